This design comes from an exercise in tuning for small area on the open sky130 flow, not from production work.
The RTL was checked by simulation tests, not by an equivalence proof against the original design.
The runs stand in the order in which they began. Some may have run side by side, so a run need not build on the results above it, and the first need not be the original design.
Some runs may be left out. An edit can pass the tests and still lose a function that they never use.
Power is estimated from default activity; no workload was simulated.

==> design.v <==
module glyph_font (
    input  logic [4:0] glyph,
    input  logic [2:0] row,
    output logic [7:0] line
);
    always_comb begin
        case ({glyph, row})
            {5'd1, 3'd0}: line = 8'b00100000;
            {5'd1, 3'd1}: line = 8'b00110000;
            {5'd1, 3'd2}: line = 8'b00111000;
            {5'd1, 3'd3}: line = 8'b00111100;
            {5'd1, 3'd4}: line = 8'b00111000;
            {5'd1, 3'd5}: line = 8'b00110000;
            {5'd1, 3'd6}: line = 8'b00100000;
            {5'd2, 3'd3}: line = 8'b01111110;
            {5'd3, 3'd0}: line = 8'b00111100;
            {5'd3, 3'd1}: line = 8'b01100110;
            {5'd3, 3'd2}: line = 8'b01101110;
            {5'd3, 3'd3}: line = 8'b01110110;
            {5'd3, 3'd4}: line = 8'b01100110;
            {5'd3, 3'd5}: line = 8'b01100110;
            {5'd3, 3'd6}: line = 8'b00111100;
            {5'd4, 3'd0}: line = 8'b00011000;
            {5'd4, 3'd1}: line = 8'b00111000;
            {5'd4, 3'd2}: line = 8'b00011000;
            {5'd4, 3'd3}: line = 8'b00011000;
            {5'd4, 3'd4}: line = 8'b00011000;
            {5'd4, 3'd5}: line = 8'b00011000;
            {5'd4, 3'd6}: line = 8'b01111110;
            {5'd5, 3'd0}: line = 8'b00111100;
            {5'd5, 3'd1}: line = 8'b01100110;
            {5'd5, 3'd2}: line = 8'b00000110;
            {5'd5, 3'd3}: line = 8'b00011100;
            {5'd5, 3'd4}: line = 8'b00110000;
            {5'd5, 3'd5}: line = 8'b01100000;
            {5'd5, 3'd6}: line = 8'b01111110;
            {5'd6, 3'd0}: line = 8'b01111110;
            {5'd6, 3'd1}: line = 8'b01100000;
            {5'd6, 3'd2}: line = 8'b01111100;
            {5'd6, 3'd3}: line = 8'b00000110;
            {5'd6, 3'd4}: line = 8'b00000110;
            {5'd6, 3'd5}: line = 8'b01100110;
            {5'd6, 3'd6}: line = 8'b00111100;
            {5'd7, 3'd0}: line = 8'b00011000;
            {5'd7, 3'd1}: line = 8'b00111100;
            {5'd7, 3'd2}: line = 8'b01100110;
            {5'd7, 3'd3}: line = 8'b01100110;
            {5'd7, 3'd4}: line = 8'b01111110;
            {5'd7, 3'd5}: line = 8'b01100110;
            {5'd7, 3'd6}: line = 8'b01100110;
            {5'd8, 3'd0}: line = 8'b00111100;
            {5'd8, 3'd1}: line = 8'b01100110;
            {5'd8, 3'd2}: line = 8'b01100000;
            {5'd8, 3'd3}: line = 8'b01100000;
            {5'd8, 3'd4}: line = 8'b01100000;
            {5'd8, 3'd5}: line = 8'b01100110;
            {5'd8, 3'd6}: line = 8'b00111100;
            {5'd9, 3'd0}: line = 8'b01111000;
            {5'd9, 3'd1}: line = 8'b01101100;
            {5'd9, 3'd2}: line = 8'b01100110;
            {5'd9, 3'd3}: line = 8'b01100110;
            {5'd9, 3'd4}: line = 8'b01100110;
            {5'd9, 3'd5}: line = 8'b01101100;
            {5'd9, 3'd6}: line = 8'b01111000;
            {5'd10, 3'd0}: line = 8'b01111110;
            {5'd10, 3'd1}: line = 8'b01100000;
            {5'd10, 3'd2}: line = 8'b01100000;
            {5'd10, 3'd3}: line = 8'b01111100;
            {5'd10, 3'd4}: line = 8'b01100000;
            {5'd10, 3'd5}: line = 8'b01100000;
            {5'd10, 3'd6}: line = 8'b01111110;
            {5'd11, 3'd0}: line = 8'b01111110;
            {5'd11, 3'd1}: line = 8'b01100000;
            {5'd11, 3'd2}: line = 8'b01100000;
            {5'd11, 3'd3}: line = 8'b01111100;
            {5'd11, 3'd4}: line = 8'b01100000;
            {5'd11, 3'd5}: line = 8'b01100000;
            {5'd11, 3'd6}: line = 8'b01100000;
            {5'd12, 3'd0}: line = 8'b00111100;
            {5'd12, 3'd1}: line = 8'b01100110;
            {5'd12, 3'd2}: line = 8'b01100000;
            {5'd12, 3'd3}: line = 8'b01101110;
            {5'd12, 3'd4}: line = 8'b01100110;
            {5'd12, 3'd5}: line = 8'b01100110;
            {5'd12, 3'd6}: line = 8'b00111110;
            {5'd13, 3'd0}: line = 8'b01100110;
            {5'd13, 3'd1}: line = 8'b01100110;
            {5'd13, 3'd2}: line = 8'b01100110;
            {5'd13, 3'd3}: line = 8'b01111110;
            {5'd13, 3'd4}: line = 8'b01100110;
            {5'd13, 3'd5}: line = 8'b01100110;
            {5'd13, 3'd6}: line = 8'b01100110;
            {5'd14, 3'd0}: line = 8'b01111110;
            {5'd14, 3'd1}: line = 8'b00011000;
            {5'd14, 3'd2}: line = 8'b00011000;
            {5'd14, 3'd3}: line = 8'b00011000;
            {5'd14, 3'd4}: line = 8'b00011000;
            {5'd14, 3'd5}: line = 8'b00011000;
            {5'd14, 3'd6}: line = 8'b01111110;
            {5'd15, 3'd0}: line = 8'b00011110;
            {5'd15, 3'd1}: line = 8'b00000110;
            {5'd15, 3'd2}: line = 8'b00000110;
            {5'd15, 3'd3}: line = 8'b00000110;
            {5'd15, 3'd4}: line = 8'b01100110;
            {5'd15, 3'd5}: line = 8'b01100110;
            {5'd15, 3'd6}: line = 8'b00111100;
            {5'd16, 3'd0}: line = 8'b01100000;
            {5'd16, 3'd1}: line = 8'b01100000;
            {5'd16, 3'd2}: line = 8'b01100000;
            {5'd16, 3'd3}: line = 8'b01100000;
            {5'd16, 3'd4}: line = 8'b01100000;
            {5'd16, 3'd5}: line = 8'b01100000;
            {5'd16, 3'd6}: line = 8'b01111110;
            {5'd17, 3'd0}: line = 8'b01100011;
            {5'd17, 3'd1}: line = 8'b01110111;
            {5'd17, 3'd2}: line = 8'b01111111;
            {5'd17, 3'd3}: line = 8'b01101011;
            {5'd17, 3'd4}: line = 8'b01100011;
            {5'd17, 3'd5}: line = 8'b01100011;
            {5'd17, 3'd6}: line = 8'b01100011;
            {5'd18, 3'd0}: line = 8'b01100110;
            {5'd18, 3'd1}: line = 8'b01110110;
            {5'd18, 3'd2}: line = 8'b01111110;
            {5'd18, 3'd3}: line = 8'b01111110;
            {5'd18, 3'd4}: line = 8'b01101110;
            {5'd18, 3'd5}: line = 8'b01100110;
            {5'd18, 3'd6}: line = 8'b01100110;
            {5'd19, 3'd0}: line = 8'b00111100;
            {5'd19, 3'd1}: line = 8'b01100110;
            {5'd19, 3'd2}: line = 8'b01100110;
            {5'd19, 3'd3}: line = 8'b01100110;
            {5'd19, 3'd4}: line = 8'b01100110;
            {5'd19, 3'd5}: line = 8'b01100110;
            {5'd19, 3'd6}: line = 8'b00111100;
            {5'd20, 3'd0}: line = 8'b01111100;
            {5'd20, 3'd1}: line = 8'b01100110;
            {5'd20, 3'd2}: line = 8'b01100110;
            {5'd20, 3'd3}: line = 8'b01111100;
            {5'd20, 3'd4}: line = 8'b01100000;
            {5'd20, 3'd5}: line = 8'b01100000;
            {5'd20, 3'd6}: line = 8'b01100000;
            {5'd21, 3'd0}: line = 8'b01111100;
            {5'd21, 3'd1}: line = 8'b01100110;
            {5'd21, 3'd2}: line = 8'b01100110;
            {5'd21, 3'd3}: line = 8'b01111100;
            {5'd21, 3'd4}: line = 8'b01101100;
            {5'd21, 3'd5}: line = 8'b01100110;
            {5'd21, 3'd6}: line = 8'b01100110;
            {5'd22, 3'd0}: line = 8'b00111100;
            {5'd22, 3'd1}: line = 8'b01100110;
            {5'd22, 3'd2}: line = 8'b01100000;
            {5'd22, 3'd3}: line = 8'b00111100;
            {5'd22, 3'd4}: line = 8'b00000110;
            {5'd22, 3'd5}: line = 8'b01100110;
            {5'd22, 3'd6}: line = 8'b00111100;
            {5'd23, 3'd0}: line = 8'b01111110;
            {5'd23, 3'd1}: line = 8'b00011000;
            {5'd23, 3'd2}: line = 8'b00011000;
            {5'd23, 3'd3}: line = 8'b00011000;
            {5'd23, 3'd4}: line = 8'b00011000;
            {5'd23, 3'd5}: line = 8'b00011000;
            {5'd23, 3'd6}: line = 8'b00011000;
            {5'd24, 3'd0}: line = 8'b01100110;
            {5'd24, 3'd1}: line = 8'b01100110;
            {5'd24, 3'd2}: line = 8'b01100110;
            {5'd24, 3'd3}: line = 8'b01100110;
            {5'd24, 3'd4}: line = 8'b01100110;
            {5'd24, 3'd5}: line = 8'b00111100;
            {5'd24, 3'd6}: line = 8'b00011000;
            {5'd25, 3'd0}: line = 8'b01100110;
            {5'd25, 3'd1}: line = 8'b01100110;
            {5'd25, 3'd2}: line = 8'b01100110;
            {5'd25, 3'd3}: line = 8'b00111100;
            {5'd25, 3'd4}: line = 8'b00011000;
            {5'd25, 3'd5}: line = 8'b00011000;
            {5'd25, 3'd6}: line = 8'b00011000;
            default: line = 8'b0;
        endcase
    end
endmodule
module text_map_status (
    input  logic [6:0] xc,
    output logic [4:0] glyph
);
    always_comb begin
        case (xc)
            7'd5: glyph = 5'd20;
            7'd6: glyph = 5'd20;
            7'd7: glyph = 5'd16;
            7'd8: glyph = 5'd16;
            7'd9: glyph = 5'd7;
            7'd10: glyph = 5'd7;
            7'd11: glyph = 5'd25;
            7'd12: glyph = 5'd25;
            7'd13: glyph = 5'd10;
            7'd14: glyph = 5'd10;
            7'd15: glyph = 5'd21;
            7'd16: glyph = 5'd21;
            7'd19: glyph = 5'd4;
            7'd20: glyph = 5'd4;
            7'd45: glyph = 5'd20;
            7'd46: glyph = 5'd20;
            7'd47: glyph = 5'd16;
            7'd48: glyph = 5'd16;
            7'd49: glyph = 5'd7;
            7'd50: glyph = 5'd7;
            7'd51: glyph = 5'd25;
            7'd52: glyph = 5'd25;
            7'd53: glyph = 5'd10;
            7'd54: glyph = 5'd10;
            7'd55: glyph = 5'd21;
            7'd56: glyph = 5'd21;
            7'd59: glyph = 5'd5;
            7'd60: glyph = 5'd5;
            default: glyph = 5'd0;
        endcase
    end
endmodule
module text_map_title (
    input  logic [6:0] xc,
    output logic [4:0] glyph
);
    always_comb begin
        case (xc)
            7'd31: glyph = 5'd9;
            7'd32: glyph = 5'd9;
            7'd33: glyph = 5'd14;
            7'd34: glyph = 5'd14;
            7'd35: glyph = 5'd8;
            7'd36: glyph = 5'd8;
            7'd37: glyph = 5'd10;
            7'd38: glyph = 5'd10;
            7'd41: glyph = 5'd21;
            7'd42: glyph = 5'd21;
            7'd43: glyph = 5'd7;
            7'd44: glyph = 5'd7;
            7'd45: glyph = 5'd8;
            7'd46: glyph = 5'd8;
            7'd47: glyph = 5'd10;
            7'd48: glyph = 5'd10;
            default: glyph = 5'd0;
        endcase
    end
endmodule
module text_map_subtitle (
    input  logic [6:0] xc,
    output logic [4:0] glyph
);
    always_comb begin
        case (xc)
            7'd30: glyph = 5'd5;
            7'd31: glyph = 5'd3;
            7'd32: glyph = 5'd5;
            7'd33: glyph = 5'd6;
            7'd35: glyph = 5'd24;
            7'd36: glyph = 5'd12;
            7'd37: glyph = 5'd7;
            7'd39: glyph = 5'd20;
            7'd40: glyph = 5'd21;
            7'd41: glyph = 5'd19;
            7'd42: glyph = 5'd15;
            7'd43: glyph = 5'd10;
            7'd44: glyph = 5'd8;
            7'd45: glyph = 5'd23;
            default: glyph = 5'd0;
        endcase
    end
endmodule
module text_map_finish (
    input  logic [6:0] xc,
    output logic [4:0] glyph
);
    always_comb begin
        case (xc)
            7'd28: glyph = 5'd11;
            7'd29: glyph = 5'd11;
            7'd30: glyph = 5'd11;
            7'd31: glyph = 5'd11;
            7'd32: glyph = 5'd14;
            7'd33: glyph = 5'd14;
            7'd34: glyph = 5'd14;
            7'd35: glyph = 5'd14;
            7'd36: glyph = 5'd18;
            7'd37: glyph = 5'd18;
            7'd38: glyph = 5'd18;
            7'd39: glyph = 5'd18;
            7'd40: glyph = 5'd14;
            7'd41: glyph = 5'd14;
            7'd42: glyph = 5'd14;
            7'd43: glyph = 5'd14;
            7'd44: glyph = 5'd22;
            7'd45: glyph = 5'd22;
            7'd46: glyph = 5'd22;
            7'd47: glyph = 5'd22;
            7'd48: glyph = 5'd13;
            7'd49: glyph = 5'd13;
            7'd50: glyph = 5'd13;
            7'd51: glyph = 5'd13;
            default: glyph = 5'd0;
        endcase
    end
endmodule
module text_map_labels (
    input  logic [6:0] xc,
    output logic [4:0] glyph
);
    always_comb begin
        case (xc)
            7'd8: glyph = 5'd8;
            7'd9: glyph = 5'd8;
            7'd10: glyph = 5'd19;
            7'd11: glyph = 5'd19;
            7'd12: glyph = 5'd16;
            7'd13: glyph = 5'd16;
            7'd14: glyph = 5'd19;
            7'd15: glyph = 5'd19;
            7'd16: glyph = 5'd21;
            7'd17: glyph = 5'd21;
            7'd20: glyph = 5'd9;
            7'd21: glyph = 5'd9;
            7'd22: glyph = 5'd10;
            7'd23: glyph = 5'd10;
            7'd24: glyph = 5'd23;
            7'd25: glyph = 5'd23;
            7'd26: glyph = 5'd10;
            7'd27: glyph = 5'd10;
            7'd28: glyph = 5'd8;
            7'd29: glyph = 5'd8;
            7'd30: glyph = 5'd23;
            7'd31: glyph = 5'd23;
            7'd54: glyph = 5'd20;
            7'd55: glyph = 5'd20;
            7'd56: glyph = 5'd16;
            7'd57: glyph = 5'd16;
            7'd58: glyph = 5'd7;
            7'd59: glyph = 5'd7;
            7'd60: glyph = 5'd25;
            7'd61: glyph = 5'd25;
            7'd62: glyph = 5'd10;
            7'd63: glyph = 5'd10;
            7'd64: glyph = 5'd21;
            7'd65: glyph = 5'd21;
            default: glyph = 5'd0;
        endcase
    end
endmodule
module text_map_menu1 (
    input  logic [6:0] xc,
    output logic [4:0] glyph
);
    always_comb begin
        case (xc)
            7'd25: glyph = 5'd22;
            7'd26: glyph = 5'd22;
            7'd27: glyph = 5'd23;
            7'd28: glyph = 5'd23;
            7'd29: glyph = 5'd7;
            7'd30: glyph = 5'd7;
            7'd31: glyph = 5'd21;
            7'd32: glyph = 5'd21;
            7'd33: glyph = 5'd23;
            7'd34: glyph = 5'd23;
            7'd37: glyph = 5'd12;
            7'd38: glyph = 5'd12;
            7'd39: glyph = 5'd7;
            7'd40: glyph = 5'd7;
            7'd41: glyph = 5'd17;
            7'd42: glyph = 5'd17;
            7'd43: glyph = 5'd10;
            7'd44: glyph = 5'd10;
            default: glyph = 5'd0;
        endcase
    end
endmodule
module text_map_menu2 (
    input  logic [6:0] xc,
    output logic [4:0] glyph
);
    always_comb begin
        case (xc)
            7'd25: glyph = 5'd10;
            7'd26: glyph = 5'd10;
            7'd27: glyph = 5'd18;
            7'd28: glyph = 5'd18;
            7'd29: glyph = 5'd9;
            7'd30: glyph = 5'd9;
            7'd33: glyph = 5'd12;
            7'd34: glyph = 5'd12;
            7'd35: glyph = 5'd7;
            7'd36: glyph = 5'd7;
            7'd37: glyph = 5'd17;
            7'd38: glyph = 5'd17;
            7'd39: glyph = 5'd10;
            7'd40: glyph = 5'd10;
            default: glyph = 5'd0;
        endcase
    end
endmodule
module text_map_score (
    input  logic [6:0] xc,
    output logic [4:0] glyph
);
    always_comb begin
        case (xc)
            7'd24: glyph = 5'd21;
            7'd25: glyph = 5'd21;
            7'd26: glyph = 5'd10;
            7'd27: glyph = 5'd10;
            7'd28: glyph = 5'd16;
            7'd29: glyph = 5'd16;
            7'd30: glyph = 5'd10;
            7'd31: glyph = 5'd10;
            7'd32: glyph = 5'd7;
            7'd33: glyph = 5'd7;
            7'd34: glyph = 5'd22;
            7'd35: glyph = 5'd22;
            7'd36: glyph = 5'd10;
            7'd37: glyph = 5'd10;
            7'd40: glyph = 5'd2;
            7'd41: glyph = 5'd2;
            7'd44: glyph = 5'd5;
            7'd45: glyph = 5'd5;
            7'd46: glyph = 5'd6;
            7'd47: glyph = 5'd6;
            7'd48: glyph = 5'd4;
            7'd49: glyph = 5'd4;
            7'd50: glyph = 5'd5;
            7'd51: glyph = 5'd5;
            7'd52: glyph = 5'd3;
            7'd53: glyph = 5'd3;
            7'd54: glyph = 5'd6;
            7'd55: glyph = 5'd6;
            default: glyph = 5'd0;
        endcase
    end
endmodule
module sprite_rom_p1 (
    input  logic [3:0] row,
    input  logic [2:0] col,
    output logic [11:0] rgb
);
    always_comb begin
        case ({row, col})
            7'd14: rgb = 12'h111;
            7'd15: rgb = 12'h111;
            7'd20: rgb = 12'h111;
            7'd21: rgb = 12'hFAA;
            7'd22: rgb = 12'hFAA;
            7'd23: rgb = 12'hFAA;
            7'd27: rgb = 12'h111;
            7'd28: rgb = 12'hE8A;
            7'd29: rgb = 12'hFAA;
            7'd30: rgb = 12'hFDD;
            7'd31: rgb = 12'hFAA;
            7'd35: rgb = 12'hE89;
            7'd36: rgb = 12'hFAA;
            7'd37: rgb = 12'hFAA;
            7'd38: rgb = 12'hFDC;
            7'd39: rgb = 12'hFAA;
            7'd41: rgb = 12'h112;
            7'd42: rgb = 12'hFA9;
            7'd43: rgb = 12'hFAA;
            7'd44: rgb = 12'hFAA;
            7'd45: rgb = 12'hFA9;
            7'd47: rgb = 12'hFAA;
            7'd48: rgb = 12'h112;
            7'd49: rgb = 12'hFA9;
            7'd50: rgb = 12'hF9A;
            7'd51: rgb = 12'hF9A;
            7'd52: rgb = 12'hC68;
            7'd53: rgb = 12'hFA9;
            7'd54: rgb = 12'hB85;
            7'd55: rgb = 12'hFAA;
            7'd56: rgb = 12'h112;
            7'd57: rgb = 12'hE8A;
            7'd58: rgb = 12'hD79;
            7'd59: rgb = 12'hFAA;
            7'd60: rgb = 12'hD79;
            7'd61: rgb = 12'hFAA;
            7'd62: rgb = 12'hFAA;
            7'd63: rgb = 12'hFAA;
            7'd64: rgb = 12'hC68;
            7'd65: rgb = 12'hC68;
            7'd66: rgb = 12'hD79;
            7'd67: rgb = 12'hFAA;
            7'd68: rgb = 12'hFAA;
            7'd69: rgb = 12'hFAA;
            7'd70: rgb = 12'hFAA;
            7'd71: rgb = 12'hFAA;
            7'd73: rgb = 12'h112;
            7'd74: rgb = 12'hF99;
            7'd75: rgb = 12'hF9A;
            7'd76: rgb = 12'hFAA;
            7'd77: rgb = 12'hFAA;
            7'd78: rgb = 12'hFAA;
            7'd79: rgb = 12'hFAA;
            7'd82: rgb = 12'h112;
            7'd83: rgb = 12'hD22;
            7'd84: rgb = 12'hF99;
            7'd85: rgb = 12'hFAA;
            7'd86: rgb = 12'hFAA;
            7'd87: rgb = 12'hFAA;
            7'd89: rgb = 12'h112;
            7'd90: rgb = 12'hC02;
            7'd91: rgb = 12'h801;
            7'd92: rgb = 12'hD23;
            7'd93: rgb = 12'hC68;
            7'd94: rgb = 12'hF9A;
            7'd95: rgb = 12'hF9A;
            7'd96: rgb = 12'h112;
            7'd97: rgb = 12'h801;
            7'd98: rgb = 12'hC02;
            7'd99: rgb = 12'hC02;
            7'd100: rgb = 12'hC02;
            7'd101: rgb = 12'hE34;
            7'd102: rgb = 12'hD23;
            7'd103: rgb = 12'hB22;
            7'd104: rgb = 12'h112;
            7'd105: rgb = 12'h801;
            7'd106: rgb = 12'hC02;
            7'd107: rgb = 12'hC02;
            7'd108: rgb = 12'hC02;
            7'd109: rgb = 12'hC02;
            7'd110: rgb = 12'hA11;
            7'd111: rgb = 12'h112;
            7'd113: rgb = 12'h112;
            7'd114: rgb = 12'h112;
            7'd115: rgb = 12'h001;
            7'd116: rgb = 12'h001;
            7'd117: rgb = 12'h112;
            7'd118: rgb = 12'h112;
            default: rgb = 12'h000;
        endcase
    end
endmodule
module sprite_rom_p2 (
    input  logic [7:0] addr,
    output logic [11:0] rgb
);
    always_comb begin
        case (addr)
            8'd6: rgb = 12'hF64;
            8'd7: rgb = 12'hF64;
            8'd8: rgb = 12'hF64;
            8'd9: rgb = 12'hF64;
            8'd20: rgb = 12'hF65;
            8'd21: rgb = 12'h832;
            8'd22: rgb = 12'hFEC;
            8'd23: rgb = 12'hFEC;
            8'd24: rgb = 12'hFEC;
            8'd25: rgb = 12'hFEC;
            8'd26: rgb = 12'hD50;
            8'd27: rgb = 12'hD50;
            8'd35: rgb = 12'hF64;
            8'd36: rgb = 12'hFEC;
            8'd37: rgb = 12'hFEC;
            8'd38: rgb = 12'hFEC;
            8'd39: rgb = 12'hFEC;
            8'd40: rgb = 12'hFEC;
            8'd41: rgb = 12'hFEC;
            8'd42: rgb = 12'hFEC;
            8'd43: rgb = 12'hA75;
            8'd44: rgb = 12'hD50;
            8'd51: rgb = 12'hFEC;
            8'd52: rgb = 12'hFEC;
            8'd53: rgb = 12'hFEC;
            8'd55: rgb = 12'hFEC;
            8'd56: rgb = 12'hFEC;
            8'd58: rgb = 12'hFEC;
            8'd59: rgb = 12'hFEC;
            8'd60: rgb = 12'hD50;
            8'd66: rgb = 12'hFEC;
            8'd67: rgb = 12'hFEC;
            8'd68: rgb = 12'hFEC;
            8'd69: rgb = 12'hFFF;
            8'd70: rgb = 12'hFEC;
            8'd71: rgb = 12'hFEC;
            8'd72: rgb = 12'hFFF;
            8'd73: rgb = 12'hFEC;
            8'd74: rgb = 12'hFEC;
            8'd75: rgb = 12'hCA6;
            8'd81: rgb = 12'hFEC;
            8'd82: rgb = 12'hFEC;
            8'd83: rgb = 12'hFEC;
            8'd85: rgb = 12'hFEC;
            8'd86: rgb = 12'hFEC;
            8'd88: rgb = 12'hFEC;
            8'd89: rgb = 12'hFEC;
            8'd90: rgb = 12'hCA6;
            8'd95: rgb = 12'hF64;
            8'd96: rgb = 12'hFEC;
            8'd97: rgb = 12'hFEC;
            8'd98: rgb = 12'hFEC;
            8'd100: rgb = 12'hFEC;
            8'd101: rgb = 12'hFEC;
            8'd103: rgb = 12'hFEC;
            8'd104: rgb = 12'hFEC;
            8'd105: rgb = 12'hCA6;
            8'd106: rgb = 12'hD50;
            8'd110: rgb = 12'hF64;
            8'd111: rgb = 12'hF64;
            8'd112: rgb = 12'hFEC;
            8'd113: rgb = 12'hFA7;
            8'd114: rgb = 12'hFA6;
            8'd115: rgb = 12'hFEC;
            8'd116: rgb = 12'hFEC;
            8'd117: rgb = 12'hFEC;
            8'd118: rgb = 12'hFEC;
            8'd119: rgb = 12'hF96;
            8'd120: rgb = 12'hFA6;
            8'd121: rgb = 12'hFEC;
            8'd122: rgb = 12'hD50;
            8'd123: rgb = 12'hD50;
            8'd126: rgb = 12'hF64;
            8'd127: rgb = 12'hF64;
            8'd128: rgb = 12'hFEC;
            8'd129: rgb = 12'hFEC;
            8'd130: rgb = 12'hFEC;
            8'd131: rgb = 12'hFEC;
            8'd132: rgb = 12'hFEC;
            8'd133: rgb = 12'hFEC;
            8'd134: rgb = 12'hFEC;
            8'd135: rgb = 12'hFEC;
            8'd136: rgb = 12'hFEC;
            8'd137: rgb = 12'hFEC;
            8'd138: rgb = 12'hFEC;
            8'd139: rgb = 12'hC60;
            8'd140: rgb = 12'hD50;
            8'd143: rgb = 12'hF64;
            8'd144: rgb = 12'hF64;
            8'd145: rgb = 12'hFEC;
            8'd146: rgb = 12'hFEC;
            8'd147: rgb = 12'hFEC;
            8'd148: rgb = 12'hFEC;
            8'd149: rgb = 12'hFEC;
            8'd150: rgb = 12'hFEC;
            8'd151: rgb = 12'hFEC;
            8'd152: rgb = 12'hFEC;
            8'd153: rgb = 12'hFEC;
            8'd154: rgb = 12'hFEC;
            8'd155: rgb = 12'hD50;
            8'd156: rgb = 12'hD50;
            8'd160: rgb = 12'hF64;
            8'd161: rgb = 12'hFEC;
            8'd162: rgb = 12'hFEC;
            8'd163: rgb = 12'hFEC;
            8'd164: rgb = 12'hFEC;
            8'd165: rgb = 12'hFEC;
            8'd166: rgb = 12'hFEC;
            8'd167: rgb = 12'hFEC;
            8'd168: rgb = 12'hFEC;
            8'd169: rgb = 12'hFEC;
            8'd170: rgb = 12'hFEC;
            8'd171: rgb = 12'hD50;
            8'd177: rgb = 12'hFEC;
            8'd178: rgb = 12'hFEC;
            8'd179: rgb = 12'hFEC;
            8'd180: rgb = 12'hFEC;
            8'd181: rgb = 12'hFEC;
            8'd182: rgb = 12'hFEC;
            8'd183: rgb = 12'hFEC;
            8'd184: rgb = 12'hFEC;
            8'd185: rgb = 12'hC50;
            8'd192: rgb = 12'hF64;
            8'd193: rgb = 12'hFEC;
            8'd194: rgb = 12'hFEC;
            8'd195: rgb = 12'hFEC;
            8'd196: rgb = 12'hFEC;
            8'd197: rgb = 12'hFEC;
            8'd198: rgb = 12'hFEC;
            8'd199: rgb = 12'hFEC;
            8'd200: rgb = 12'hC50;
            8'd201: rgb = 12'h100;
            8'd206: rgb = 12'hF92;
            8'd207: rgb = 12'hFA2;
            8'd208: rgb = 12'hF64;
            8'd209: rgb = 12'hF64;
            8'd210: rgb = 12'hFEC;
            8'd211: rgb = 12'hFEC;
            8'd212: rgb = 12'hFEC;
            8'd213: rgb = 12'hFEC;
            8'd214: rgb = 12'hC50;
            8'd215: rgb = 12'hC50;
            8'd216: rgb = 12'hFA2;
            8'd217: rgb = 12'hFA2;
            8'd221: rgb = 12'hF92;
            8'd222: rgb = 12'hF92;
            8'd223: rgb = 12'hF64;
            8'd224: rgb = 12'hF64;
            8'd225: rgb = 12'h840;
            8'd226: rgb = 12'h840;
            8'd227: rgb = 12'h840;
            8'd228: rgb = 12'h840;
            8'd229: rgb = 12'hC50;
            8'd230: rgb = 12'hC50;
            8'd231: rgb = 12'hF92;
            8'd232: rgb = 12'hFA2;
            default: rgb = 12'h000;
        endcase
    end
endmodule
`timescale 1ns / 1ps
module UI_Generator (
    input logic       clk,
    input logic       reset,
    input logic [9:0] x_pixel,
    input logic [9:0] y_pixel,
    input logic is_intro_state,
    input logic menu_select,
    input  logic [3:0] p1_pos,
    input  logic [3:0] p2_pos,
    output logic       turn_done,
    input  logic       pos_valid,
    input  logic       winner_valid,
    input  logic       turn,
    output logic [3:0] ui_r,
    output logic [3:0] ui_g,
    output logic [3:0] ui_b,
    output logic       ui_enable
);
    logic [9:0] x, y;
    assign x = x_pixel;
    assign y = y_pixel;
    localparam logic [1:0] S_IDLE = 2'd0, S_MOVE = 2'd1, S_JUMP = 2'd2, S_FLAG = 2'd3;
    logic [8:0] tick;
    logic       frame_tick;
    logic       pv_prev;
    logic [1:0] state;
    logic [4:0] cnt;
    logic       cur;
    logic [3:0] tgt_t, p1_t, p2_t;
    logic       td;
    always_ff @(posedge clk or posedge reset) begin
        if (reset) begin
            tick <= 9'd0;
            frame_tick <= 1'b0;
        end else if (tick == 9'd399) begin
            tick <= 9'd0;
            frame_tick <= 1'b1;
        end else begin
            tick <= tick + 9'd1;
            frame_tick <= 1'b0;
        end
    end
    always_ff @(posedge clk or posedge reset) begin
        if (reset) pv_prev <= 1'b0;
        else       pv_prev <= pos_valid;
    end
    logic pos_pulse;
    assign pos_pulse = pos_valid && !pv_prev;
    logic last_step;
    always_comb begin
        case (state)
            S_MOVE:  last_step = (cnt == 5'd23);
            S_JUMP:  last_step = (cnt == 5'd15);
            default: last_step = (cnt == 5'd19);
        endcase
    end
    always_ff @(posedge clk or posedge reset) begin
        if (reset) begin
            state <= S_IDLE;
            cnt   <= 5'd0;
            cur   <= 1'b0;
            tgt_t <= 4'd0;
            p1_t  <= 4'd0;
            p2_t  <= 4'd0;
            td    <= 1'b0;
        end else begin
            td <= 1'b0;
            if (state == S_IDLE) begin
                cnt <= 5'd0;
                if (pos_pulse) begin
                    cur   <= turn;
                    tgt_t <= turn ? p2_pos : p1_pos;
                    state <= S_MOVE;
                end
            end else if (frame_tick) begin
                if (last_step) begin
                    cnt <= 5'd0;
                    case (state)
                        S_MOVE: begin
                            if (cur) p2_t <= tgt_t;
                            else     p1_t <= tgt_t;
                            state <= S_JUMP;
                        end
                        S_JUMP: begin
                            state <= (tgt_t == 4'd10) ? S_FLAG : S_IDLE;
                            td    <= (tgt_t != 4'd10);
                        end
                        default: begin
                            state <= S_IDLE;
                            td    <= 1'b1;
                        end
                    endcase
                end else begin
                    cnt <= cnt + 5'd1;
                end
            end
        end
    end
    assign turn_done = td;
    function automatic logic [4:0] tile_unit(input logic [3:0] t);   
        tile_unit = (t <= 4'd10) ? 5'(4'd1 + 3 * t) : 5'd0;
    endfunction
    logic [3:0]  st_t;
    logic [4:0]  u_s, u_t, kmag;
    logic        kneg, neg;
    logic [9:0]  kc;
    logic [11:0] n5;
    logic [9:0]  q;
    logic [9:0]  xs, mv_x;
    assign st_t = cur ? p2_t : p1_t;
    assign u_s  = tile_unit(st_t);
    assign u_t  = tile_unit(tgt_t);
    assign kneg = (u_t < u_s);
    assign kmag = kneg ? (u_s - u_t) : (u_t - u_s);
    assign kc   = kmag * cnt;
    assign neg  = kneg && (cnt != 5'd0);
    assign n5   = {kc, 2'b00} + {2'b00, kc} + {11'd0, neg};
    always_comb begin
        logic [1:0] r;
        logic [2:0] t3;
        r = 2'd0;
        q = 10'd0;
        for (int i = 10; i >= 0; i--) begin
            t3 = {r, n5[i+1]};
            if (t3 >= 3'd3) begin
                if (i < 10) q[i] = 1'b1;
                r = 2'(t3 - 3'd3);
            end else begin
                r = t3[1:0];
            end
        end
    end
    assign xs   = 10'(u_s * 20);
    assign mv_x = xs + (neg ? 10'd683 : 10'd0) + (q ^ {10{neg}});
    logic [9:0] p1x, p2x, p1y, p2y;
    logic [9:0] cur_y;
    logic [5:0] jump_off;
    logic [9:0] slide_y;
    always_comb begin
        case (cnt[3:0])
            4'd0:  jump_off = 6'd0;
            4'd1:  jump_off = 6'd4;
            4'd2:  jump_off = 6'd8;
            4'd3:  jump_off = 6'd12;
            4'd4:  jump_off = 6'd16;
            4'd5:  jump_off = 6'd20;
            4'd6:  jump_off = 6'd24;
            4'd7:  jump_off = 6'd28;
            4'd8:  jump_off = 6'd30;
            4'd9:  jump_off = 6'd28;
            4'd10: jump_off = 6'd24;
            4'd11: jump_off = 6'd20;
            4'd12: jump_off = 6'd16;
            4'd13: jump_off = 6'd12;
            4'd14: jump_off = 6'd8;
            default: jump_off = 6'd4;
        endcase
        case (cnt)
            5'd0:  slide_y = 10'd90;
            5'd1:  slide_y = 10'd91;
            5'd2:  slide_y = 10'd93;
            5'd3:  slide_y = 10'd95;
            5'd4:  slide_y = 10'd96;
            5'd5:  slide_y = 10'd98;
            5'd6:  slide_y = 10'd100;
            5'd7:  slide_y = 10'd101;
            5'd8:  slide_y = 10'd103;
            5'd9:  slide_y = 10'd105;
            5'd10: slide_y = 10'd107;
            5'd11: slide_y = 10'd108;
            5'd12: slide_y = 10'd110;
            5'd13: slide_y = 10'd112;
            5'd14: slide_y = 10'd113;
            5'd15: slide_y = 10'd115;
            5'd16: slide_y = 10'd117;
            5'd17: slide_y = 10'd118;
            5'd18: slide_y = 10'd120;
            5'd19: slide_y = 10'd122;
            default: slide_y = 10'd124;
        endcase
        if (state == S_FLAG)      cur_y = slide_y;
        else if (state == S_JUMP) cur_y = 10'd124 - 10'(jump_off);
        else                      cur_y = 10'd124;
    end
    assign p1x = (state == S_MOVE && !cur) ? mv_x : 10'(tile_unit(p1_t) * 20);
    assign p2x = (state == S_MOVE &&  cur) ? mv_x : 10'(tile_unit(p2_t) * 20);
    assign p1y = !cur ? cur_y : 10'd124;
    assign p2y =  cur ? cur_y : 10'd124;
    logic [10:0] d1x, d1y, d2x, d2y;
    logic in_p1, in_p2, icon_rows, in_i1, in_i2;
    assign d1x = {1'b0, x} - {1'b0, p1x};
    assign d1y = {1'b0, y} - {1'b0, p1y};
    assign d2x = {1'b0, x} - {1'b0, p2x};
    assign d2y = {1'b0, y} - {1'b0, p2y};
    assign in_p1 = (d1x[10:4] == 7'd0) && (d1y[10:4] == 7'd0);
    assign in_p2 = (d2x[10:4] == 7'd0) && (d2y[10:4] == 7'd0);
    assign icon_rows = (y[9:4] == 6'd2);
    assign in_i1 = icon_rows && (x[9:4] == 6'd13);
    assign in_i2 = icon_rows && (x[9:4] == 6'd33);
    logic [3:0] k_row, k_col, e_row, e_col;
    logic [11:0] k_rgb, e_rgb;
    assign k_row = icon_rows ? y[3:0] : d1y[3:0];
    assign k_col = icon_rows ? x[3:0] : d1x[3:0];
    assign e_row = icon_rows ? y[3:0] : d2y[3:0];
    assign e_col = icon_rows ? x[3:0] : d2x[3:0];
    sprite_rom_p1 u_k (.row(k_row), .col(k_col[2:0] ^ {3{k_col[3]}}), .rgb(k_rgb));
    sprite_rom_p2 u_e (.addr({e_row, e_col}), .rgb(e_rgb));
    logic k_op, e_op;
    assign k_op = (k_rgb != 12'h000);
    assign e_op = (e_rgb != 12'h000);
    logic b_status, b_title, b_sub, b_fin, b_lab, b_m1, b_m2, b_score;
    assign b_status = (y >= 10'd32)  && (y < 10'd48);
    assign b_title  = (y >= 10'd140) && (y < 10'd156);
    assign b_sub    = (y >= 10'd200) && (y < 10'd208);
    assign b_fin    = (y >= 10'd224) && (y < 10'd256);
    assign b_lab    = (y >= 10'd257) && (y < 10'd273);
    assign b_m1     = (y >= 10'd280) && (y < 10'd296);
    assign b_m2     = (y >= 10'd320) && (y < 10'd336);
    assign b_score  = (y >= 10'd380) && (y < 10'd396);
    logic in_cur1, in_cur2, in_cursor_x, cursor_on;
    assign in_cursor_x = (x >= 10'd170) && (x < 10'd186);
    assign in_cur1 = b_m1 && in_cursor_x;
    assign in_cur2 = b_m2 && in_cursor_x;
    assign cursor_on = (in_cur1 && !menu_select) || (in_cur2 && menu_select);
    logic [4:0] g_status, g_title, g_sub, g_fin, g_lab, g_m1, g_m2, g_score, glyph;
    text_map_status   u_ts (.xc(x[9:3]), .glyph(g_status));
    text_map_title    u_tt (.xc(x[9:3]), .glyph(g_title));
    text_map_subtitle u_tu (.xc(x[9:3]), .glyph(g_sub));
    text_map_finish   u_tf (.xc(x[9:3]), .glyph(g_fin));
    text_map_labels   u_tl (.xc(x[9:3]), .glyph(g_lab));
    text_map_menu1    u_t1 (.xc(x[9:3]), .glyph(g_m1));
    text_map_menu2    u_t2 (.xc(x[9:3]), .glyph(g_m2));
    text_map_score    u_tc (.xc(x[9:3]), .glyph(g_score));
    logic [2:0] trow, tcol;
    logic [9:0] ym140, ym257, ym380, xm170;
    assign ym140 = y - 10'd140;
    assign ym257 = y - 10'd257;
    assign ym380 = y - 10'd380;
    assign xm170 = x - 10'd170;
    always_comb begin
        glyph = 5'd0;
        trow  = 3'd0;
        tcol  = 3'd0;
        if (b_status) begin
            glyph = g_status; trow = y[3:1];     tcol = {~x[3], x[2:1]};
        end else if (b_title) begin
            glyph = g_title;  trow = ym140[3:1]; tcol = {~x[3], x[2:1]};
        end else if (b_sub) begin
            glyph = g_sub;    trow = y[2:0];     tcol = x[2:0];
        end else if (b_fin) begin
            glyph = g_fin;    trow = y[4:2];     tcol = x[4:2];
        end else if (b_lab) begin
            glyph = g_lab;    trow = ym257[3:1]; tcol = x[3:1];
        end else if (b_m1) begin
            glyph = g_m1;     trow = {~y[3], y[2:1]}; tcol = {~x[3], x[2:1]};
        end else if (b_m2) begin
            glyph = g_m2;     trow = y[3:1];     tcol = {~x[3], x[2:1]};
        end else if (b_score) begin
            glyph = g_score;  trow = ym380[3:1]; tcol = x[3:1];
        end
        if (cursor_on) begin
            glyph = 5'd1;     tcol = xm170[3:1];
        end
    end
    logic [7:0] tline;
    logic tp;
    glyph_font u_font (.glyph(glyph), .row(trow), .line(tline));
    assign tp = tline[3'd7 - tcol];
    logic [11:0] game_c;
    logic        fin_area, fin_inner, fin_on;
    assign fin_area  = (x >= 10'd160) && (x < 10'd480) && (y >= 10'd160) && (y < 10'd320);
    assign fin_inner = (x >= 10'd168) && (x < 10'd472) && (y >= 10'd168) && (y < 10'd312);
    assign fin_on    = winner_valid && fin_area;
    logic       qb_rows, qb1, qb2, qb3, qb4, in_qb;
    logic [3:0] qlx, qly;
    logic       q_mark, q_outer, q_inner;
    assign qb_rows = (y >= 10'd72) && (y < 10'd88);
    assign qb1 = (x >= 10'd132) && (x < 10'd148);
    assign qb2 = (x >= 10'd252) && (x < 10'd268);
    assign qb3 = (x >= 10'd372) && (x < 10'd388);
    assign qb4 = (x >= 10'd492) && (x < 10'd508);
    assign in_qb = qb_rows && (qb1 || qb2 || qb3 || qb4);
    assign qlx = (qb1 || qb3) ? (x[3:0] - 4'd4) : (x[3:0] + 4'd4);
    assign qly = {~y[3], y[2:0]};
    always_comb begin
        case (qly)
            4'd3:  q_mark = (qlx >= 4'd5 && qlx <= 4'd10);
            4'd4:  q_mark = (qlx >= 4'd4 && qlx <= 4'd11);
            4'd5:  q_mark = (qlx == 4'd4 || qlx == 4'd11);
            4'd6:  q_mark = (qlx == 4'd10 || qlx == 4'd11);
            4'd7:  q_mark = (qlx == 4'd9 || qlx == 4'd10);
            4'd8:  q_mark = (qlx == 4'd8 || qlx == 4'd9);
            4'd9, 4'd10, 4'd12, 4'd13:
                   q_mark = (qlx == 4'd7 || qlx == 4'd8);
            default: q_mark = 1'b0;
        endcase
    end
    assign q_outer = (qlx == 4'd0) || (qlx == 4'd15) || (qly == 4'd0) || (qly == 4'd15);
    assign q_inner = (qlx == 4'd1) || (qlx == 4'd14) || (qly == 4'd1) || (qly == 4'd14);
    logic in_pole, in_flag;
    logic [3:0] flx;
    assign in_pole = (x >= 10'd620) && (x <= 10'd621) && (y >= 10'd80) && (y < 10'd150);
    assign in_flag = (x >= 10'd622) && (x <= 10'd637) && (y >= 10'd80) && (y < 10'd95);
    assign flx = x[3:0] + 4'd2;
    logic [9:0] ym150;
    logic [3:0] dcode;
    assign ym150 = y - 10'd150;
    assign dcode = {x[2:1], ym150[2:1]};
    always_comb begin
        game_c = 12'h000;
        if (y < 10'd70)        game_c = 12'h8CE;
        else if (y < 10'd140)  game_c = 12'h5AE;
        else if (y == 10'd140) game_c = 12'h7C3;
        else if (y < 10'd150)  game_c = 12'h5A2;
        else if (y < 10'd180) begin
            case (dcode)
                4'b0000, 4'b0101, 4'b1010, 4'b1111: game_c = 12'h642;
                4'b0001, 4'b0100, 4'b1001, 4'b1100: game_c = 12'h863;
                4'b0010, 4'b0111, 4'b1000, 4'b1101: game_c = 12'hA75;
                default:                            game_c = 12'h777;
            endcase
        end
        if (in_qb) begin
            if (q_mark)       game_c = 12'hFFF;
            else if (q_outer) game_c = 12'h852;
            else if (q_inner) game_c = 12'hC90;
            else              game_c = 12'hFC0;
        end
        if (in_pole)      game_c = 12'hEEE;
        else if (in_flag) game_c = (flx[2] ^ y[2]) ? 12'h000 : 12'hFFF;
        if (in_p2 && e_op) game_c = e_rgb;
        if (in_p1 && k_op) game_c = k_rgb;
        if (in_i1 && k_op)      game_c = k_rgb;
        else if (in_i2 && e_op) game_c = e_rgb;
        else if (b_status && tp) game_c = 12'h000;
        if (fin_on) begin
            if (!fin_inner)   game_c = 12'h000;
            else if (b_fin && tp) game_c = 12'hFCB;
            else              game_c = 12'hC40;
        end
    end
    logic [11:0] game_q;
    logic        fin_q;
    always_ff @(posedge clk) begin
        game_q <= game_c;
        fin_q  <= fin_on;
    end
    logic lab_rows, l1_box, l2_box, lab_edge_y, lab_on, lab_black;
    assign lab_rows   = (y >= 10'd250) && (y < 10'd280);
    assign lab_edge_y = (y < 10'd252) || (y >= 10'd278);
    assign l1_box = lab_rows && (x >= 10'd57) && (x < 10'd263);
    assign l2_box = lab_rows && (x >= 10'd425) && (x < 10'd535);
    assign lab_on = l1_box || l2_box;
    assign lab_black = lab_edge_y ||
                       (l1_box && (x < 10'd59 || x >= 10'd261)) ||
                       (l2_box && (x < 10'd427 || x >= 10'd533)) ||
                       (b_lab && tp);
    logic cam_border;
    assign cam_border = (y >= 10'd240) &&
                        ((y < 10'd252) || (y >= 10'd468) || (x < 10'd12) || (x >= 10'd628) ||
                         (x >= 10'd312 && x < 10'd328));
    function automatic logic disc(input logic [9:0] px, input logic [9:0] py,
                                  input int cx, input int cy, input int r);
        logic [10:0] dx, dy;
        logic [10:0] ax, ay;
        logic [10:0] s;
        dx = {1'b0, px} - 11'(cx);
        dy = {1'b0, py} - 11'(cy);
        ax = {6'd0, dx[10] ? 5'(-dx) : dx[4:0]};
        ay = {6'd0, dy[10] ? 5'(-dy) : dy[4:0]};
        s  = ax * ax + ay * ay;
        disc = (dx[10] ? (-dx < 11'(r)) : (dx < 11'(r))) &&
               (dy[10] ? (-dy < 11'(r)) : (dy < 11'(r))) &&
               (s < 11'(r * r));
    endfunction
    logic in_cloud, in_hill, in_bush, pipe_top, pipe_body, in_qblk, qblk_mark;
    logic t_border, t_box, in_ground, mortar;
    assign in_cloud = disc(x, y, 100, 70, 20) || disc(x, y, 120, 60, 25) || disc(x, y, 145, 65, 22) ||
                      disc(x, y, 500, 90, 18) || disc(x, y, 520, 80, 22) || disc(x, y, 540, 88, 18);
    logic [9:0] h1x, h2x, hy;
    assign h1x = x - 10'd520;
    assign h2x = x - 10'd180;
    assign hy  = y - 10'd416;
    assign in_hill = ((y >= 10'd356) && (y < 10'd416) && (10'(h1x * h1x + hy * hy) < 10'd256)) ||
                     ((y >= 10'd376) && (y < 10'd416) && (10'(h2x * h2x + hy * hy) < 10'd452));
    assign in_bush = ((y >= 10'd392) && (y < 10'd416) &&
                      (disc(x, y, 260, 404, 16) || disc(x, y, 280, 400, 20) || disc(x, y, 300, 404, 16))) ||
                     ((y >= 10'd396) && (y < 10'd416) &&
                      (disc(x, y, 560, 406, 14) || disc(x, y, 580, 402, 18) || disc(x, y, 600, 406, 14)));
    assign pipe_top  = (x >= 10'd80) && (x < 10'd136) && (y >= 10'd348) && (y < 10'd368);
    assign pipe_body = (x >= 10'd88) && (x < 10'd128) && (y >= 10'd368) && (y < 10'd416);
    logic [3:0] qx, qy;
    assign in_qblk = (x >= 10'd400) && (x < 10'd432) && (y >= 10'd200) && (y < 10'd232);
    assign qx = {~x[3], x[2:0]};
    assign qy = y[3:0];
    assign qblk_mark = (x >= 10'd408) && (x < 10'd424) && (y >= 10'd208) && (y < 10'd224) &&
                       ((qy < 4'd4 && qx >= 4'd4 && qx < 4'd12) ||
                        (qy >= 4'd4 && qy < 4'd8 && qx >= 4'd8 && qx < 4'd12) ||
                        (qy >= 4'd8 && qy < 4'd12 && qx >= 4'd6 && qx < 4'd10) ||
                        (qy >= 4'd14 && qx >= 4'd6 && qx < 4'd10));
    assign t_box    = (x >= 10'd168) && (x < 10'd472) && (y >= 10'd108) && (y < 10'd212);
    assign t_border = (x >= 10'd160) && (x < 10'd480) && (y >= 10'd100) && (y < 10'd220) && !t_box;
    logic [9:0] gy;
    assign in_ground = (y >= 10'd416);
    assign gy = y - 10'd416;
    assign mortar = (gy[4:0] == 5'd0) || (gy[4:0] == 5'd31) ||
                    ((y < 10'd448) ? (x[4:0] == 5'd0 || x[4:0] == 5'd31)
                                   : (x[4:0] == 5'd16 || x[4:0] == 5'd15));
    logic [11:0] intro_c;
    always_comb begin
        intro_c = 12'h5AF;
        if (in_cloud) intro_c = 12'hFFF;
        if (in_hill || in_bush) intro_c = 12'h0A8;
        if (pipe_top || pipe_body) begin
            intro_c = 12'h0A8;
            if (pipe_top && x < 10'd92)  intro_c = 12'h068;
            if (pipe_body && x < 10'd96) intro_c = 12'h068;
        end
        if (in_qblk) intro_c = qblk_mark ? 12'h000 : 12'hFA5;
        if (t_border) intro_c = 12'h000;
        if (t_box)    intro_c = 12'hC40;
        if ((b_title || b_sub) && tp) intro_c = 12'hFCB;
        if ((b_m1 || b_m2) && tp) intro_c = 12'hFFF;
        if (cursor_on && tp) intro_c = 12'hC40;
        if (b_score && tp) intro_c = 12'hFFF;
        if (in_ground) intro_c = mortar ? 12'h000 : 12'hC40;
    end
    always_comb begin
        if (is_intro_state) begin
            {ui_r, ui_g, ui_b} = intro_c;
            ui_enable = 1'b1;
        end else if (y < 10'd240 || fin_q) begin
            {ui_r, ui_g, ui_b} = game_q;
            ui_enable = 1'b1;
        end else if (lab_on) begin
            {ui_r, ui_g, ui_b} = lab_black ? 12'h000 : 12'hFFF;
            ui_enable = 1'b1;
        end else if (cam_border) begin
            {ui_r, ui_g, ui_b} = 12'hF9C;
            ui_enable = 1'b1;
        end else begin
            {ui_r, ui_g, ui_b} = 12'h000;
            ui_enable = 1'b0;
        end
    end
endmodule
==> run.sh <==
#!/bin/bash
# synth_recipe.tcl (not shown) runs the flow's synth.tcl, then flattens the netlist and writes it again
# the make line also repeats each setting of config.mk as NAME=value (left out here)
make -C /OpenROAD-flow-scripts/flow DESIGN_CONFIG=/design/flow/config.mk WORK_HOME=/design/flow/orfs CLKGATE_MAP_FILE= SYNTH_SCRIPT=/design/flow/synth_recipe.tcl finish
==> config.mk <==
export PLATFORM = sky130hd
export DESIGN_NAME = UI_Generator
export DESIGN_NICKNAME = UI_Generator
export VERILOG_FILES = /design/flow/design.v
export SDC_FILE = /design/flow/constraint.sdc
export NUM_CORES = 4
export LEC_CHECK = 0
export CAP_MARGIN = 20
export CORE_MARGIN = 2
export CORE_UTILIZATION = 40
export SLEW_MARGIN = 20
==> constraint.sdc <==
create_clock -name core_clock -period 40.0 [get_ports {clk}]
set_input_delay 8.0000 -clock core_clock [delete_from_list [all_inputs] [get_ports {clk}]]
set_output_delay 8.0000 -clock core_clock [all_outputs]
set_load 0.01 [all_outputs]
==> impl_metrics.yaml, run 1 <==
global_routing:
  grt_remaining_overflow: 0
  grt_max_degree: 50
  grt_pass1_wl_mm: 220.2
  grt_use_total: 0.2790
  antenna_found_initial: 6
  grt_pass1_vias: 37890
sta:
  fin_crit_sh: 0.6814
  drv_slew: 0
  clock_skew_ps: 17.24
  rsz0062_at_grt: "no"
  hold_ws_ps: 451.5
  hold_viol: 0
  setup_violations: 0
  relSlewSlack: 0.2318
  tightest_slew_ps: 1140
  tns_ps: 0
  fin_crit_ps: 27260
  fmax_ghz: 0.03669
placement:
  hpwl_mm: 111.5
  globalplace.congestion: 1.010
  numPortBuffers: 48
  placed_area_sq_mm: 0.04070
  placed_cells: 6507
run_status:
  outcome: "no timing/DRC/antenna violations"
pwr:
  power_mw: 1.741
  power.density_mw_per_mm2: 42.59
  p_sw_mw: 0.9614
  p_leak_nw: 19.27
  p_clk_frac: 0.031
  combPwrFrac: 0.943
  seqPwrFrac: 0.027
  ir_worst_vdd_v: 0.00007599
  switching_share: 0.5522
  p_int_mw: 0.7795
clock_network:
  cts_max_level: 2
  cts_buffers: 5
  clkLatencyLatePin_ps: 320
  postCtsHoldBufs: 0
  clkSinkCount: 45
  path_clk_slew_ps: 70
  cts_buffer_depth: 2
  cts_tree: "built"
  postCtsSetupRepairBufs: 0
  cts_resized: 0
  cts_root_buffer: "clkbuf_16"
synthesis:
  ys_top_cells_by_count: "nor2_1, ha_1, inv_1, nand2_1, a21oi_1"
  synth_cells: 5336
  ys_ff_latch: 45
  synth.largest_area_cell: "ha_1"
  synth_area_sq_mm: 0.03887
  synth.avg_cell_area_sq_um: 7.284
  ys_types: 115
  syn-num-nets: 6278
  synth-edff-count: 0
  yosys_warnings: 12
  synth_top_area_frac: 0.1970
  synth_flop_cell: "dfrtp_1"
  synth.most_common_cell: "nor2_1"
  synthArstFlopShare: 0.7111
  synthTopCellsByArea: "ha_1, fa_1, xnor2_1"
  yosysSeqAreaShare: 0.02730
cells_and_area:
  finalNonFillerCells: 6516
  drive_gt1_frac: 0.04600
  fillers: 10005
  num-nets-final: 6180
  area_growth_syn_to_layout_pct: 5.160
  postLayoutCellArea_sq_mm: 0.04087
setup_path:
  end_kind: "output pin"
  crit_arrival_ps: 19260
  cp_max_fo: 27
  max_stage_delay_ps: 850
  cp.required_ps: 32000
  cp_slowest_cell: "a41oi_1"
  worst_setup_path_start_kind: "primary input"
  path_class: "in -> out"
drt:
  drt_wl_total_mm: 142.1
  drc: 0
  vias: 39408
  firstDrtPassIters: 7
  routed_via_density: 6.048
  drt_iter0_markers: 4372
  drt.antenna.violating_nets: 0
  wl_per_cell_microns: 21.81
flow_run:
  cap_viol_max_count: 0
worst_hold_path:
  worst_hold_path_type: "reg -> reg"
floorplan:
  fp.dieW_microns: 315.7
  initial_utilization: 0.4025
  die_h_microns: 315.7
  dieArea_sq_mm: 0.09968
  io_pins: 49
  core_sq_mm: 0.09657
  num_rows: 114
## metrics by stage
step | util | worst slack (ps)
floorplan | - | 15670
global placement | 0.4214 | 13050
detailed placement | 0.4215 | 12980
CTS | 0.4233 | 12950
global route | 0.4233 | 12170
finish | 0.4233 | 12740
## path summary, 6_finish.rpt
kind / start / end / slack (ps) / depth (start not counted)
worst max register to register: cur / game_q[6] / 14780 / 96
min in group asynchronous: reset / cur / 8070 / 3
worst min register to register: tick[0] / tick[0] / 450 / 1
max in group asynchronous: reset / tick[1] / 31600 / 3
worst min-delay path: tick[0] / tick[0] / 450 / 1
worst max-delay path: y_pixel[5] / ui_g[2] / 12740 / 40
## power by group through the flow
stage	Combinational, mW	Clock (mW)	Sequential (mW)
6_report	1.64	0.0532	0.0466
5_1_grt	1.87	0.0554	0.0467
4_1_cts	1.64	0.0537	0.0466
3_5_place_dp	1.62	0	0.0475
3_3_place_gp	1.59	0	0.0476
2_1_floorplan	1.26	0	0.0474
## cell usage in the layout (no fill, tap or decap), types with 18 or more instances in the layout
cell type and instances:
a211oi_1 51, a21boi_0 18, a21o_1 75, a21oi_1 393, a221oi_1 21, a31oi_1 81, and2_1 61, and3_1 21
buf_4 109, clkdlybuf4s50_1 34, dfrtp_1 32, fa_1 295, ha_1 612, inv_1 582, mux2i_1 55, nand2_1 465
nand2b_1 60, nand3_1 99, nand4_1 35, nor2_1 617, nor2b_1 64, nor3_1 128, nor4_1 37, o211ai_1 45
o21a_1 20, o21ai_0 273, o21bai_1 66, o22ai_1 36, o31ai_1 25, or2_2 22, or3_1 24, xnor2_1 265
xor2_1 85
## final cells by class
class | count | area [sq um] | share of cell area
sequential | 45 | 1061 | 0.02596
tap | 1276 | 1597 | 0.03906
antenna | 1 | 2.502 | 0.00006122
clock inverter | 3 | 48.80 | 0.001194
multi-input combinational | 4433 | 34570 | 0.8459
inverter | 596 | 2237 | 0.05473
timing repair buffer | 157 | 1229 | 0.03006
clock buffer | 5 | 125.1 | 0.003061
## flip-flops by register name, indices dropped and copies added, names as in the netlist
name and flops:
td 1, fin_q 1, p2_t 4, state 2, frame_tick 1, cur 1
game_q 12, tick 9, pv_prev 1, p1_t 4, cnt 5, tgt_t 4
## critical path, delay by kind of cell
family / cells / cell delay [ps]
buffers and inverters: 9 / 1860
AND/OR/NAND/NOR: 4 / 1030
adder cells (fa/ha/maj): 9 / 3770
XOR/XNOR: 2 / 580
AO/OA/AOI/OAI: 16 / 3950
## cell families after synthesis
kind of cell | synth area share
AO/OA/AOI/OAI | 0.2314
XOR/XNOR | 0.08102
adder cells (fa/ha/maj) | 0.3492
buffers and inverters | 0.08405
flip-flops | 0.02730
multiplexers | 0.02005
AND/OR/NAND/NOR | 0.2070
## routing by layer
layer	wire length [microns]	GRT usage	vias up
met5	53	0	-
met4	6314	0.1084	8
met3	12690	0.03994	381
met2	60200	0.4272	1960
met1	62870	0.3947	18703
li1	-	-	18356
==> run 2, diff against run 1 <==
--- a/design.v
+++ b/design.v
@@ -435,4 +435,139 @@
     end
 endmodule
+module intro_hills (
+    input  logic [9:0] x,
+    input  logic [9:0] y,
+    output logic       o
+);
+    function automatic logic [9:0] radd(input logic [9:0] a, input logic [9:0] b, input logic ci);
+        logic c;
+        c = ci;
+        for (int i = 0; i < 10; i++) begin
+            radd[i] = a[i] ^ b[i] ^ c;
+            c = (a[i] & b[i]) | (c & (a[i] ^ b[i]));
+        end
+    endfunction
+    logic [4:0] q;
+    logic [3:0] p;
+    logic [9:0] qq, s1, s2, mm, x2;
+    assign q = x[4:0];
+    assign p = x[8:5];
+    assign s1 = radd({6'd0, p & {4{q[0]}}}, {6'd0, p[2:0] & {3{q[1]}}, 1'b0}, 1'b0);
+    assign s2 = radd({6'd0, p[1:0] & {2{q[2]}}, 2'b0}, {6'd0, p[0] & q[3], 3'b0}, 1'b0);
+    assign mm = radd(s1, s2, 1'b0);
+    always_comb begin
+        case (q)
+            5'd0: qq = 10'd0;
+            5'd1: qq = 10'd1;
+            5'd2: qq = 10'd4;
+            5'd3: qq = 10'd9;
+            5'd4: qq = 10'd16;
+            5'd5: qq = 10'd25;
+            5'd6: qq = 10'd36;
+            5'd7: qq = 10'd49;
+            5'd8: qq = 10'd64;
+            5'd9: qq = 10'd81;
+            5'd10: qq = 10'd100;
+            5'd11: qq = 10'd121;
+            5'd12: qq = 10'd144;
+            5'd13: qq = 10'd169;
+            5'd14: qq = 10'd196;
+            5'd15: qq = 10'd225;
+            5'd16: qq = 10'd256;
+            5'd17: qq = 10'd289;
+            5'd18: qq = 10'd324;
+            5'd19: qq = 10'd361;
+            5'd20: qq = 10'd400;
+            5'd21: qq = 10'd441;
+            5'd22: qq = 10'd484;
+            5'd23: qq = 10'd529;
+            5'd24: qq = 10'd576;
+            5'd25: qq = 10'd625;
+            5'd26: qq = 10'd676;
+            5'd27: qq = 10'd729;
+            5'd28: qq = 10'd784;
+            5'd29: qq = 10'd841;
+            5'd30: qq = 10'd900;
+            5'd31: qq = 10'd961;
+        endcase
+    end
+    assign x2 = radd(qq, {mm[3:0], 6'd0}, 1'b0);
+    logic [9:0] b;
+    always_comb begin
+        case (6'(10'd416 - y))
+            6'd60: b = 10'd528;
+            6'd59: b = 10'd409;
+            6'd58: b = 10'd292;
+            6'd57: b = 10'd177;
+            6'd56: b = 10'd64;
+            6'd55: b = 10'd977;
+            6'd54: b = 10'd868;
+            6'd53: b = 10'd761;
+            6'd52: b = 10'd656;
+            6'd51: b = 10'd553;
+            6'd50: b = 10'd452;
+            6'd49: b = 10'd353;
+            6'd48: b = 10'd256;
+            6'd47: b = 10'd161;
+            6'd46: b = 10'd68;
+            6'd45: b = 10'd1001;
+            6'd44: b = 10'd912;
+            6'd43: b = 10'd825;
+            6'd42: b = 10'd740;
+            6'd41: b = 10'd657;
+            6'd40: b = 10'd576;
+            6'd39: b = 10'd497;
+            6'd38: b = 10'd420;
+            6'd37: b = 10'd345;
+            6'd36: b = 10'd272;
+            6'd35: b = 10'd201;
+            6'd34: b = 10'd132;
+            6'd33: b = 10'd65;
+            6'd32: b = 10'd0;
+            6'd31: b = 10'd961;
+            6'd30: b = 10'd900;
+            6'd29: b = 10'd841;
+            6'd28: b = 10'd784;
+            6'd27: b = 10'd729;
+            6'd26: b = 10'd676;
+            6'd25: b = 10'd625;
+            6'd24: b = 10'd576;
+            6'd23: b = 10'd529;
+            6'd22: b = 10'd484;
+            6'd21: b = 10'd441;
+            6'd20: b = 10'd400;
+            6'd19: b = 10'd361;
+            6'd18: b = 10'd324;
+            6'd17: b = 10'd289;
+            6'd16: b = 10'd256;
+            6'd15: b = 10'd225;
+            6'd14: b = 10'd196;
+            6'd13: b = 10'd169;
+            6'd12: b = 10'd144;
+            6'd11: b = 10'd121;
+            6'd10: b = 10'd100;
+            6'd9: b = 10'd81;
+            6'd8: b = 10'd64;
+            6'd7: b = 10'd49;
+            6'd6: b = 10'd36;
+            6'd5: b = 10'd25;
+            6'd4: b = 10'd16;
+            6'd3: b = 10'd9;
+            6'd2: b = 10'd4;
+            6'd1: b = 10'd1;
+            default: b = 10'd0;
+        endcase
+    end
+    logic [9:0] u1, u2, u3;
+    assign u1 = radd({3'd0, x[6:0]}, {1'b0, x[6:0], 2'b0}, 1'b0);
+    assign u2 = radd({x[6:0], 3'b0}, {x[4:0], 5'b0}, 1'b0);
+    assign u3 = radd(u1, u2, 1'b0);
+    logic [9:0] xb, t1, t2;
+    assign xb = radd(x2, b, 1'b0);
+    assign t1 = radd(radd(xb, 10'd64, 1'b0), ~{x[5:0], 4'd0}, 1'b1);
+    assign t2 = radd(radd(xb, 10'd656, 1'b0), ~{u3[6:0], 3'd0}, 1'b1);
+    assign o = ((y >= 10'd356) && (y < 10'd416) && (t1[9:8] == 2'b00)) ||
+               ((y >= 10'd376) && (y < 10'd416) && (t2 < 10'd452));
+endmodule
 module sprite_rom_p1 (
     input  logic [3:0] row,
@@ -700,26 +835,17 @@
     end
 endmodule
-`timescale 1ns / 1ps
-module UI_Generator (
-    input logic       clk,
-    input logic       reset,
-    input logic [9:0] x_pixel,
-    input logic [9:0] y_pixel,
-    input logic is_intro_state,
-    input logic menu_select,
+module player_controller (
+    input  logic       clk,
+    input  logic       rst,
     input  logic [3:0] p1_pos,
     input  logic [3:0] p2_pos,
-    output logic       turn_done,
     input  logic       pos_valid,
-    input  logic       winner_valid,
     input  logic       turn,
-    output logic [3:0] ui_r,
-    output logic [3:0] ui_g,
-    output logic [3:0] ui_b,
-    output logic       ui_enable
+    output logic [9:0] p1x,
+    output logic [9:0] p2x,
+    output logic [6:0] cur_y,       
+    output logic       cur,         
+    output logic       turn_done
 );
-    logic [9:0] x, y;
-    assign x = x_pixel;
-    assign y = y_pixel;
     localparam logic [1:0] S_IDLE = 2'd0, S_MOVE = 2'd1, S_JUMP = 2'd2, S_FLAG = 2'd3;
     logic [8:0] tick;
@@ -728,9 +854,34 @@
     logic [1:0] state;
     logic [4:0] cnt;
-    logic       cur;
     logic [3:0] tgt_t, p1_t, p2_t;
-    logic       td;
-    always_ff @(posedge clk or posedge reset) begin
-        if (reset) begin
+    logic [9:0] mvx;
+    logic [2:0] rem;
+    function automatic logic [9:0] tile_x(input logic [3:0] t);
+        case (t)
+            4'd0:  tile_x = 10'd20;
+            4'd1:  tile_x = 10'd80;
+            4'd2:  tile_x = 10'd140;
+            4'd3:  tile_x = 10'd200;
+            4'd4:  tile_x = 10'd260;
+            4'd5:  tile_x = 10'd320;
+            4'd6:  tile_x = 10'd380;
+            4'd7:  tile_x = 10'd440;
+            4'd8:  tile_x = 10'd500;
+            4'd9:  tile_x = 10'd560;
+            4'd10: tile_x = 10'd620;
+            4'd11: tile_x = 10'd0;
+            default: tile_x = 'x;
+        endcase
+    endfunction
+    function automatic logic [9:0] radd(input logic [9:0] a, input logic [9:0] b, input logic ci);
+        logic c;
+        c = ci;
+        for (int i = 0; i < 10; i++) begin
+            radd[i] = a[i] ^ b[i] ^ c;
+            c = (a[i] & b[i]) | (c & (a[i] ^ b[i]));
+        end
+    endfunction
+    always_ff @(posedge clk or posedge rst) begin
+        if (rst) begin
             tick <= 9'd0;
             frame_tick <= 1'b0;
@@ -743,10 +894,8 @@
         end
     end
-    always_ff @(posedge clk or posedge reset) begin
-        if (reset) pv_prev <= 1'b0;
-        else       pv_prev <= pos_valid;
+    always_ff @(posedge clk or posedge rst) begin
+        if (rst) pv_prev <= 1'b0;
+        else     pv_prev <= pos_valid;
     end
-    logic pos_pulse;
-    assign pos_pulse = pos_valid && !pv_prev;
     logic last_step;
     always_comb begin
@@ -757,20 +906,22 @@
         endcase
     end
-    always_ff @(posedge clk or posedge reset) begin
-        if (reset) begin
-            state <= S_IDLE;
-            cnt   <= 5'd0;
-            cur   <= 1'b0;
-            tgt_t <= 4'd0;
-            p1_t  <= 4'd0;
-            p2_t  <= 4'd0;
-            td    <= 1'b0;
+    logic [3:0] new_t;
+    assign new_t = turn ? ((p2_pos > 4'd10) ? 4'd11 : p2_pos) : ((p1_pos > 4'd10) ? 4'd11 : p1_pos);
+    always_ff @(posedge clk or posedge rst) begin
+        if (rst) begin
+            state     <= S_IDLE;
+            cnt       <= 5'd0;
+            cur       <= 1'b0;
+            tgt_t     <= 4'd0;
+            p1_t      <= 4'd0;
+            p2_t      <= 4'd0;
+            turn_done <= 1'b0;
         end else begin
-            td <= 1'b0;
+            turn_done <= 1'b0;
             if (state == S_IDLE) begin
                 cnt <= 5'd0;
-                if (pos_pulse) begin
+                if (pos_valid && !pv_prev) begin
                     cur   <= turn;
-                    tgt_t <= turn ? p2_pos : p1_pos;
+                    tgt_t <= new_t;
                     state <= S_MOVE;
                 end
@@ -785,10 +936,10 @@
                         end
                         S_JUMP: begin
-                            state <= (tgt_t == 4'd10) ? S_FLAG : S_IDLE;
-                            td    <= (tgt_t != 4'd10);
+                            state     <= (tgt_t == 4'd10) ? S_FLAG : S_IDLE;
+                            turn_done <= (tgt_t != 4'd10);
                         end
                         default: begin
-                            state <= S_IDLE;
-                            td    <= 1'b1;
+                            state     <= S_IDLE;
+                            turn_done <= 1'b1;
                         end
                     endcase
@@ -799,100 +950,393 @@
         end
     end
-    assign turn_done = td;
-    function automatic logic [4:0] tile_unit(input logic [3:0] t);   
-        tile_unit = (t <= 4'd10) ? 5'(4'd1 + 3 * t) : 5'd0;
-    endfunction
-    logic [3:0]  st_t;
-    logic [4:0]  u_s, u_t, kmag;
-    logic        kneg, neg;
-    logic [9:0]  kc;
-    logic [11:0] n5;
-    logic [9:0]  q;
-    logic [9:0]  xs, mv_x;
-    assign st_t = cur ? p2_t : p1_t;
-    assign u_s  = tile_unit(st_t);
-    assign u_t  = tile_unit(tgt_t);
-    assign kneg = (u_t < u_s);
-    assign kmag = kneg ? (u_s - u_t) : (u_t - u_s);
-    assign kc   = kmag * cnt;
-    assign neg  = kneg && (cnt != 5'd0);
-    assign n5   = {kc, 2'b00} + {2'b00, kc} + {11'd0, neg};
-    always_comb begin
-        logic [1:0] r;
-        logic [2:0] t3;
-        r = 2'd0;
-        q = 10'd0;
-        for (int i = 10; i >= 0; i--) begin
-            t3 = {r, n5[i+1]};
-            if (t3 >= 3'd3) begin
-                if (i < 10) q[i] = 1'b1;
-                r = 2'(t3 - 3'd3);
-            end else begin
-                r = t3[1:0];
-            end
+    logic [3:0] st_t, w, m;
+    logic [4:0] dtt;
+    logic       s_zero, t_zero, kneg;
+    logic [4:0] a, a1, a2;
+    logic [2:0] b, b1, b2;
+    assign st_t   = cur ? p2_t : p1_t;
+    assign s_zero = (st_t == 4'd11);
+    assign t_zero = (tgt_t == 4'd11);
+    assign dtt    = {1'b0, tgt_t} + {1'b1, ~st_t} + 5'd1;
+    assign m      = dtt[4] ? 4'(~dtt[3:0] + 4'd1) : dtt[3:0];
+    assign w      = t_zero ? st_t : tgt_t;
+    always_comb begin
+        case (m)   
+            4'd0:  begin a1 = 5'd0;  b1 = 3'd0; end
+            4'd1:  begin a1 = 5'd2;  b1 = 3'd3; end
+            4'd2:  begin a1 = 5'd5;  b1 = 3'd0; end
+            4'd3:  begin a1 = 5'd7;  b1 = 3'd3; end
+            4'd4:  begin a1 = 5'd10; b1 = 3'd0; end
+            4'd5:  begin a1 = 5'd12; b1 = 3'd3; end
+            4'd6:  begin a1 = 5'd15; b1 = 3'd0; end
+            4'd7:  begin a1 = 5'd17; b1 = 3'd3; end
+            4'd8:  begin a1 = 5'd20; b1 = 3'd0; end
+            4'd9:  begin a1 = 5'd22; b1 = 3'd3; end
+            4'd10: begin a1 = 5'd25; b1 = 3'd0; end
+            default: begin a1 = 'x; b1 = 'x; end
+        endcase
+        case (w)   
+            4'd0:  begin a2 = 5'd0;  b2 = 3'd5; end
+            4'd1:  begin a2 = 5'd3;  b2 = 3'd2; end
+            4'd2:  begin a2 = 5'd5;  b2 = 3'd5; end
+            4'd3:  begin a2 = 5'd8;  b2 = 3'd2; end
+            4'd4:  begin a2 = 5'd10; b2 = 3'd5; end
+            4'd5:  begin a2 = 5'd13; b2 = 3'd2; end
+            4'd6:  begin a2 = 5'd15; b2 = 3'd5; end
+            4'd7:  begin a2 = 5'd18; b2 = 3'd2; end
+            4'd8:  begin a2 = 5'd20; b2 = 3'd5; end
+            4'd9:  begin a2 = 5'd23; b2 = 3'd2; end
+            4'd10: begin a2 = 5'd25; b2 = 3'd5; end
+            default: begin a2 = 'x; b2 = 'x; end
+        endcase
+        if (s_zero && t_zero) begin
+            a = 5'd0; b = 3'd0; kneg = 1'b0;
+        end else if (s_zero || t_zero) begin
+            a = a2; b = b2; kneg = t_zero;
+        end else begin
+            a = a1; b = b1; kneg = dtt[4];
+        end
+    end
+    logic       first, carry;
+    logic [3:0] rsum;
+    logic [4:0] delta;
+    logic [9:0] dstep, mvx_next;
+    assign first = (cnt == 5'd0);
+    assign rsum  = {1'b0, rem} + {1'b0, b} + {3'd0, first && kneg};
+    assign carry = (rsum >= 4'd6);
+    assign delta = a + {4'd0, carry};
+    assign dstep = kneg ? ~{5'd0, delta} : {5'd0, delta};
+    assign mvx_next = radd(radd(mvx, dstep, kneg), (first && kneg) ? 10'd682 : 10'd0, 1'b0);
+    always_ff @(posedge clk) begin
+        if (state == S_IDLE) begin
+            mvx <= tile_x(turn ? p2_t : p1_t);
+            rem <= 3'd0;
+        end else if (state == S_MOVE && frame_tick) begin
+            mvx <= mvx_next;
+            rem <= carry ? 3'(rsum - 4'd6) : rsum[2:0];
+        end
+    end
+    always_comb begin
+        cur_y = 7'd124;
+        if (state == S_JUMP) begin
+            case (cnt[3:0])
+                4'd1, 4'd15: cur_y = 7'd120;
+                4'd2, 4'd14: cur_y = 7'd116;
+                4'd3, 4'd13: cur_y = 7'd112;
+                4'd4, 4'd12: cur_y = 7'd108;
+                4'd5, 4'd11: cur_y = 7'd104;
+                4'd6, 4'd10: cur_y = 7'd100;
+                4'd7, 4'd9:  cur_y = 7'd96;
+                4'd8:        cur_y = 7'd94;
+                default:     cur_y = 7'd124;
+            endcase
+        end else if (state == S_FLAG) begin
+            case (cnt)
+                5'd0:  cur_y = 7'd90;
+                5'd1:  cur_y = 7'd91;
+                5'd2:  cur_y = 7'd93;
+                5'd3:  cur_y = 7'd95;
+                5'd4:  cur_y = 7'd96;
+                5'd5:  cur_y = 7'd98;
+                5'd6:  cur_y = 7'd100;
+                5'd7:  cur_y = 7'd101;
+                5'd8:  cur_y = 7'd103;
+                5'd9:  cur_y = 7'd105;
+                5'd10: cur_y = 7'd107;
+                5'd11: cur_y = 7'd108;
+                5'd12: cur_y = 7'd110;
+                5'd13: cur_y = 7'd112;
+                5'd14: cur_y = 7'd113;
+                5'd15: cur_y = 7'd115;
+                5'd16: cur_y = 7'd117;
+                5'd17: cur_y = 7'd118;
+                5'd18: cur_y = 7'd120;
+                default: cur_y = 7'd122;
+            endcase
         end
     end
-    assign xs   = 10'(u_s * 20);
-    assign mv_x = xs + (neg ? 10'd683 : 10'd0) + (q ^ {10{neg}});
-    logic [9:0] p1x, p2x, p1y, p2y;
-    logic [9:0] cur_y;
-    logic [5:0] jump_off;
-    logic [9:0] slide_y;
-    always_comb begin
-        case (cnt[3:0])
-            4'd0:  jump_off = 6'd0;
-            4'd1:  jump_off = 6'd4;
-            4'd2:  jump_off = 6'd8;
-            4'd3:  jump_off = 6'd12;
-            4'd4:  jump_off = 6'd16;
-            4'd5:  jump_off = 6'd20;
-            4'd6:  jump_off = 6'd24;
-            4'd7:  jump_off = 6'd28;
-            4'd8:  jump_off = 6'd30;
-            4'd9:  jump_off = 6'd28;
-            4'd10: jump_off = 6'd24;
-            4'd11: jump_off = 6'd20;
-            4'd12: jump_off = 6'd16;
-            4'd13: jump_off = 6'd12;
-            4'd14: jump_off = 6'd8;
-            default: jump_off = 6'd4;
-        endcase
-        case (cnt)
-            5'd0:  slide_y = 10'd90;
-            5'd1:  slide_y = 10'd91;
-            5'd2:  slide_y = 10'd93;
-            5'd3:  slide_y = 10'd95;
-            5'd4:  slide_y = 10'd96;
-            5'd5:  slide_y = 10'd98;
-            5'd6:  slide_y = 10'd100;
-            5'd7:  slide_y = 10'd101;
-            5'd8:  slide_y = 10'd103;
-            5'd9:  slide_y = 10'd105;
-            5'd10: slide_y = 10'd107;
-            5'd11: slide_y = 10'd108;
-            5'd12: slide_y = 10'd110;
-            5'd13: slide_y = 10'd112;
-            5'd14: slide_y = 10'd113;
-            5'd15: slide_y = 10'd115;
-            5'd16: slide_y = 10'd117;
-            5'd17: slide_y = 10'd118;
-            5'd18: slide_y = 10'd120;
-            5'd19: slide_y = 10'd122;
-            default: slide_y = 10'd124;
-        endcase
-        if (state == S_FLAG)      cur_y = slide_y;
-        else if (state == S_JUMP) cur_y = 10'd124 - 10'(jump_off);
-        else                      cur_y = 10'd124;
-    end
-    assign p1x = (state == S_MOVE && !cur) ? mv_x : 10'(tile_unit(p1_t) * 20);
-    assign p2x = (state == S_MOVE &&  cur) ? mv_x : 10'(tile_unit(p2_t) * 20);
-    assign p1y = !cur ? cur_y : 10'd124;
-    assign p2y =  cur ? cur_y : 10'd124;
-    logic [10:0] d1x, d1y, d2x, d2y;
+    assign p1x = (state == S_MOVE && !cur) ? mvx : tile_x(p1_t);
+    assign p2x = (state == S_MOVE &&  cur) ? mvx : tile_x(p2_t);
+endmodule
+module shape_cloud1 (
+    input  logic [9:0] x,
+    input  logic [9:0] y,
+    output logic       o
+);
+    function automatic logic ge(input logic [9:0] a, input logic [9:0] b);   
+        logic c;
+        c = 1'b1;
+        for (int i = 0; i < 10; i++) c = (a[i] & ~b[i]) | (c & ~(a[i] ^ b[i]));
+        ge = c;
+    endfunction
+    logic [9:0] l1, r1, l2, r2;
+    logic v1, v2;
+    always_comb begin
+        l1 = 'x; r1 = 'x; l2 = 'x; r2 = 'x; v1 = 1'b0; v2 = 1'b0;
+        case (y)
+            10'd36: begin v1 = 1'b1; l1 = 10'd114; r1 = 10'd126; end
+            10'd37: begin v1 = 1'b1; l1 = 10'd111; r1 = 10'd129; end
+            10'd38: begin v1 = 1'b1; l1 = 10'd109; r1 = 10'd131; end
+            10'd39: begin v1 = 1'b1; l1 = 10'd107; r1 = 10'd133; end
+            10'd40: begin v1 = 1'b1; l1 = 10'd106; r1 = 10'd134; end
+            10'd41: begin v1 = 1'b1; l1 = 10'd104; r1 = 10'd136; end
+            10'd42: begin v1 = 1'b1; l1 = 10'd103; r1 = 10'd137; end
+            10'd43: begin v1 = 1'b1; l1 = 10'd102; r1 = 10'd138; end
+            10'd44: begin v1 = 1'b1; l1 = 10'd101; r1 = 10'd151; end
+            10'd45: begin v1 = 1'b1; l1 = 10'd101; r1 = 10'd154; end
+            10'd46: begin v1 = 1'b1; l1 = 10'd100; r1 = 10'd156; end
+            10'd47: begin v1 = 1'b1; l1 = 10'd99; r1 = 10'd157; end
+            10'd48: begin v1 = 1'b1; l1 = 10'd99; r1 = 10'd158; end
+            10'd49: begin v1 = 1'b1; l1 = 10'd98; r1 = 10'd160; end
+            10'd50: begin v1 = 1'b1; l1 = 10'd98; r1 = 10'd161; end
+            10'd51: begin v1 = 1'b1; l1 = 10'd94; r1 = 10'd161; end
+            10'd52: begin v1 = 1'b1; l1 = 10'd92; r1 = 10'd162; end
+            10'd53: begin v1 = 1'b1; l1 = 10'd90; r1 = 10'd163; end
+            10'd54: begin v1 = 1'b1; l1 = 10'd89; r1 = 10'd164; end
+            10'd55: begin v1 = 1'b1; l1 = 10'd87; r1 = 10'd164; end
+            10'd56: begin v1 = 1'b1; l1 = 10'd86; r1 = 10'd165; end
+            10'd57: begin v1 = 1'b1; l1 = 10'd85; r1 = 10'd165; end
+            10'd58: begin v1 = 1'b1; l1 = 10'd85; r1 = 10'd165; end
+            10'd59: begin v1 = 1'b1; l1 = 10'd84; r1 = 10'd166; end
+            10'd60: begin v1 = 1'b1; l1 = 10'd83; r1 = 10'd166; end
+            10'd61: begin v1 = 1'b1; l1 = 10'd83; r1 = 10'd166; end
+            10'd62: begin v1 = 1'b1; l1 = 10'd82; r1 = 10'd166; end
+            10'd63: begin v1 = 1'b1; l1 = 10'd82; r1 = 10'd166; end
+            10'd64: begin v1 = 1'b1; l1 = 10'd81; r1 = 10'd166; end
+            10'd65: begin v1 = 1'b1; l1 = 10'd81; r1 = 10'd166; end
+            10'd66: begin v1 = 1'b1; l1 = 10'd81; r1 = 10'd166; end
+            10'd67: begin v1 = 1'b1; l1 = 10'd81; r1 = 10'd166; end
+            10'd68: begin v1 = 1'b1; l1 = 10'd81; r1 = 10'd166; end
+            10'd69: begin v1 = 1'b1; l1 = 10'd81; r1 = 10'd166; end
+            10'd70: begin v1 = 1'b1; l1 = 10'd81; r1 = 10'd166; end
+            10'd71: begin v1 = 1'b1; l1 = 10'd81; r1 = 10'd166; end
+            10'd72: begin v1 = 1'b1; l1 = 10'd81; r1 = 10'd165; end
+            10'd73: begin v1 = 1'b1; l1 = 10'd81; r1 = 10'd165; end
+            10'd74: begin v1 = 1'b1; l1 = 10'd81; r1 = 10'd165; end
+            10'd75: begin v1 = 1'b1; l1 = 10'd81; r1 = 10'd164; end
+            10'd76: begin v1 = 1'b1; l1 = 10'd81; r1 = 10'd164; end
+            10'd77: begin v1 = 1'b1; l1 = 10'd82; r1 = 10'd163; end
+            10'd78: begin v1 = 1'b1; l1 = 10'd82; r1 = 10'd162; end
+            10'd79: begin v1 = 1'b1; l1 = 10'd83; r1 = 10'd161; end
+            10'd80: begin v1 = 1'b1; l1 = 10'd83; r1 = 10'd161; end
+            10'd81: begin v1 = 1'b1; l1 = 10'd84; r1 = 10'd160; end
+            10'd82: begin v1 = 1'b1; l1 = 10'd85; r1 = 10'd158; end
+            10'd83: begin v1 = 1'b1; l1 = 10'd85; r1 = 10'd129; v2 = 1'b1; l2 = 10'd133; r2 = 10'd157; end
+            10'd84: begin v1 = 1'b1; l1 = 10'd86; r1 = 10'd126; v2 = 1'b1; l2 = 10'd134; r2 = 10'd156; end
+            10'd85: begin v1 = 1'b1; l1 = 10'd87; r1 = 10'd113; v2 = 1'b1; l2 = 10'd136; r2 = 10'd154; end
+            10'd86: begin v1 = 1'b1; l1 = 10'd89; r1 = 10'd111; v2 = 1'b1; l2 = 10'd139; r2 = 10'd151; end
+            10'd87: begin v1 = 1'b1; l1 = 10'd90; r1 = 10'd110; end
+            10'd88: begin v1 = 1'b1; l1 = 10'd92; r1 = 10'd108; end
+            10'd89: begin v1 = 1'b1; l1 = 10'd94; r1 = 10'd106; end
+            default: ;
+        endcase
+    end
+    assign o = (v1 && ge(x, l1) && ge(r1, x)) || (v2 && ge(x, l2) && ge(r2, x));
+endmodule
+module shape_cloud2 (
+    input  logic [9:0] x,
+    input  logic [9:0] y,
+    output logic       o
+);
+    function automatic logic ge(input logic [9:0] a, input logic [9:0] b);   
+        logic c;
+        c = 1'b1;
+        for (int i = 0; i < 10; i++) c = (a[i] & ~b[i]) | (c & ~(a[i] ^ b[i]));
+        ge = c;
+    endfunction
+    logic [9:0] l1, r1, l2, r2;
+    logic v1, v2;
+    always_comb begin
+        l1 = 'x; r1 = 'x; l2 = 'x; r2 = 'x; v1 = 1'b0; v2 = 1'b0;
+        case (y)
+            10'd59: begin v1 = 1'b1; l1 = 10'd514; r1 = 10'd526; end
+            10'd60: begin v1 = 1'b1; l1 = 10'd511; r1 = 10'd529; end
+            10'd61: begin v1 = 1'b1; l1 = 10'd509; r1 = 10'd531; end
+            10'd62: begin v1 = 1'b1; l1 = 10'd508; r1 = 10'd532; end
+            10'd63: begin v1 = 1'b1; l1 = 10'd507; r1 = 10'd533; end
+            10'd64: begin v1 = 1'b1; l1 = 10'd505; r1 = 10'd535; end
+            10'd65: begin v1 = 1'b1; l1 = 10'd504; r1 = 10'd536; end
+            10'd66: begin v1 = 1'b1; l1 = 10'd504; r1 = 10'd536; end
+            10'd67: begin v1 = 1'b1; l1 = 10'd503; r1 = 10'd537; end
+            10'd68: begin v1 = 1'b1; l1 = 10'd502; r1 = 10'd538; end
+            10'd69: begin v1 = 1'b1; l1 = 10'd501; r1 = 10'd539; end
+            10'd70: begin v1 = 1'b1; l1 = 10'd501; r1 = 10'd539; end
+            10'd71: begin v1 = 1'b1; l1 = 10'd500; r1 = 10'd545; end
+            10'd72: begin v1 = 1'b1; l1 = 10'd500; r1 = 10'd548; end
+            10'd73: begin v1 = 1'b1; l1 = 10'd495; r1 = 10'd549; end
+            10'd74: begin v1 = 1'b1; l1 = 10'd492; r1 = 10'd551; end
+            10'd75: begin v1 = 1'b1; l1 = 10'd491; r1 = 10'd552; end
+            10'd76: begin v1 = 1'b1; l1 = 10'd489; r1 = 10'd553; end
+            10'd77: begin v1 = 1'b1; l1 = 10'd488; r1 = 10'd554; end
+            10'd78: begin v1 = 1'b1; l1 = 10'd487; r1 = 10'd554; end
+            10'd79: begin v1 = 1'b1; l1 = 10'd486; r1 = 10'd555; end
+            10'd80: begin v1 = 1'b1; l1 = 10'd486; r1 = 10'd556; end
+            10'd81: begin v1 = 1'b1; l1 = 10'd485; r1 = 10'd556; end
+            10'd82: begin v1 = 1'b1; l1 = 10'd484; r1 = 10'd556; end
+            10'd83: begin v1 = 1'b1; l1 = 10'd484; r1 = 10'd557; end
+            10'd84: begin v1 = 1'b1; l1 = 10'd484; r1 = 10'd557; end
+            10'd85: begin v1 = 1'b1; l1 = 10'd483; r1 = 10'd557; end
+            10'd86: begin v1 = 1'b1; l1 = 10'd483; r1 = 10'd557; end
+            10'd87: begin v1 = 1'b1; l1 = 10'd483; r1 = 10'd557; end
+            10'd88: begin v1 = 1'b1; l1 = 10'd483; r1 = 10'd557; end
+            10'd89: begin v1 = 1'b1; l1 = 10'd483; r1 = 10'd557; end
+            10'd90: begin v1 = 1'b1; l1 = 10'd483; r1 = 10'd557; end
+            10'd91: begin v1 = 1'b1; l1 = 10'd483; r1 = 10'd557; end
+            10'd92: begin v1 = 1'b1; l1 = 10'd483; r1 = 10'd557; end
+            10'd93: begin v1 = 1'b1; l1 = 10'd483; r1 = 10'd557; end
+            10'd94: begin v1 = 1'b1; l1 = 10'd483; r1 = 10'd556; end
+            10'd95: begin v1 = 1'b1; l1 = 10'd483; r1 = 10'd556; end
+            10'd96: begin v1 = 1'b1; l1 = 10'd484; r1 = 10'd556; end
+            10'd97: begin v1 = 1'b1; l1 = 10'd484; r1 = 10'd555; end
+            10'd98: begin v1 = 1'b1; l1 = 10'd484; r1 = 10'd554; end
+            10'd99: begin v1 = 1'b1; l1 = 10'd485; r1 = 10'd554; end
+            10'd100: begin v1 = 1'b1; l1 = 10'd486; r1 = 10'd553; end
+            10'd101: begin v1 = 1'b1; l1 = 10'd486; r1 = 10'd526; v2 = 1'b1; l2 = 10'd528; r2 = 10'd552; end
+            10'd102: begin v1 = 1'b1; l1 = 10'd487; r1 = 10'd513; v2 = 1'b1; l2 = 10'd529; r2 = 10'd551; end
+            10'd103: begin v1 = 1'b1; l1 = 10'd488; r1 = 10'd512; v2 = 1'b1; l2 = 10'd531; r2 = 10'd549; end
+            10'd104: begin v1 = 1'b1; l1 = 10'd489; r1 = 10'd511; v2 = 1'b1; l2 = 10'd532; r2 = 10'd548; end
+            10'd105: begin v1 = 1'b1; l1 = 10'd491; r1 = 10'd509; v2 = 1'b1; l2 = 10'd535; r2 = 10'd545; end
+            10'd106: begin v1 = 1'b1; l1 = 10'd492; r1 = 10'd508; end
+            10'd107: begin v1 = 1'b1; l1 = 10'd495; r1 = 10'd505; end
+            default: ;
+        endcase
+    end
+    assign o = (v1 && ge(x, l1) && ge(r1, x)) || (v2 && ge(x, l2) && ge(r2, x));
+endmodule
+module shape_bush1 (
+    input  logic [9:0] x,
+    input  logic [9:0] y,
+    output logic       o
+);
+    function automatic logic ge(input logic [9:0] a, input logic [9:0] b);   
+        logic c;
+        c = 1'b1;
+        for (int i = 0; i < 10; i++) c = (a[i] & ~b[i]) | (c & ~(a[i] ^ b[i]));
+        ge = c;
+    endfunction
+    logic [9:0] l1, r1, l2, r2;
+    logic v1, v2;
+    always_comb begin
+        l1 = 'x; r1 = 'x; l2 = 'x; r2 = 'x; v1 = 1'b0; v2 = 1'b0;
+        case (y)
+            10'd392: begin v1 = 1'b1; l1 = 10'd250; r1 = 10'd310; end
+            10'd393: begin v1 = 1'b1; l1 = 10'd249; r1 = 10'd311; end
+            10'd394: begin v1 = 1'b1; l1 = 10'd248; r1 = 10'd312; end
+            10'd395: begin v1 = 1'b1; l1 = 10'd247; r1 = 10'd313; end
+            10'd396: begin v1 = 1'b1; l1 = 10'd247; r1 = 10'd313; end
+            10'd397: begin v1 = 1'b1; l1 = 10'd246; r1 = 10'd314; end
+            10'd398: begin v1 = 1'b1; l1 = 10'd246; r1 = 10'd314; end
+            10'd399: begin v1 = 1'b1; l1 = 10'd245; r1 = 10'd315; end
+            10'd400: begin v1 = 1'b1; l1 = 10'd245; r1 = 10'd315; end
+            10'd401: begin v1 = 1'b1; l1 = 10'd245; r1 = 10'd315; end
+            10'd402: begin v1 = 1'b1; l1 = 10'd245; r1 = 10'd315; end
+            10'd403: begin v1 = 1'b1; l1 = 10'd245; r1 = 10'd315; end
+            10'd404: begin v1 = 1'b1; l1 = 10'd245; r1 = 10'd315; end
+            10'd405: begin v1 = 1'b1; l1 = 10'd245; r1 = 10'd315; end
+            10'd406: begin v1 = 1'b1; l1 = 10'd245; r1 = 10'd315; end
+            10'd407: begin v1 = 1'b1; l1 = 10'd245; r1 = 10'd315; end
+            10'd408: begin v1 = 1'b1; l1 = 10'd245; r1 = 10'd315; end
+            10'd409: begin v1 = 1'b1; l1 = 10'd245; r1 = 10'd315; end
+            10'd410: begin v1 = 1'b1; l1 = 10'd246; r1 = 10'd314; end
+            10'd411: begin v1 = 1'b1; l1 = 10'd246; r1 = 10'd314; end
+            10'd412: begin v1 = 1'b1; l1 = 10'd247; r1 = 10'd313; end
+            10'd413: begin v1 = 1'b1; l1 = 10'd247; r1 = 10'd313; end
+            10'd414: begin v1 = 1'b1; l1 = 10'd248; r1 = 10'd312; end
+            10'd415: begin v1 = 1'b1; l1 = 10'd249; r1 = 10'd311; end
+            default: ;
+        endcase
+    end
+    assign o = (v1 && ge(x, l1) && ge(r1, x));
+endmodule
+module shape_bush2 (
+    input  logic [9:0] x,
+    input  logic [9:0] y,
+    output logic       o
+);
+    function automatic logic ge(input logic [9:0] a, input logic [9:0] b);   
+        logic c;
+        c = 1'b1;
+        for (int i = 0; i < 10; i++) c = (a[i] & ~b[i]) | (c & ~(a[i] ^ b[i]));
+        ge = c;
+    endfunction
+    logic [9:0] l1, r1, l2, r2;
+    logic v1, v2;
+    always_comb begin
+        l1 = 'x; r1 = 'x; l2 = 'x; r2 = 'x; v1 = 1'b0; v2 = 1'b0;
+        case (y)
+            10'd396: begin v1 = 1'b1; l1 = 10'd551; r1 = 10'd609; end
+            10'd397: begin v1 = 1'b1; l1 = 10'd550; r1 = 10'd610; end
+            10'd398: begin v1 = 1'b1; l1 = 10'd549; r1 = 10'd611; end
+            10'd399: begin v1 = 1'b1; l1 = 10'd548; r1 = 10'd612; end
+            10'd400: begin v1 = 1'b1; l1 = 10'd548; r1 = 10'd612; end
+            10'd401: begin v1 = 1'b1; l1 = 10'd547; r1 = 10'd613; end
+            10'd402: begin v1 = 1'b1; l1 = 10'd547; r1 = 10'd613; end
+            10'd403: begin v1 = 1'b1; l1 = 10'd547; r1 = 10'd613; end
+            10'd404: begin v1 = 1'b1; l1 = 10'd547; r1 = 10'd613; end
+            10'd405: begin v1 = 1'b1; l1 = 10'd547; r1 = 10'd613; end
+            10'd406: begin v1 = 1'b1; l1 = 10'd547; r1 = 10'd613; end
+            10'd407: begin v1 = 1'b1; l1 = 10'd547; r1 = 10'd613; end
+            10'd408: begin v1 = 1'b1; l1 = 10'd547; r1 = 10'd613; end
+            10'd409: begin v1 = 1'b1; l1 = 10'd547; r1 = 10'd613; end
+            10'd410: begin v1 = 1'b1; l1 = 10'd547; r1 = 10'd613; end
+            10'd411: begin v1 = 1'b1; l1 = 10'd547; r1 = 10'd613; end
+            10'd412: begin v1 = 1'b1; l1 = 10'd548; r1 = 10'd612; end
+            10'd413: begin v1 = 1'b1; l1 = 10'd548; r1 = 10'd612; end
+            10'd414: begin v1 = 1'b1; l1 = 10'd549; r1 = 10'd611; end
+            10'd415: begin v1 = 1'b1; l1 = 10'd550; r1 = 10'd610; end
+            default: ;
+        endcase
+    end
+    assign o = (v1 && ge(x, l1) && ge(r1, x));
+endmodule
+`timescale 1ns / 1ps
+module UI_Generator (
+    input logic       clk,
+    input logic       reset,
+    input logic [9:0] x_pixel,
+    input logic [9:0] y_pixel,
+    input logic is_intro_state,
+    input logic menu_select,
+    input  logic [3:0] p1_pos,
+    input  logic [3:0] p2_pos,
+    output logic       turn_done,
+    input  logic       pos_valid,
+    input  logic       winner_valid,
+    input  logic       turn,
+    output logic [3:0] ui_r,
+    output logic [3:0] ui_g,
+    output logic [3:0] ui_b,
+    output logic       ui_enable
+);
+    logic [9:0] x, y;
+    assign x = x_pixel;
+    assign y = y_pixel;
+    logic [9:0] p1x, p2x;
+    logic [6:0] cur_y;
+    logic       cur;
+    player_controller u_ctrl (
+        .clk(clk), .rst(reset), .p1_pos(p1_pos), .p2_pos(p2_pos),
+        .pos_valid(pos_valid), .turn(turn),
+        .p1x(p1x), .p2x(p2x), .cur_y(cur_y), .cur(cur), .turn_done(turn_done)
+    );
+    function automatic logic [10:0] rsub11(input logic [9:0] a, input logic [9:0] b);   
+        logic c;
+        logic [10:0] r;
+        c = 1'b1;
+        for (int i = 0; i < 10; i++) begin
+            r[i] = a[i] ^ ~b[i] ^ c;
+            c = (a[i] & ~b[i]) | (c & (a[i] ^ ~b[i]));
+        end
+        r[10] = ~c;
+        rsub11 = r;
+    endfunction
+    logic [10:0] d1x, d1y, d2x, d2y, dyc, dy124;
     logic in_p1, in_p2, icon_rows, in_i1, in_i2;
-    assign d1x = {1'b0, x} - {1'b0, p1x};
-    assign d1y = {1'b0, y} - {1'b0, p1y};
-    assign d2x = {1'b0, x} - {1'b0, p2x};
-    assign d2y = {1'b0, y} - {1'b0, p2y};
+    assign d1x   = rsub11(x, p1x);
+    assign d2x   = rsub11(x, p2x);
+    assign dyc   = rsub11(y, {3'd0, cur_y});
+    assign dy124 = {1'b0, y} - 11'd124;
+    assign d1y   = cur ? dy124 : dyc;
+    assign d2y   = cur ? dyc : dy124;
     assign in_p1 = (d1x[10:4] == 7'd0) && (d1y[10:4] == 7'd0);
     assign in_p2 = (d2x[10:4] == 7'd0) && (d2y[10:4] == 7'd0);
@@ -1062,32 +1506,14 @@
                         ((y < 10'd252) || (y >= 10'd468) || (x < 10'd12) || (x >= 10'd628) ||
                          (x >= 10'd312 && x < 10'd328));
-    function automatic logic disc(input logic [9:0] px, input logic [9:0] py,
-                                  input int cx, input int cy, input int r);
-        logic [10:0] dx, dy;
-        logic [10:0] ax, ay;
-        logic [10:0] s;
-        dx = {1'b0, px} - 11'(cx);
-        dy = {1'b0, py} - 11'(cy);
-        ax = {6'd0, dx[10] ? 5'(-dx) : dx[4:0]};
-        ay = {6'd0, dy[10] ? 5'(-dy) : dy[4:0]};
-        s  = ax * ax + ay * ay;
-        disc = (dx[10] ? (-dx < 11'(r)) : (dx < 11'(r))) &&
-               (dy[10] ? (-dy < 11'(r)) : (dy < 11'(r))) &&
-               (s < 11'(r * r));
-    endfunction
     logic in_cloud, in_hill, in_bush, pipe_top, pipe_body, in_qblk, qblk_mark;
     logic t_border, t_box, in_ground, mortar;
-    assign in_cloud = disc(x, y, 100, 70, 20) || disc(x, y, 120, 60, 25) || disc(x, y, 145, 65, 22) ||
-                      disc(x, y, 500, 90, 18) || disc(x, y, 520, 80, 22) || disc(x, y, 540, 88, 18);
-    logic [9:0] h1x, h2x, hy;
-    assign h1x = x - 10'd520;
-    assign h2x = x - 10'd180;
-    assign hy  = y - 10'd416;
-    assign in_hill = ((y >= 10'd356) && (y < 10'd416) && (10'(h1x * h1x + hy * hy) < 10'd256)) ||
-                     ((y >= 10'd376) && (y < 10'd416) && (10'(h2x * h2x + hy * hy) < 10'd452));
-    assign in_bush = ((y >= 10'd392) && (y < 10'd416) &&
-                      (disc(x, y, 260, 404, 16) || disc(x, y, 280, 400, 20) || disc(x, y, 300, 404, 16))) ||
-                     ((y >= 10'd396) && (y < 10'd416) &&
-                      (disc(x, y, 560, 406, 14) || disc(x, y, 580, 402, 18) || disc(x, y, 600, 406, 14)));
+    logic c1, c2, bu1, bu2;
+    shape_cloud1 u_c1 (.x(x), .y(y), .o(c1));
+    shape_cloud2 u_c2 (.x(x), .y(y), .o(c2));
+    shape_bush1  u_b1 (.x(x), .y(y), .o(bu1));
+    shape_bush2  u_b2 (.x(x), .y(y), .o(bu2));
+    intro_hills  u_h  (.x(x), .y(y), .o(in_hill));
+    assign in_cloud = c1 || c2;
+    assign in_bush  = bu1 || bu2;
     assign pipe_top  = (x >= 10'd80) && (x < 10'd136) && (y >= 10'd348) && (y < 10'd368);
     assign pipe_body = (x >= 10'd88) && (x < 10'd128) && (y >= 10'd368) && (y < 10'd416);
--- a/config.mk
+++ b/config.mk
@@ -6,4 +6,5 @@
 export NUM_CORES = 4
 export LEC_CHECK = 0
+export ABC_AREA = 1
 export CAP_MARGIN = 20
 export CORE_MARGIN = 2
==> impl_metrics.yaml, run 2 <==
run_status:
  outcome: "no timing/DRC/antenna violations"
pwr:
  p_clk_frac: 0.181
  p_leak_nw: 10.88
  combPwrFrac: 0.678
  p_sw_mw: 0.2286
  seqPwrFrac: 0.141
  power.density_mw_per_mm2: 20.21
  switching_share: 0.5252
  ir_worst_vdd_v: 0.00001989
  p_int_mw: 0.2067
synthesis:
  synth_area_sq_mm: 0.02028
  synth_cells: 3521
  synth.avg_cell_area_sq_um: 5.759
  synth_flop_cell: "dfrtp_1"
  synth_top_area_frac: 0.1740
  synthTopCellsByArea: "nand2_1, ha_1, inv_1"
  synth.most_common_cell: "nand2_1"
  ys_types: 78
  ys_ff_latch: 58
  synth-edff-count: 10
  yosysSeqAreaShare: 0.07010
  ys_top_cells_by_count: "nand2_1, inv_1, nor2_1, o21ai_0, nand3_1"
  syn-num-nets: 3845
  yosys_warnings: 18
  synth.largest_area_cell: "nand2_1"
  synthArstFlopShare: 0.5517
drt:
  routed_via_density: 5.925
  drc: 0
  vias: 24706
  drt_wl_total_mm: 85.17
  drt.antenna.violating_nets: 0
  wl_per_cell_microns: 20.43
  firstDrtPassIters: 6
  drt_iter0_markers: 3096
cells_and_area:
  largest_register_ffs: 12
  ff_latch_area_sq_mm: 0.001421
  fillers: 5686
  drive_gt1_frac: 0.04059
  num-nets-final: 3817
  regMostFlops: "game_q"
  final_cell_mix: "nand2_1, inv_1, nor2_1, o21ai_0, nand3_1"
  multi_input_area_sq_mm: 0.01633
  final_common_cell: "nand2_1"
  final_util: 0.4302
  insertedDiodeCount: 0
  area_growth_syn_to_layout_pct: 6.220
  largestRegisters: "game_q x12, u_ctrl.mvx x10, u_ctrl.tick x9"
clock_network:
  cts_buffer_depth: 2
  path_clk_slew_ps: 60
  cts_resized: 0
  cts_root_buffer: "clkbuf_16"
  clkSinkCount: 58
  postCtsSetupRepairBufs: 0
  cts_tree: "built"
  cts_max_level: 3
  postCtsHoldBufs: 0
  clkLatencyLatePin_ps: 350
  cts_buffers: 9
floorplan:
  initial_utilization: 0.4050
  dieArea_sq_mm: 0.05251
  die_h_microns: 229.2
  num_rows: 82
  io_pins: 49
  fp.dieW_microns: 229.2
  core_sq_mm: 0.05007
global_routing:
  top_usage_layer: "met2"
  antenna_found_initial: 0
  grt_use_total: 0.3135
  grt_remaining_overflow: 0
  met2_usage: 0.5065
  grt_max_degree: 48
  grt_pass1_wl_mm: 131.3
  use_met3: 0.04532
  use_met1: 0.4146
  grt_pass1_vias: 22877
setup_path:
  max_stage_delay_ps: 590
  r2r_slack_ps: 30690
  cp_max_fo: 19
  reg2regPathDepth: 38
  crit_arrival_ps: 17470
  worst_setup_path_start_kind: "primary input"
  cp_slowest_cell: "clkinv_1"
  timing.rr.end: "u_ctrl.mvx[9]"
  crit_path_end: "ui_r[0]"
  cp_common_cell: "fa_1"
  cp.required_ps: 32000
  r2r-start: "u_ctrl.cur"
  end_kind: "output pin"
  worstSetupStartpoint: "y_pixel[1]"
  path_class: "in -> out"
sta:
  tightest_slew_ps: 1176
  clock_skew_ps: 20.33
  hold_viol: 0
  tns_ps: 0
  fin_crit_sh: 0.6369
  fin_crit_ps: 25470
  setup_violations: 0
  fmax_ghz: 0.03926
  hold_ws_ps: 482.7
  relSlewSlack: 0.2088
  drv_slew: 0
  rsz0062_at_grt: "no"
placement:
  globalplace.congestion: 1.054
  numPortBuffers: 48
  hpwl_mm: 65.22
worst_hold_path:
  worst_hold_path_type: "reg -> reg"
flow_run:
  cap_viol_max_count: 0
run 2: cell types whose count changed in the layout (fill, tap and decap cells not counted), moves of 69 or more:
| cell | before | now |
|---|---|---|
| nand2_1 | 465 | 940 |
| fa_1 | 295 | 57 |
| inv_1 | 582 | 469 |
| nor2_1 | 617 | 349 |
| buf_4 | 109 | 40 |
| xnor2_1 | 265 | 18 |
| a21oi_1 | 393 | 218 |
| a21o_1 | 75 | 0 |
| ha_1 | 612 | 232 |
| nand3_1 | 99 | 251 |
| nor3_1 | 128 | 49 |
run 2: area by class of cell:
type,instances,share of cell area
Inverter,503,0.08778
Sequential cell,58,0.06599
Tap cell,672,0.03904
Multi-Input combinational cell,2833,0.7583
Timing Repair Buffer,88,0.03555
Clock inverter,6,0.002672
Clock buffer,10,0.01063
run 2: logic make-up after synthesis:
| group | share of synthesized area |
|---|---|
| XOR/XNOR | 0.02160 |
| AO/OA/AOI/OAI | 0.2260 |
| buffers and inverters | 0.1244 |
| flip-flops | 0.07010 |
| AND/OR/NAND/NOR | 0.3570 |
| multiplexers | 0.001481 |
| adder cells (fa/ha/maj) | 0.1994 |
run 2: worst min-delay path by stage:
stage / from / to / slack (ps) / cells past startpoint
finish: u_ctrl.tick[0] / u_ctrl.tick[0] / 480 / 1
global route: u_ctrl.rem[2] / u_ctrl.rem[2] / 520 / 2
CTS: u_ctrl.tick[0] / u_ctrl.tick[0] / 490 / 1
detailed placement: u_ctrl.tick[0] / u_ctrl.tick[0] / 480 / 1
global placement: u_ctrl.rem[2] / u_ctrl.rem[2] / 470 / 2
floorplan: u_ctrl.rem[2] / u_ctrl.rem[2] / 450 / 2
run 2: per-layer routing:
metal	vias up	share of wire
met2	1516	0.44
met3	282	0.096
li1	11640	-
met4	0	0.048
met5	-	0
met1	11268	0.41
run 2: critical path: cells and delay by family:
family | cells | cell delay (ps)
fa+ha+maj | 10 | 3630
buf+inv | 11 | 2660
simple gates | 10 | 1490
compound gates | 4 | 960
xor+xnor | 4 | 710
run 2: power by group through the flow:
stage               Combinational, mW  Clock (mW)  Sequential, mW
floorplan                       0.203           0          0.0623
global placement                0.286           0          0.0624
detailed placement              0.285           0          0.0624
CTS                             0.287      0.0798          0.0613
global route                    0.327      0.0822          0.0613
finish                          0.295      0.0787          0.0613
run 2: through the flow:
step | worst slack, ps | total power, mW | instance area, sq um | instances
2_1_floorplan | 16980 | 0.2648 | 20280 | 3521
3_3_place_gp | 14930 | 0.3483 | 21250 | 4154
3_5_place_dp | 14780 | 0.3476 | 21250 | 4154
4_1_cts | 14750 | 0.4281 | 21540 | 4170
5_1_grt | 13960 | 0.4708 | 21540 | 4170
6_report | 14530 | 0.4354 | 21540 | 4170

[re-timing with driven ports]
In the flow no input, the clock included, has a driving cell. The finished layouts below were timed again as built, in two steps. Step 1 (the two cells are an assumption about what drives the block):
set clk [get_ports {clk}]
set_driving_cell -lib_cell sky130_fd_sc_hd__clkbuf_16 $clk
set_driving_cell -lib_cell sky130_fd_sc_hd__buf_2 [delete_from_list [all_inputs] $clk]
Step 2 also shifts input and output timing later by t, the mid clock arrival at the registers, as if the neighbouring blocks saw the same clock. Slacks: ideal ports / drivers / drivers and shift; pairs: ideal ports / drivers.
run | t (ns) | setup WS [ns] | hold WS [ns] | slew at the worst register clock pin (ns) | worst data-port slew with drivers (ns)
run 1 | 0.355 | 12.745 / 12.724 / 12.724 | 0.451 / 0.451 / 0.451 | 0.08 / 0.08 | 0.10
run 2 | 0.392 | 14.526 / 14.504 / 14.504 | 0.483 / 0.483 / 0.483 | 0.06 / 0.06 | 0.04
After both steps setup and hold are still met in every run listed. The setup slack of run 2, which loses most, moves by -0.022 ns with the drivers and by -0.022 ns with both steps.
